This is an optimization exercise on Yosys and OpenROAD, whose aim is small area, a short achievable clock period and few clock cycles, not a production implementation.
The RTL was checked by simulation tests, not by an equivalence proof against the original design.
Order is by start time. A run may have started before the one above it ended, and the first run may already hold edits.
The series may have gaps, and a smaller design here may also do less where the tests do not look.
Power and IR drop assume default switching activity.

--- flow/config.mk ---
export PLATFORM = sky130hd
export DESIGN_NAME = MIPS_TopModule
export DESIGN_NICKNAME = MIPS_TopModule
export VERILOG_FILES = /design/flow/design.v
export SDC_FILE = /design/flow/constraint.sdc
export NUM_CORES = 4
export LEC_CHECK = 0
export CAP_MARGIN = 20
export CORE_MARGIN = 2
export CORE_UTILIZATION = 40
export SLEW_MARGIN = 20
--- flow/constraint.sdc ---
create_clock -name core_clock -period 9.0 [get_ports {clk}]
set_input_delay 1.8000 -clock core_clock [delete_from_list [all_inputs] [get_ports {clk}]]
set_output_delay 1.8000 -clock core_clock [all_outputs]
set_load 0.01 [all_outputs]
--- flow/design.v ---
`timescale 1ns / 1ps
module Control(
    input [5:0] inst_in,
    output reg [1:0] RegDst,      
    output reg Branch,
    output reg MemRead,
    output reg [1:0] MemtoReg,    
    output reg [1:0] ALUop,       
    output reg MemWrite,
    output reg ALUsrc,
    output reg RegWrite,
    output reg Jump,
    output reg JumpReg,
    output reg Halt
    );
always @(*)
begin
	RegDst = 2'b00;
	ALUsrc = 0;
	MemtoReg = 2'b00;
	RegWrite = 0;
	MemRead = 0;
	MemWrite = 0;
	Branch = 0;
	ALUop = 2'b00;
	Jump = 0;
	JumpReg = 0;
	Halt = 0;
	case (inst_in)
	6'b000000: begin  
		RegDst = 2'b01; RegWrite = 1; ALUop = 2'b10;
	end
	6'b100011: begin  
		ALUsrc = 1; MemtoReg = 2'b01; RegWrite = 1; MemRead = 1;
	end
	6'b101011: begin  
		ALUsrc = 1; MemWrite = 1;
	end
	6'b001000: begin  
		ALUsrc = 1; RegWrite = 1;
	end
	6'b001100, 6'b001101: begin  
		ALUsrc = 1; RegWrite = 1; ALUop = 2'b11;
	end
	6'b000100: begin  
		Branch = 1; ALUop = 2'b01;
	end
	6'b000010: begin  
		Jump = 1;
	end
	6'b000011: begin  
		RegDst = 2'b10; MemtoReg = 2'b10; RegWrite = 1; Jump = 1;
	end
	6'b000111: begin  
		JumpReg = 1;
	end
	6'b111111: begin  
		Halt = 1;
	end
	default: ;
	endcase
end
endmodule
`timescale 1ns / 1ps
module ALU_control(
input [1:0]ALU_op,
input [5:0]inst,
input opcode_lsb,
output reg [3:0]op
 );
always @(*)
begin
	op = 4'b0010;
	if(ALU_op == 2'b01)
		op = 4'b0110;
	else if(ALU_op == 2'b11)
		op = opcode_lsb ? 4'b0001 : 4'b0000;  
	else if(ALU_op == 2'b10)
	begin
		case (inst)
		6'b100000: op = 4'b0010;  
		6'b011000: op = 4'b0010;  
		6'b100010: op = 4'b0110;  
		6'b100100: op = 4'b0000;  
		6'b100101: op = 4'b0001;  
		6'b101010: op = 4'b0111;  
		6'b100111: op = 4'b1100;  
		default:   op = 4'b0010;
		endcase
	end
end
endmodule
`timescale 1ns / 1ps
module ALU_32(
    output reg Zero,
    output reg [31:0] ALU_Result,
    input [3:0] ALU_Operation,
    input [31:0] in_left,
    input [31:0] in_right,
    input en,
	 input clk
    );
	reg [31:0] internal_ALU_Result;
	reg internal_Zero;
	always@(*)begin
		internal_Zero = (in_left==in_right);
		case(ALU_Operation)
			0: internal_ALU_Result = in_left & in_right;
			1:	internal_ALU_Result = in_left | in_right;
			2: internal_ALU_Result = in_left + in_right;
			6:	internal_ALU_Result = in_left - in_right;
			7:	internal_ALU_Result = ($signed(in_left) < $signed(in_right)) ? 32'd1 : 32'd0;
			12:internal_ALU_Result = ~(in_left | in_right);
			default:internal_ALU_Result = in_left + in_right;
		endcase
	end
	always@(posedge clk)begin
		if (en) begin
			Zero <= internal_Zero;
			ALU_Result <= internal_ALU_Result;
		end
	end
endmodule
`timescale 1ns / 1ps
module Register_File(
    input [4:0] ReadRegister_1,
	 output [31:0] Read_Data_1,
    input [4:0] ReadRegister_2,
	 output [31:0] Read_Data_2,
    input [4:0] WriteRegister,
    input [31:0] WriteData,
	 input RegWrite,
	 input clk
    );
	reg [31:0]reg_array[31:1];
	assign Read_Data_1 = (ReadRegister_1 == 5'd0) ? 32'd0 : reg_array[ReadRegister_1];
	assign Read_Data_2 = (ReadRegister_2 == 5'd0) ? 32'd0 : reg_array[ReadRegister_2];
	always@(posedge clk)begin
		if(RegWrite && WriteRegister != 5'd0)
			reg_array[WriteRegister] <= WriteData;
	end
endmodule
`timescale 1ns / 1ps
module Sign_Extend(
    input [15:0] in,
    output reg [31:0] out,
    input en,
	 input clk
    );
	always @( posedge clk ) begin
		if (en)
			out[31:0] <= { {16{in[15]}}, in[15:0] };
	end
endmodule
`timescale 1ns / 1ps
module MUX_2to1 #(parameter param = 32) (
    input [param-1:0] in_0,
    input [param-1:0] in_1,
	 input select,
    output reg [param-1:0] Out
    );
	always@(*)begin
		if(select)
			Out = in_1;
		else
			Out = in_0;
	end
endmodule
`timescale 1ns / 1ps
module MUX_3to1 #(parameter param = 32) (
	 input [param-1:0] in_0,
    input [param-1:0] in_1,
	 input [param-1:0] in_2,
	 input [1:0]select,
    output reg [param-1:0] Out
    );
	always@(*)begin
		if(select==2'd0)
			Out = in_0;
		else if(select==2'd1)
			Out = in_1;
		else
			Out = in_2;
	end
endmodule
`timescale 1ns / 1ps
module Incrementer(
    input [7:0] d,
    output [7:0] q
    );
	assign q = d + 8'd1;
endmodule
`timescale 1ns / 1ps
module Add(
    input [7:0] in_1,
    input [7:0] in_2,
    output [7:0] out
    );
	assign out = in_1 + in_2;
endmodule
`timescale 1ns / 1ps
module PC_Register(
    input clk,
    input rst,
    input en,
    input [7:0] d,
    output reg [7:0] q
    );
	always@(posedge clk)
		if (rst)
			q <= 8'd0;
		else if (en)
			q <= d;
endmodule
`timescale 1ns / 1ps
module MIPS_TopModule(
    input clk,
    input rst,
    output wire [7:0]  imem_addr,
    input  wire [31:0] imem_rdata,
    output wire [6:0]  dmem_addr,
    output wire [31:0] dmem_wdata,
    output wire        dmem_we,
    output wire        dmem_re,
    input  wire [31:0] dmem_rdata,
    output wire        halted
    );
	localparam S_FETCH = 3'd0, S_DECODE = 3'd1, S_EXEC = 3'd2, S_MEMWB = 3'd3,
	           S_LOADWB = 3'd4, S_HALT = 3'd5;
	reg [2:0] state;
	wire [31:0] Instruction = imem_rdata;
	wire [1:0] RegDst, MemtoReg, ALUop;
	wire Branch, MemRead, MemWrite, ALUsrc, RegWrite, Jump, JumpReg, Halt;
	Control UUT_Control(Instruction[31:26],RegDst,Branch,MemRead,MemtoReg,
	ALUop,MemWrite,ALUsrc,RegWrite,Jump,JumpReg,Halt);
	wire [7:0] q_pc, q_incrementer, output_mux_5, Add_Result, output_mux_4, jump_address;
	wire pc_en = (state == S_MEMWB && !MemRead && !Halt) || (state == S_LOADWB);
	PC_Register UUT_PC_Register(clk,rst,pc_en,output_mux_5,q_pc);
	Incrementer UUT_Incrementer(q_pc,q_incrementer);
	assign imem_addr = q_pc;
	wire [4:0] output_mux_1;
	MUX_3to1 #(5) UUT_1(Instruction[20:16],Instruction[15:11],5'd31,RegDst,output_mux_1);
	wire [31:0] Read_Data_1, Read_Data_2, output_mux_3;
	wire rf_we = (state == S_MEMWB && RegWrite && !MemRead) || (state == S_LOADWB);
	Register_File UUT_Register_File(Instruction[25:21],Read_Data_1,
	Instruction[20:16],Read_Data_2,output_mux_1,output_mux_3,rf_we,clk);
	wire [31:0] output_signExtend;
	Sign_Extend UUT_Sign_Extend(Instruction[15:0],output_signExtend,state == S_DECODE,clk);
	wire [31:0] output_mux_2;
	MUX_2to1 #(32) UUT_2(Read_Data_2,output_signExtend,ALUsrc,output_mux_2);
	wire [3:0] op;
	ALU_control UUT_ALU_control(ALUop,Instruction[5:0],Instruction[26],op);
	wire Zero;
	wire [31:0] ALU_Result;
	ALU_32 UUT_ALU_32(Zero,ALU_Result,op,Read_Data_1,output_mux_2,state == S_EXEC,clk);
	assign dmem_addr  = ALU_Result[6:0];
	assign dmem_wdata = Read_Data_2;
	assign dmem_we    = (state == S_MEMWB) && MemWrite;
	assign dmem_re    = (state == S_MEMWB) && MemRead;
	MUX_3to1 #(32) UUT_3(ALU_Result,dmem_rdata,{24'd0, q_incrementer},MemtoReg,output_mux_3);
	wire output_and = Branch & Zero;
	Add UUT_Add(output_signExtend[7:0],q_incrementer,Add_Result);
	MUX_2to1 #(8) UUT_4(q_incrementer,Add_Result,output_and,output_mux_4);
	assign jump_address = JumpReg ? Read_Data_1[7:0] : Instruction[7:0];
	MUX_2to1 #(8) UUT_5(output_mux_4,jump_address,Jump | JumpReg,output_mux_5);
	always @(posedge clk) begin
		if (rst)
			state <= S_FETCH;
		else case (state)
			S_FETCH:  state <= S_DECODE;
			S_DECODE: state <= S_EXEC;
			S_EXEC:   state <= S_MEMWB;
			S_MEMWB:  state <= Halt ? S_HALT : (MemRead ? S_LOADWB : S_FETCH);
			S_LOADWB: state <= S_FETCH;
			S_HALT:   state <= S_HALT;
			default:  state <= S_FETCH;
		endcase
	end
	assign halted = (state == S_HALT);
endmodule
--- flow/run.sh ---
#!/bin/bash
# synth_recipe.tcl (not shown) runs the flow's synth.tcl, then flattens the netlist and writes it again
# the make line also repeats each setting of config.mk as NAME=value (left out here)
make -C /OpenROAD-flow-scripts/flow DESIGN_CONFIG=/design/flow/config.mk WORK_HOME=/design/flow/orfs CLKGATE_MAP_FILE= SYNTH_SCRIPT=/design/flow/synth_recipe.tcl finish
==> flow_summary.ini, run 1 <==
[status]
status = finished clean

[yosys]
synth_edf_count = 1041
async_reset_ff_share_pct = 0
ys_warn_count = 11
syn_area_um2 = 55200
ys_ff_latch = 1052
syn-num-nets = 3698
yosys.area.top_type = edfxtp_1
ys_types = 98
synthCells = 3512
synth_top_area_share_pct = 56.7
yosys-top-cells-area = edfxtp_1, mux4_2, mux2i_1, ha_1, a21oi_1
yosysSeqAreaShare_pct = 57.1
avgSynthCellArea_um2 = 15.7
synth-main-ff-cell = edfxtp_1

[routing]
drc_errors = 0
wl_per_cell_um = 32.2
firstDrtPassIters = 5
vias = 35000
ant_nets = 0
vias_per_cell = 6.35
drt_iter0_drc = 4447
routed_wl_um = 177000

[timing]
setup_ws_ns = 1.60
max_freq_mhz = 135
finalCriticalPeriod_ns = 7.40
slew_headroom_pct = 19.1
finalHoldViolCount = 0
fin_skew_ns = 0.0440
rsz0062_at_grt = no
tightestPinTransition_ns = 1.21
setup-tns-final_ns = 0
finalSetupViolCount = 0
final-max-slew-violation-count = 0
fin_crit_sh_pct = 82.3

[final_layout]
fillerInstances = 11800
fin_util_pct = 45.7
final_cell_mix = edfxtp_1, mux4_2, nor2_1, a21oi_1, mux2i_1
fin_area_um2 = 62700
layout-drive-gt1-share_pct = 25.9
final_common_cell = edfxtp_1
area_growth_syn_to_layout_pct = 13.7
nNetsFinal = 3815

[placement]
dpl.hpwl_um = 110000
portBuffers = 115
pre_cts_ws_ns = 0.966
gp_congestion = 0.931
placed_area_um2 = 59000

[worst_setup_path]
path_class = in2out
start_kind = input pin
cp.arrival_ns = 5.60
cp_data_required_time_ns = 7.20
rr_startpoint = UUT_Register_File.reg_array[11][1]
reg2reg_to = UUT_ALU_32.ALU_Result[26]
cp-end-kind = output port
path_max_fanout = 65
rrSetupSlack_ns = 2.88
rr_worst_depth = 19

[clocking]
cts_tree = done
cts.sinks = 1052
cts_hold_buf = 0
postCtsResizedCells = 0
root_buffer = clkbuf_16
cts-buffers-inserted = 107
cts_htree_levels = 3
worstSkewPairLatency_ns = 0.74
clock_path_buffers = 3
clk_pin_slew_ns = 0.07
post-cts-setup-buffers = 0

[global_routing]
grt_max_degree = 80
track_usage_pct = 24.9
antenna_found_initial = 7
grt_pass1_vias = 34600
grt_pass1_wl_um = 253000
overflow = 0

[min_path]
min_from = UUT_PC_Register.q[7]
min_to = UUT_PC_Register.q[7]
hp-class = reg2reg
min_path_cells = 2

[floorplan]
dieArea_um2 = 141000
die-height_um = 375
core-area_um2 = 137000
die_x_um = 375
start_util_pct = 40.2
num_rows = 136
io_pins = 116

[power]
irDropWorstVdd_uv = 166
power_leakage_nw = 20.7
pwr_density_cell_nw_per_um2 = 193
power.total_w = 0.0121

[job]
drv_cap = 0
-- how the worst max path moves through the flow --
stage	startpoint	endpoint	slack (ns)	cells past startpoint
after floorplan	imem_rdata[16]	UUT_ALU_32.ALU_Result[26]	1.02	25
after global placement	imem_rdata[16]	UUT_ALU_32.ALU_Result[0]	0.98	18
after detailed placement	imem_rdata[16]	UUT_ALU_32.ALU_Result[0]	0.97	18
after CTS	imem_rdata[16]	dmem_wdata[16]	1.49	10
after global routing	imem_rdata[21]	UUT_ALU_32.ALU_Result[26]	1.30	20
final	imem_rdata[16]	dmem_wdata[16]	1.60	10
-- flip-flops by register name (all words and copies together), names as in the netlist --
signal	cells
UUT_ALU_32.Zero	1
UUT_ALU_32.ALU_Result	32
UUT_Register_File.reg_array	992
state	3
UUT_PC_Register.q	8
UUT_Sign_Extend.out	16
-- routing by layer --
metal | up-vias | part of all wire [%] | GRT usage, %
li1 | 14500 | - | -
met1 | 18400 | 40 | 35.0
met2 | 1828 | 47 | 39.7
met3 | 275 | 9.4 | 4.08
met4 | 4 | 3.0 | 8.18
met5 | - | 0.011 | 0
-- stage by stage --
step	instances	hold WS, ns
final	5516	0.538
after global routing	5516	0.554
after CTS	5515	0.547
after detailed placement	5314	0.532
after global placement	5313	0.524
after floorplan	3512	0.520
-- cell usage after synthesis, types with 7 or more instances --
| cell type | instances |
|---|---|
| nor3b_1 | 18 |
| dfxtp_1 | 11 |
| mux2_1 | 8 |
| nand3_1 | 21 |
| nor2b_1 | 19 |
| o21ai_1 | 10 |
| a221o_1 | 15 |
| ha_1 | 117 |
| o21bai_1 | 26 |
| a22oi_1 | 9 |
| o22ai_1 | 26 |
| nand3b_1 | 9 |
| a221oi_1 | 11 |
| or3_1 | 7 |
| nor2_1 | 268 |
| inv_1 | 105 |
| o221ai_1 | 17 |
| xnor2_1 | 31 |
| a2111oi_0 | 9 |
| a21o_1 | 13 |
| a31o_2 | 7 |
| clkbuf_1 | 146 |
| o21ai_0 | 91 |
| edfxtp_1 | 1041 |
| mux4_2 | 507 |
| nand2_1 | 162 |
| nand2b_1 | 19 |
| buf_2 | 41 |
| nor3_1 | 35 |
| and3_1 | 9 |
| a211oi_1 | 65 |
| xor2_1 | 14 |
| a211o_1 | 7 |
| buf_4 | 9 |
| a21oi_1 | 215 |
| mux2_2 | 10 |
| or2_2 | 29 |
| buf_1 | 41 |
| a31oi_1 | 9 |
| a311oi_1 | 20 |
| o31ai_1 | 8 |
| mux2i_1 | 162 |
| nor4_1 | 9 |
| and2_1 | 9 |
-- worst max-delay path, cell delays in order --
cell             delay [ns]
buf_8                  0.34
buf_4                  0.36
buf_12                 0.43
buf_12                 0.41
mux4_2                 0.60
a22o_1                 0.24
nand2_1                0.06
o2111ai_1              0.34
and2_1                 0.37
clkdlybuf4s50_1        0.53
-- layout make-up --
cell class,count,area [um2],area share [%]
antenna,1,2.50,0.00399
clock buffer,120,2750,4.38
clock inverter,81,880,1.40
inverter,108,410,0.654
multi-input combinational,2108,22700,36.2
sequential,1052,31500,50.2
tap,1794,2240,3.58
timing repair buffer,252,2270,3.63
-- where the power goes --
part           switching [W]  internal (W)
clock network        0.00200       0.00264
logic                0.00118      0.000760
registers          0.0000142       0.00550
-- cell families after synthesis --
kind of cell / after synthesis / synth area share [%]
DFF: 1052 / 57.1
muxes: 687 / 24.0
and+or+nand+nor: 640 / 5.37
AOI/OAI and AO/OA: 616 / 7.42
buffers and inverters: 352 / 2.66
adders and majority gates: 120 / 2.76
xor gates and xnor gates: 45 / 0.715
Testbench counts, summed over its fixed seeds: cycles 106,987.
==> run 2, diff against run 1 <==
--- a/flow/design.v
+++ b/flow/design.v
@@ -225,56 +225,144 @@
     input  wire [31:0] dmem_rdata,
     output wire        halted
     );
-	localparam S_FETCH = 3'd0, S_DECODE = 3'd1, S_EXEC = 3'd2, S_MEMWB = 3'd3,
-	           S_LOADWB = 3'd4, S_HALT = 3'd5;
-	reg [2:0] state;
-	wire [31:0] Instruction = imem_rdata;
-	wire [1:0] RegDst, MemtoReg, ALUop;
-	wire Branch, MemRead, MemWrite, ALUsrc, RegWrite, Jump, JumpReg, Halt;
-	Control UUT_Control(Instruction[31:26],RegDst,Branch,MemRead,MemtoReg,
-	ALUop,MemWrite,ALUsrc,RegWrite,Jump,JumpReg,Halt);
-	wire [7:0] q_pc, q_incrementer, output_mux_5, Add_Result, output_mux_4, jump_address;
-	wire pc_en = (state == S_MEMWB && !MemRead && !Halt) || (state == S_LOADWB);
-	PC_Register UUT_PC_Register(clk,rst,pc_en,output_mux_5,q_pc);
-	Incrementer UUT_Incrementer(q_pc,q_incrementer);
-	assign imem_addr = q_pc;
-	wire [4:0] output_mux_1;
-	MUX_3to1 #(5) UUT_1(Instruction[20:16],Instruction[15:11],5'd31,RegDst,output_mux_1);
-	wire [31:0] Read_Data_1, Read_Data_2, output_mux_3;
-	wire rf_we = (state == S_MEMWB && RegWrite && !MemRead) || (state == S_LOADWB);
-	Register_File UUT_Register_File(Instruction[25:21],Read_Data_1,
-	Instruction[20:16],Read_Data_2,output_mux_1,output_mux_3,rf_we,clk);
-	wire [31:0] output_signExtend;
-	Sign_Extend UUT_Sign_Extend(Instruction[15:0],output_signExtend,state == S_DECODE,clk);
-	wire [31:0] output_mux_2;
-	MUX_2to1 #(32) UUT_2(Read_Data_2,output_signExtend,ALUsrc,output_mux_2);
-	wire [3:0] op;
-	ALU_control UUT_ALU_control(ALUop,Instruction[5:0],Instruction[26],op);
-	wire Zero;
-	wire [31:0] ALU_Result;
-	ALU_32 UUT_ALU_32(Zero,ALU_Result,op,Read_Data_1,output_mux_2,state == S_EXEC,clk);
-	assign dmem_addr  = ALU_Result[6:0];
-	assign dmem_wdata = Read_Data_2;
-	assign dmem_we    = (state == S_MEMWB) && MemWrite;
-	assign dmem_re    = (state == S_MEMWB) && MemRead;
-	MUX_3to1 #(32) UUT_3(ALU_Result,dmem_rdata,{24'd0, q_incrementer},MemtoReg,output_mux_3);
-	wire output_and = Branch & Zero;
-	Add UUT_Add(output_signExtend[7:0],q_incrementer,Add_Result);
-	MUX_2to1 #(8) UUT_4(q_incrementer,Add_Result,output_and,output_mux_4);
-	assign jump_address = JumpReg ? Read_Data_1[7:0] : Instruction[7:0];
-	MUX_2to1 #(8) UUT_5(output_mux_4,jump_address,Jump | JumpReg,output_mux_5);
+	reg  [7:0]  pcR;    
+	reg         vR;     
+	reg  [31:0] ir;
+	reg  [7:0]  pcI;
+	reg         vI;
+	reg  [7:0]  link;   
+	reg         vE;
+	reg  [31:0] A, B, Op2;
+	reg  [4:0]  rdE;
+	reg         weE, isLwE, isSwE, isBeqE, isJrE, isHaltE;
+	reg         opAdd, opSub, opAnd, opOr, opNor, opSlt, opLink;
+	reg  [7:0]  tgtE;
+	reg         weW, isLwW;
+	reg  [4:0]  rdW;
+	reg  [31:0] resW;
+	reg         halted_r;
+	reg [31:0] rf [1:31];
+	wire [5:0] op    = ir[31:26];
+	wire [5:0] funct = ir[5:0];
+	wire [4:0] rs    = ir[25:21];
+	wire [4:0] rt    = ir[20:16];
+	wire [4:0] rd    = ir[15:11];
+	wire isR    = (op == 6'b000000);
+	wire isAddi = (op == 6'b001000);
+	wire isAndi = (op == 6'b001100);
+	wire isOri  = (op == 6'b001101);
+	wire isLw   = (op == 6'b100011);
+	wire isSw   = (op == 6'b101011);
+	wire isBeq  = (op == 6'b000100);
+	wire isJ    = (op == 6'b000010);
+	wire isJal  = (op == 6'b000011);
+	wire isJr   = (op == 6'b000111);
+	wire isHalt = (op == 6'b111111);
+	wire fSub = (funct == 6'b100010);
+	wire fAnd = (funct == 6'b100100);
+	wire fOr  = (funct == 6'b100101);
+	wire fSlt = (funct == 6'b101010);
+	wire fNor = (funct == 6'b100111);
+	wire dOpSub  = isR & fSub;
+	wire dOpAnd  = (isR & fAnd) | isAndi;
+	wire dOpOr   = (isR & fOr) | isOri;
+	wire dOpNor  = isR & fNor;
+	wire dOpSlt  = isR & fSlt;
+	wire dOpLink = isJal;
+	wire dOpAdd  = ~(dOpSub | dOpAnd | dOpOr | dOpNor | dOpSlt | dOpLink);
+	wire [4:0] dDest = isJal ? 5'd31 : (isR ? rd : rt);
+	wire dWrites = (isR | isAddi | isAndi | isOri | isLw | isJal) & (dDest != 5'd0);
+	wire usesRs  = ~(isJ | isJal | isHalt);
+	wire usesRt  = isR | isSw | isBeq;
+	wire [31:0] immExt = {{16{ir[15]}}, ir[15:0]};
+	wire [7:0]  pcI1   = pcI + 8'd1;
+	wire        sub    = opSub | opSlt;
+	wire [31:0] sum    = A + (Op2 ^ {32{sub}}) + {31'd0, sub};
+	wire        lt     = (A[31] ^ Op2[31]) ? A[31] : sum[31];
+	wire [31:0] orv    = A | Op2;
+	wire [31:0] resE   = ({32{opAdd | opSub}} & sum)
+	                   | ({32{opAnd}} & (A & Op2))
+	                   | ({32{opOr}}  & orv)
+	                   | ({32{opNor}} & ~orv)
+	                   | ({31'd0, opSlt & lt})
+	                   | ({32{opLink}} & Op2);
+	wire eq       = (A == B);
+	wire jrMiss   = (A[7:0] != tgtE);
+	wire redirE   = vE & ((isBeqE & eq) | (isJrE & jrMiss));
+	wire [7:0] targetE = isBeqE ? tgtE : A[7:0];
+	wire haltE      = vE & isHaltE;
+	wire halted_now = halted_r | haltE;
+	assign dmem_addr  = A[6:0] + Op2[6:0];
+	assign dmem_wdata = B;
+	assign dmem_we    = vE & isSwE;
+	assign dmem_re    = vE & isLwE;
+	assign halted     = halted_now;
+	wire [31:0] valW = isLwW ? dmem_rdata : resW;
+	wire stall = vI & vE & isLwE & weE &
+	             ((usesRs & (rdE == rs)) | (usesRt & (rdE == rt)));
+	wire fwdEa = vE & weE & (rdE == rs);
+	wire fwdEb = vE & weE & (rdE == rt);
+	wire fwdWa = weW & (rdW == rs);
+	wire fwdWb = weW & (rdW == rt);
+	wire [31:0] rfA = (rs == 5'd0) ? 32'd0 : rf[rs];
+	wire [31:0] rfB = (rt == 5'd0) ? 32'd0 : rf[rt];
+	wire [31:0] Av  = fwdEa ? resE : (fwdWa ? valW : rfA);
+	wire [31:0] Bv  = fwdEb ? resE : (fwdWb ? valW : rfB);
+	wire redirD = vI & ~stall & (isJ | isJal | isJr);
+	wire [7:0] targetD = isJr ? link : ir[7:0];
+	assign imem_addr = redirE ? targetE :
+	                   stall  ? pcR :
+	                   redirD ? targetD :
+	                            pcR + 8'd1;
 	always @(posedge clk) begin
-		if (rst)
-			state <= S_FETCH;
-		else case (state)
-			S_FETCH:  state <= S_DECODE;
-			S_DECODE: state <= S_EXEC;
-			S_EXEC:   state <= S_MEMWB;
-			S_MEMWB:  state <= Halt ? S_HALT : (MemRead ? S_LOADWB : S_FETCH);
-			S_LOADWB: state <= S_FETCH;
-			S_HALT:   state <= S_HALT;
-			default:  state <= S_FETCH;
-		endcase
+		if (rst) begin
+			pcR      <= 8'hff;
+			vR       <= 1'b0;
+			vI       <= 1'b0;
+			vE       <= 1'b0;
+			weW      <= 1'b0;
+			halted_r <= 1'b0;
+			link     <= 8'd0;
+		end else begin
+			pcR      <= imem_addr;
+			vR       <= ~halted_now;
+			halted_r <= halted_now;
+			if (!stall) begin
+				vI  <= vR & ~redirE & ~redirD & ~halted_now;
+				ir  <= imem_rdata;
+				pcI <= pcR;
+			end else begin
+				vI  <= vI & ~redirE & ~halted_now;
+			end
+			if (vI & ~stall & ~redirE & isJal)
+				link <= pcI1;
+			vE <= vI & ~stall & ~redirE & ~halted_now;
+			weW <= vE & weE;
+		end
+	end
+	always @(posedge clk) begin
+		A      <= Av;
+		B      <= Bv;
+		Op2    <= isJal ? {24'd0, pcI1} : (isR ? Bv : immExt);
+		rdE    <= dDest;
+		weE    <= dWrites;
+		isLwE  <= isLw;
+		isSwE  <= isSw;
+		isBeqE <= isBeq;
+		isJrE  <= isJr;
+		isHaltE<= isHalt;
+		opAdd  <= dOpAdd;
+		opSub  <= dOpSub;
+		opAnd  <= dOpAnd;
+		opOr   <= dOpOr;
+		opNor  <= dOpNor;
+		opSlt  <= dOpSlt;
+		opLink <= dOpLink;
+		tgtE   <= isJr ? link : (pcI1 + ir[7:0]);
+		rdW    <= rdE;
+		isLwW  <= isLwE;
+		resW   <= resE;
+		if (weW)
+			rf[rdW] <= valW;
 	end
-	assign halted = (state == S_HALT);
 endmodule
==> run 2 against run 1 <==
  * Clock skew is 0.018 ns lower
  * Worst setup slack improved by 0.83 ns
  * Synthesized area increased by 7.5%
  * Non-clock buffer count is 58 lower
  * Register-to-register slack improved by 1.9 ns
  * Clock power increased by 18%
  * Routed wire length grew 4.6%
  * Via count is 2.5% higher
  * Critical path depth is 2 lower
  * Critical path type is now reg2out
  * Largest cell class unchanged
==> flow_summary.ini, run 2 <==
[status]
status = finished clean

[min_path]
hp-class = reg2reg
min_from = isLwE

[power]
irDropWorstVdd_uv = 185
pwr_density_cell_nw_per_um2 = 239
power_leakage_nw = 21.8

[final_layout]
layout-drive-gt1-share_pct = 25.6
seq_area_um2 = 34800
final_cell_mix = edfxtp_1, mux4_2, dfxtp_1, mux2i_1, a21oi_1
nNetsFinal = 3786
multiInputGateArea_um2 = 23300
fin_util_pct = 45.4
num_antenna_cells = 0
fin_area_um2 = 66900
fillerInstances = 12600
area_growth_syn_to_layout_pct = 12.8
largest_reg_flops = 992
final_common_cell = edfxtp_1
largest-register = rf

[placement]
dpl.hpwl_um = 110000
gp_congestion = 0.936
portBuffers = 115
placed_area_um2 = 62600
pre_cts_ws_ns = 3.31

[worst_setup_path]
critPathLaunch = A[27]
max_stage_delay_ns = 0.86
start_kind = flip-flop
crit_family = simple AND/OR/NAND/NOR gates
cp_data_required_time_ns = 7.20
path_max_fanout = 21
path_cells = xor2_1 > nor4_1 > nand3_1 > o31ai_1 > nand2_1 > a211oi_1 > a31oi_1 > clkdlybuf4s50_1
worst_path_max_delay_cell = nor4_1
cp.arrival_ns = 4.77
path_buf_inv = 1
cp-end-kind = output port
path_class = reg2out

[timing]
max_freq_mhz = 152
fin_crit_sh_pct = 73.0
final-max-slew-violation-count = 0
finalHoldViolCount = 0
fin_skew_ns = 0.0258
finalSetupViolCount = 0
finalCriticalPeriod_ns = 6.57
tightestPinTransition_ns = 1.10
slew_headroom_pct = 26.6
setup_ws_ns = 2.43
rsz0062_at_grt = no
setup-tns-final_ns = 0

[clocking]
postCtsResizedCells = 0
cts_tree = done
cts_htree_levels = 4
cts_hold_buf = 0
clock_path_buffers = 3
clk_pin_slew_ns = 0.06
cts-buffers-inserted = 132
worstSkewPairLatency_ns = 0.77
cts.sinks = 1223
post-cts-setup-buffers = 0
root_buffer = clkbuf_16

[floorplan]
io_pins = 116
dieArea_um2 = 151000
start_util_pct = 40.2
die-height_um = 389
core-area_um2 = 147000
die_x_um = 389
num_rows = 141

[yosys]
yosys.area_share.simple_pct = 3.79
synth_common_cells = edfxtp_1, mux4_2, dfxtp_1
synth_top_family_by_area = multiplexers
yosysSeqAreaShare_pct = 58.7
synthXorXnorAreaFrac_pct = 1.79
synth_edf_count = 1032
ys_warn_count = 1
yosysMostFrequentCell = edfxtp_1
synth_compound_area_share_pct = 7.04
syn_area_um2 = 59300
synthCells = 3585
synthMuxAreaShare_pct = 24.7
synth-main-ff-cell = edfxtp_1
async_reset_ff_share_pct = 0
synth_top_area_share_pct = 52.2
yosys-top-cells-area = edfxtp_1, mux4_2, dfxtp_1, mux2i_1, a21oi_1
ys_ff_latch = 1223
syn-num-nets = 3715
yosys.area.top_type = edfxtp_1
avgSynthCellArea_um2 = 16.5
yosys.area_share.adder_pct = 1.39
ys_types = 101

[routing]
wl_met2_um = 89300
firstDrtPassIters = 5
vias_per_cell = 6.31
top_layer_used = met4
vias = 35900
drc_errors = 0
met1_length_um = 74500
wl_per_cell_um = 32.6
routed_wl_um = 185000
dr_wl_met3_um = 14500
drt_iter0_drc = 4163
ant_nets = 0

[global_routing]
antenna_found_initial = 3
grt_max_degree = 120
grt_pass1_wl_um = 264000
overflow = 0
grt_pass1_vias = 35900
track_usage_pct = 24.4

[job]
drv_cap = 0
==> run 2: final timing paths <==
check	endpoint	slack, ns	cells past startpoint
worst max register to register	A[20]	4.73	7
worst max-delay path	imem_addr[3]	2.43	8
worst min-delay path	isLwW	0.40	0
worst min register to register	isLwW	0.40	0
==> run 2: layout make-up <==
type,instances,area share [%]
Clock inverter,74,1.12
Sequential cell,1223,52.1
Tap cell,1930,3.61
Timing Repair Buffer,194,2.72
Multi-Input combinational cell,2039,34.7
Clock buffer,165,5.37
Inverter,66,0.370
==> run 2: logic make-up after synthesis <==
family                   after synthesis
flip-flops                          1223
multiplexers                         775
AO/OA/AOI/OAI                        604
AND/OR/NAND/NOR                      475
buffers and inverters                323
XOR/XNOR                             121
adder cells (fa/ha/maj)               64
==> run 2: per-stage QoR <==
stage	instances	total power [W]	hold WS, ns
after floorplan	3585	0.00933	0.337
after global placement	5452	0.0105	0.386
after detailed placement	5452	0.0106	0.394
after CTS	5691	0.0160	0.408
after global routing	5691	0.0165	0.409
final	5691	0.0160	0.397
==> run 2: worst register-to-register path, stage by stage (launching register included) <==
cell and delay [ns]:
dfxtp_4 0.94, buf_4 0.62, buf_4 0.84, mux4_2 0.51, mux4_2 0.52, mux2i_1 0.31, o22ai_1 0.12, mux2_2 0.29
==> run 2: per-layer routing <==
metal	track usage, %	vias to the layer above
li1	-	14900
met1	32.5	19000
met2	39.6	1697
met3	4.65	317
met4	9.35	0
met5	0	-
==> run 2: report_power, final <==
part           leakage, nW  internal [W]  switching (W)  total, W
Clock                 2.14       0.00321        0.00229   0.00551
Sequential            10.9       0.00702       0.000239   0.00726
Combinational         8.83       0.00114        0.00210   0.00324
Testbench counts for the RTL of run 2, summed over its fixed seeds: cycles 31,459.
==> run 3, diff against run 2 <==
--- a/flow/design.v
+++ b/flow/design.v
@@ -225,21 +225,30 @@
     input  wire [31:0] dmem_rdata,
     output wire        halted
     );
+	reg  [7:0]  fa;     
 	reg  [7:0]  pcR;    
 	reg         vR;     
 	reg  [31:0] ir;
 	reg  [7:0]  pcI;
 	reg         vI;
-	reg  [7:0]  link;   
+	reg         irJump, irJr;   
+	reg  [7:0]  link;           
+	reg         stall;          
+	reg  [31:1] selA, selB;     
+	reg         fEa, fEb, fMa, fMb, fWa, fWb;   
 	reg         vE;
 	reg  [31:0] A, B, Op2;
+	reg  [31:0] subE;           
 	reg  [4:0]  rdE;
 	reg         weE, isLwE, isSwE, isBeqE, isJrE, isHaltE;
 	reg         opAdd, opSub, opAnd, opOr, opNor, opSlt, opLink;
 	reg  [7:0]  tgtE;
-	reg         weW, isLwW;
-	reg  [4:0]  rdW;
+	reg  [31:0] resM, stM;
+	reg  [4:0]  rdM;
+	reg         weM, isLwM, memWe, memRe;
 	reg  [31:0] resW;
+	reg  [4:0]  rdW;
+	reg         weW, isLwW;
 	reg         halted_r;
 	reg [31:0] rf [1:31];
 	wire [5:0] op    = ir[31:26];
@@ -254,7 +263,6 @@
 	wire isLw   = (op == 6'b100011);
 	wire isSw   = (op == 6'b101011);
 	wire isBeq  = (op == 6'b000100);
-	wire isJ    = (op == 6'b000010);
 	wire isJal  = (op == 6'b000011);
 	wire isJr   = (op == 6'b000111);
 	wire isHalt = (op == 6'b111111);
@@ -272,12 +280,9 @@
 	wire dOpAdd  = ~(dOpSub | dOpAnd | dOpOr | dOpNor | dOpSlt | dOpLink);
 	wire [4:0] dDest = isJal ? 5'd31 : (isR ? rd : rt);
 	wire dWrites = (isR | isAddi | isAndi | isOri | isLw | isJal) & (dDest != 5'd0);
-	wire usesRs  = ~(isJ | isJal | isHalt);
-	wire usesRt  = isR | isSw | isBeq;
 	wire [31:0] immExt = {{16{ir[15]}}, ir[15:0]};
 	wire [7:0]  pcI1   = pcI + 8'd1;
-	wire        sub    = opSub | opSlt;
-	wire [31:0] sum    = A + (Op2 ^ {32{sub}}) + {31'd0, sub};
+	wire [31:0] sum    = A + (Op2 ^ subE) + {31'd0, subE[0]};
 	wire        lt     = (A[31] ^ Op2[31]) ? A[31] : sum[31];
 	wire [31:0] orv    = A | Op2;
 	wire [31:0] resE   = ({32{opAdd | opSub}} & sum)
@@ -286,61 +291,114 @@
 	                   | ({32{opNor}} & ~orv)
 	                   | ({31'd0, opSlt & lt})
 	                   | ({32{opLink}} & Op2);
-	wire eq       = (A == B);
-	wire jrMiss   = (A[7:0] != tgtE);
-	wire redirE   = vE & ((isBeqE & eq) | (isJrE & jrMiss));
+	wire eq      = (A == B);
+	wire jrMiss  = (A[7:0] != tgtE);
+	wire redirE  = vE & ((isBeqE & eq) | (isJrE & jrMiss));
 	wire [7:0] targetE = isBeqE ? tgtE : A[7:0];
-	wire haltE      = vE & isHaltE;
-	wire halted_now = halted_r | haltE;
-	assign dmem_addr  = A[6:0] + Op2[6:0];
-	assign dmem_wdata = B;
-	assign dmem_we    = vE & isSwE;
-	assign dmem_re    = vE & isLwE;
-	assign halted     = halted_now;
+	wire haltE   = vE & isHaltE;
+	assign imem_addr  = fa;
+	assign dmem_addr  = resM[6:0];
+	assign dmem_wdata = stM;
+	assign dmem_we    = memWe;
+	assign dmem_re    = memRe;
+	assign halted     = halted_r;
 	wire [31:0] valW = isLwW ? dmem_rdata : resW;
-	wire stall = vI & vE & isLwE & weE &
-	             ((usesRs & (rdE == rs)) | (usesRt & (rdE == rt)));
-	wire fwdEa = vE & weE & (rdE == rs);
-	wire fwdEb = vE & weE & (rdE == rt);
-	wire fwdWa = weW & (rdW == rs);
-	wire fwdWb = weW & (rdW == rt);
-	wire [31:0] rfA = (rs == 5'd0) ? 32'd0 : rf[rs];
-	wire [31:0] rfB = (rt == 5'd0) ? 32'd0 : rf[rt];
-	wire [31:0] Av  = fwdEa ? resE : (fwdWa ? valW : rfA);
-	wire [31:0] Bv  = fwdEb ? resE : (fwdWb ? valW : rfB);
-	wire redirD = vI & ~stall & (isJ | isJal | isJr);
-	wire [7:0] targetD = isJr ? link : ir[7:0];
-	assign imem_addr = redirE ? targetE :
-	                   stall  ? pcR :
-	                   redirD ? targetD :
-	                            pcR + 8'd1;
+	wire fwdEa = fEa & ~isLwE;
+	wire fwdEb = fEb & ~isLwE;
+	wire fwdMa = fMa & ~isLwM;
+	wire fwdMb = fMb & ~isLwM;
+	wire fwdWa = fWa;
+	wire fwdWb = fWb;
+	reg [31:0] rfA, rfB;
+	integer k, j;
+	always @(*) begin
+		rfA = 32'd0; rfB = 32'd0;
+		for (k = 1; k < 32; k = k + 1) begin
+			rfA = rfA | ({32{selA[k]}} & rf[k]);
+			rfB = rfB | ({32{selB[k]}} & rf[k]);
+		end
+	end
+	wire [31:0] Av = fwdEa ? resE : fwdMa ? resM : fwdWa ? valW : rfA;
+	wire [31:0] Bv = fwdEb ? resE : fwdMb ? resM : fwdWb ? valW : rfB;
+	wire redirD = vI & ~stall & irJump;
+	wire [5:0] opR = imem_rdata[31:26];
+	wire jumpR   = (opR == 6'b000010) | (opR == 6'b000011) | (opR == 6'b000111);
+	wire jrR     = (opR == 6'b000111);
+	wire vR_n  = ~redirE & ~haltE & ~halted_r;
+	wire vI_n  = stall ? (vI & ~redirE & ~haltE)
+	                   : (vR & ~redirE & ~redirD & ~haltE);
+	wire vE_n  = vI & ~stall & ~redirE & ~haltE;
+	wire [31:0] irN   = stall ? ir : imem_rdata;
+	wire [5:0]  opN   = irN[31:26];
+	wire [4:0]  rsN   = irN[25:21];
+	wire [4:0]  rtN   = irN[20:16];
+	wire usesRsN = ~((opN == 6'b000010) | (opN == 6'b000011) | (opN == 6'b111111));
+	wire usesRtN = (opN == 6'b000000) | (opN == 6'b101011) | (opN == 6'b000100);
+	wire ldE_n  = vE_n & isLw & dWrites;       
+	wire ldM_n  = vE & isLwE & weE;            
+	wire stall_n = vI_n &
+	     ((ldE_n & ((usesRsN & (dDest == rsN)) | (usesRtN & (dDest == rtN)))) |
+	      (ldM_n & ((usesRsN & (rdE   == rsN)) | (usesRtN & (rdE   == rtN)))));
+	wire wE_n = vE_n & dWrites;
+	wire wM_n = vE & weE;
+	wire wW_n = weM;
+	wire fEa_n = wE_n & (dDest == rsN);
+	wire fEb_n = wE_n & (dDest == rtN);
+	wire fMa_n = wM_n & (rdE == rsN);
+	wire fMb_n = wM_n & (rdE == rtN);
+	wire fWa_n = wW_n & (rdM == rsN);
+	wire fWb_n = wW_n & (rdM == rtN);
+	wire       irJump_n = stall ? irJump : jumpR;
+	wire       irJr_n   = stall ? irJr   : jrR;
+	wire [7:0] link_n   = (vI & ~stall & ~redirE & isJal) ? pcI1 : link;
+	wire       redirD_n = vI_n & ~stall_n & irJump_n;
+	wire [7:0] targetD_n = irJr_n ? link_n : irN[7:0];
+	wire [7:0] fa_n = redirE    ? targetE :
+	                  stall_n   ? fa :
+	                  redirD_n  ? targetD_n :
+	                              fa + 8'd1;
 	always @(posedge clk) begin
 		if (rst) begin
-			pcR      <= 8'hff;
+			fa       <= 8'd0;
 			vR       <= 1'b0;
 			vI       <= 1'b0;
+			stall    <= 1'b0;
+			link     <= 8'd0;
 			vE       <= 1'b0;
+			weM      <= 1'b0;
+			memWe    <= 1'b0;
+			memRe    <= 1'b0;
 			weW      <= 1'b0;
 			halted_r <= 1'b0;
-			link     <= 8'd0;
 		end else begin
-			pcR      <= imem_addr;
-			vR       <= ~halted_now;
-			halted_r <= halted_now;
-			if (!stall) begin
-				vI  <= vR & ~redirE & ~redirD & ~halted_now;
-				ir  <= imem_rdata;
-				pcI <= pcR;
-			end else begin
-				vI  <= vI & ~redirE & ~halted_now;
-			end
-			if (vI & ~stall & ~redirE & isJal)
-				link <= pcI1;
-			vE <= vI & ~stall & ~redirE & ~halted_now;
-			weW <= vE & weE;
+			fa       <= fa_n;
+			vR       <= vR_n;
+			vI       <= vI_n;
+			stall    <= stall_n;
+			link     <= link_n;
+			vE       <= vE_n;
+			weM      <= vE & weE;
+			memWe    <= vE & isSwE;
+			memRe    <= vE & isLwE;
+			weW      <= weM;
+			halted_r <= halted_r | haltE;
 		end
 	end
 	always @(posedge clk) begin
+		pcR <= fa;
+		if (!stall) begin
+			ir     <= imem_rdata;
+			pcI    <= pcR;
+			irJump <= jumpR;
+			irJr   <= jrR;
+			for (j = 1; j < 32; j = j + 1) begin
+				selA[j] <= (imem_rdata[25:21] == j);
+				selB[j] <= (imem_rdata[20:16] == j);
+			end
+		end
+		fEa <= fEa_n; fEb <= fEb_n;
+		fMa <= fMa_n; fMb <= fMb_n;
+		fWa <= fWa_n; fWb <= fWb_n;
 		A      <= Av;
 		B      <= Bv;
 		Op2    <= isJal ? {24'd0, pcI1} : (isR ? Bv : immExt);
@@ -353,15 +411,20 @@
 		isHaltE<= isHalt;
 		opAdd  <= dOpAdd;
 		opSub  <= dOpSub;
+		subE   <= {32{dOpSub | dOpSlt}};
 		opAnd  <= dOpAnd;
 		opOr   <= dOpOr;
 		opNor  <= dOpNor;
 		opSlt  <= dOpSlt;
 		opLink <= dOpLink;
 		tgtE   <= isJr ? link : (pcI1 + ir[7:0]);
-		rdW    <= rdE;
-		isLwW  <= isLwE;
-		resW   <= resE;
+		resM   <= resE;
+		stM    <= B;
+		rdM    <= rdE;
+		isLwM  <= isLwE;
+		resW   <= resM;
+		rdW    <= rdM;
+		isLwW  <= isLwM;
 		if (weW)
 			rf[rdW] <= valW;
 	end
==> flow/flow/run.sh (new file) <==
#!/bin/bash
set -o pipefail
export SETUP_SLACK_MARGIN=5.7
bash standard.sh > standard_flow.log 2>&1
==> flow/standard.sh (new file) <==
#!/bin/bash
# synth_recipe.tcl (not shown) runs the flow's synth.tcl, then flattens the netlist and writes it again
# the make line also repeats each setting of config.mk as NAME=value (left out here)
make -C /OpenROAD-flow-scripts/flow DESIGN_CONFIG=/design/flow/config.mk WORK_HOME=/design/flow/orfs CLKGATE_MAP_FILE= SYNTH_SCRIPT=/design/flow/synth_recipe.tcl "${@:-finish}"
removed: flow/run.sh
==> run 3 against run 2 <==
  * Register-to-register slack improved by 0.82 ns
  * Routed wire length up 42%
  * Count of clock-buffer cells in the layout increased by 8
  * Synthesized area is 2.4% lower
  * Largest cell class unchanged
  * Largest power group unchanged
==> flow_summary.ini, run 3 <==
[yosys]
synth_edf_count = 1070
yosys-top-cells-area = edfxtp_1, dfxtp_1, a22oi_1, a221oi_1, a22o_1
ys_types = 91
synth-main-ff-cell = edfxtp_1
yosysMostFrequentCell = edfxtp_1
synthCells = 4304
ys_ff_latch = 1366
synth_common_cells = edfxtp_1, a22oi_1, dfxtp_1
yosysSeqAreaShare_pct = 65.7
async_reset_ff_share_pct = 0
syn_area_um2 = 57900
avgSynthCellArea_um2 = 13.5
syn-num-nets = 4413
synth_top_area_share_pct = 55.5
ys_warn_count = 1
yosys.area.top_type = edfxtp_1

[final_layout]
fillerInstances = 12800
layout-drive-gt1-share_pct = 14.3
fin_area_um2 = 67700
final_cell_mix = edfxtp_1, a22oi_1, a221oi_1, a22o_1, dfxtp_1
seq_area_um2 = 38100
final_common_cell = edfxtp_1
multiInputGateArea_um2 = 19400
nNetsFinal = 4570
area_growth_syn_to_layout_pct = 17.0
largest_reg_flops = 992
largest-register = rf

[timing]
final-max-slew-violation-count = 0
finalSetupViolCount = 0
max_freq_mhz = 290
finalHoldViolCount = 0
fin_skew_ns = 0.0368
finalCriticalPeriod_ns = 3.45
tightestPinTransition_ns = 1.35
rsz0062_at_grt = yes
setup-tns-final_ns = 0
holdWs_ns = 0.365
slew_headroom_pct = 9.00
fin_crit_sh_pct = 38.3

[worst_setup_path]
cp-end-kind = flip-flop
path_max_fanout = 18
start_kind = flip-flop
cp.arrival_ns = 4.12
cp_data_required_time_ns = 9.67
path_class = reg2reg

[clocking]
root_buffer = clkbuf_16
clock_path_buffers = 3
cts_htree_levels = 4
cts-buffers-inserted = 142
cts_hold_buf = 0
clk_pin_slew_ns = 0.06
cts_tree = done
cts.sinks = 1366
worstSkewPairLatency_ns = 0.80

[routing]
vias_per_cell = 7.34
vias = 47600
wl_per_cell_um = 40.6
drt_iter0_drc = 11200
ant_nets = 0
firstDrtPassIters = 9
routed_wl_um = 263000
drc_errors = 0

[power]
irDropWorstVdd_uv = 156
pwr_density_cell_nw_per_um2 = 233
power_leakage_nw = 22.5
power.total_w = 0.0158

[placement]
dpl.hpwl_um = 139000
portBuffers = 115
placed_area_um2 = 61600
gp_congestion = 0.939

[global_routing]
met2_usage_pct = 46.5
track_usage_pct = 34.5
grt_use_met1_pct = 45.5
overflow = 0
grt_max_degree = 65
grt_pass1_vias = 44500
antenna_found_initial = 7
grt_pass1_wl_um = 354000
met3_usage_pct = 14.9
busiest_layer = met2

[floorplan]
io_pins = 116
core-area_um2 = 144000
dieArea_um2 = 148000
die_x_um = 384
start_util_pct = 40.3
die-height_um = 384
num_rows = 139

[status]
status = finished clean

[min_path]
hp-class = reg2reg

[job]
drv_cap = 0
==> run 3: changes by cell type in the layout (fill, tap and decap cells not counted), moves of 54 or more <==
cell / change
buf_4: +119
clkdlybuf4s50_1: -66
nand3_1: +64
a22oi_1: +375
a22o_1: +274
mux2_2: -54
dfxtp_1: +89
mux4_2: -545
mux2i_1: -74
a221oi_1: +273
nand4_1: +130
==> run 3: cell families (layout without fill, tap and decap cells) <==
logic type                 after synthesis  in the layout  synth area share (%)
AOI/OAI and AO/OA                     1491           1491                  19.6
xor gates and xnor gates               130            130                  2.02
adders and majority gates               43             43                 0.955
buffers and inverters                  394            661                  2.74
DFF                                   1366           1366                  65.7
muxes                                  122            122                  2.14
other                                    0              7                     0
and+or+nand+nor                        758            759                  6.82
==> run 3: layout make-up <==
cell class / count / area share, %
multi-input cells: 2545 / 28.7
clock buffers: 173 / 5.65
repair inverters: 3 / 0.0259
well taps: 1903 / 3.52
clock inverters: 82 / 1.33
repair buffers: 317 / 4.00
inverters: 86 / 0.501
flip-flops and latches: 1366 / 56.3
diodes: 7 / 0.0259
==> run 3: final timing paths <==
check	from	end	slack (ns)	cells after the start
setup reg to reg	selB[10]	Op2[30]	5.55	10
hold / removal	resM[8]	resW[8]	0.36	0
hold reg to reg	resM[8]	resW[8]	0.36	0
setup / recovery	selB[10]	Op2[30]	5.55	10
==> run 3: worst max-delay path, stage by stage, from the launching register on <==
cell	delay (ns)
edfxtp_1	0.36
buf_4	0.29
buf_4	0.38
a22o_1	0.27
a221oi_1	0.26
nand4_1	0.22
nor3_2	0.58
a211oi_1	0.13
a211oi_1	0.53
a311oi_2	0.09
a21o_1	0.20
==> run 3: through the flow <==
stage | setup slack, ns | instances | utilization [%]
floorplan | 5.21 | 4304 | -
global placement | 3.95 | 6159 | 42.9
detailed placement | 3.90 | 6159 | 42.9
CTS | 5.65 | 6442 | 46.6
global route | 5.56 | 6476 | 47.1
finish | 5.55 | 6482 | 47.1
==> run 3: what timing repair did <==
action,in CTS,in global routing
pin swaps,23,54
buffers inserted,25,28
cloned,3,3
resized for setup,206,125
setup endpoints to repair,145,153
==> run 3: power breakdown <==
part	leakage, nW	switching (W)	internal, W
sequential	12.3	0.000206	0.00754
combinational	7.93	0.00137	0.000526
clock	2.30	0.00254	0.00357
total	22.5	0.00412	0.0116
==> run 3: metal layers <==
layer | up-vias | part of all wire, % | wire length, um
met2 | 5224 | 39 | 103000
met4 | 4 | 7.7 | 20400
met1 | 23100 | 35 | 92400
li1 | 17900 | - | -
met5 | - | 0.022 | 57
met3 | 1234 | 18 | 46700
Testbench counts for the RTL of run 3, summed over its fixed seeds: cycles 32,672.
==> run 4, diff against run 3 <==
--- a/flow/design.v
+++ b/flow/design.v
@@ -238,17 +238,18 @@
 	reg         fEa, fEb, fMa, fMb, fWa, fWb;   
 	reg         vE;
 	reg  [31:0] A, B, Op2;
-	reg  [31:0] subE;           
+	reg  [3:0]  subE;           
+	reg  [6:0]  memA;           
 	reg  [4:0]  rdE;
-	reg         weE, isLwE, isSwE, isBeqE, isJrE, isHaltE;
+	reg         weE, isLwE, isSwE, isBeqE, isJrE;
 	reg         opAdd, opSub, opAnd, opOr, opNor, opSlt, opLink;
 	reg  [7:0]  tgtE;
-	reg  [31:0] resM, stM;
+	reg  [31:0] resM;
 	reg  [4:0]  rdM;
 	reg         weM, isLwM, memWe, memRe;
 	reg  [31:0] resW;
 	reg  [4:0]  rdW;
-	reg         weW, isLwW;
+	reg         weW;
 	reg         halted_r;
 	reg [31:0] rf [1:31];
 	wire [5:0] op    = ir[31:26];
@@ -282,7 +283,8 @@
 	wire dWrites = (isR | isAddi | isAndi | isOri | isLw | isJal) & (dDest != 5'd0);
 	wire [31:0] immExt = {{16{ir[15]}}, ir[15:0]};
 	wire [7:0]  pcI1   = pcI + 8'd1;
-	wire [31:0] sum    = A + (Op2 ^ subE) + {31'd0, subE[0]};
+	wire [31:0] subV   = {{8{subE[3]}}, {8{subE[2]}}, {8{subE[1]}}, {8{subE[0]}}};
+	wire [31:0] sum    = A + (Op2 ^ subV) + {31'd0, subE[0]};
 	wire        lt     = (A[31] ^ Op2[31]) ? A[31] : sum[31];
 	wire [31:0] orv    = A | Op2;
 	wire [31:0] resE   = ({32{opAdd | opSub}} & sum)
@@ -295,18 +297,17 @@
 	wire jrMiss  = (A[7:0] != tgtE);
 	wire redirE  = vE & ((isBeqE & eq) | (isJrE & jrMiss));
 	wire [7:0] targetE = isBeqE ? tgtE : A[7:0];
-	wire haltE   = vE & isHaltE;
 	assign imem_addr  = fa;
-	assign dmem_addr  = resM[6:0];
-	assign dmem_wdata = stM;
+	assign dmem_addr  = memA;
+	assign dmem_wdata = B;
 	assign dmem_we    = memWe;
 	assign dmem_re    = memRe;
 	assign halted     = halted_r;
-	wire [31:0] valW = isLwW ? dmem_rdata : resW;
+	wire [31:0] valM = isLwM ? dmem_rdata : resM;
 	wire fwdEa = fEa & ~isLwE;
 	wire fwdEb = fEb & ~isLwE;
-	wire fwdMa = fMa & ~isLwM;
-	wire fwdMb = fMb & ~isLwM;
+	wire fwdMa = fMa;
+	wire fwdMb = fMb;
 	wire fwdWa = fWa;
 	wire fwdWb = fWb;
 	reg [31:0] rfA, rfB;
@@ -318,27 +319,34 @@
 			rfB = rfB | ({32{selB[k]}} & rf[k]);
 		end
 	end
-	wire [31:0] Av = fwdEa ? resE : fwdMa ? resM : fwdWa ? valW : rfA;
-	wire [31:0] Bv = fwdEb ? resE : fwdMb ? resM : fwdWb ? valW : rfB;
+	wire [31:0] AvM = fwdMa ? valM : fwdWa ? resW : rfA;   
+	wire [31:0] Av  = fwdEa ? resE : AvM;
+	wire [31:0] Bv  = fwdEb ? resE : fwdMb ? valM : fwdWb ? resW : rfB;
+	wire [6:0]  addrD = AvM[6:0] + ir[6:0];
+	wire beqSame = isBeq & (rs == rt);
+	wire [7:0] tgtD = pcI1 + ir[7:0];
 	wire redirD = vI & ~stall & irJump;
 	wire [5:0] opR = imem_rdata[31:26];
 	wire jumpR   = (opR == 6'b000010) | (opR == 6'b000011) | (opR == 6'b000111);
 	wire jrR     = (opR == 6'b000111);
-	wire vR_n  = ~redirE & ~haltE & ~halted_r;
-	wire vI_n  = stall ? (vI & ~redirE & ~haltE)
-	                   : (vR & ~redirE & ~redirD & ~haltE);
-	wire vE_n  = vI & ~stall & ~redirE & ~haltE;
+	wire redirB = vI & ~stall & ~redirE & beqSame;    
+	wire haltD  = vI & ~stall & ~redirE & isHalt;
+	wire vR_n  = ~redirE & ~redirB & ~haltD & ~halted_r;
+	wire vI_n  = stall ? (vI & ~redirE)
+	                   : (vR & ~redirE & ~redirD & ~redirB & ~haltD);
+	wire vE_n  = vI & ~stall & ~redirE;
 	wire [31:0] irN   = stall ? ir : imem_rdata;
 	wire [5:0]  opN   = irN[31:26];
 	wire [4:0]  rsN   = irN[25:21];
 	wire [4:0]  rtN   = irN[20:16];
 	wire usesRsN = ~((opN == 6'b000010) | (opN == 6'b000011) | (opN == 6'b111111));
 	wire usesRtN = (opN == 6'b000000) | (opN == 6'b101011) | (opN == 6'b000100);
+	wire memN   = (opN == 6'b100011) | (opN == 6'b101011);
 	wire ldE_n  = vE_n & isLw & dWrites;       
-	wire ldM_n  = vE & isLwE & weE;            
+	wire wrE_n  = vE_n & dWrites;              
 	wire stall_n = vI_n &
 	     ((ldE_n & ((usesRsN & (dDest == rsN)) | (usesRtN & (dDest == rtN)))) |
-	      (ldM_n & ((usesRsN & (rdE   == rsN)) | (usesRtN & (rdE   == rtN)))));
+	      (wrE_n & memN & (dDest == rsN)));
 	wire wE_n = vE_n & dWrites;
 	wire wM_n = vE & weE;
 	wire wW_n = weM;
@@ -354,6 +362,7 @@
 	wire       redirD_n = vI_n & ~stall_n & irJump_n;
 	wire [7:0] targetD_n = irJr_n ? link_n : irN[7:0];
 	wire [7:0] fa_n = redirE    ? targetE :
+	                  redirB    ? tgtD :
 	                  stall_n   ? fa :
 	                  redirD_n  ? targetD_n :
 	                              fa + 8'd1;
@@ -378,10 +387,10 @@
 			link     <= link_n;
 			vE       <= vE_n;
 			weM      <= vE & weE;
-			memWe    <= vE & isSwE;
-			memRe    <= vE & isLwE;
+			memWe    <= vE_n & isSw;
+			memRe    <= vE_n & isLw;
 			weW      <= weM;
-			halted_r <= halted_r | haltE;
+			halted_r <= halted_r | haltD;
 		end
 	end
 	always @(posedge clk) begin
@@ -406,26 +415,24 @@
 		weE    <= dWrites;
 		isLwE  <= isLw;
 		isSwE  <= isSw;
-		isBeqE <= isBeq;
+		isBeqE <= isBeq & ~beqSame;
+		memA   <= addrD;
 		isJrE  <= isJr;
-		isHaltE<= isHalt;
 		opAdd  <= dOpAdd;
 		opSub  <= dOpSub;
-		subE   <= {32{dOpSub | dOpSlt}};
+		subE   <= {4{dOpSub | dOpSlt}};
 		opAnd  <= dOpAnd;
 		opOr   <= dOpOr;
 		opNor  <= dOpNor;
 		opSlt  <= dOpSlt;
 		opLink <= dOpLink;
-		tgtE   <= isJr ? link : (pcI1 + ir[7:0]);
+		tgtE   <= isJr ? link : tgtD;
 		resM   <= resE;
-		stM    <= B;
 		rdM    <= rdE;
 		isLwM  <= isLwE;
-		resW   <= resM;
+		resW   <= valM;
 		rdW    <= rdM;
-		isLwW  <= isLwM;
 		if (weW)
-			rf[rdW] <= valW;
+			rf[rdW] <= resW;
 	end
 endmodule
==> run 4 against run 3 <==
  * Largest power group unchanged
  * Total power is 1.0% lower
  * Die area decreased by 0.57%
  * Cell count up 2.0%
  * Core utilization up 1.2 points
  * Global-route usage up 2.1 points
==> flow_summary.ini, run 4 <==
[final_layout]
area_growth_syn_to_layout_pct = 20.4
final_common_cell = edfxtp_1
layout-drive-gt1-share_pct = 18.7
largest-register = rf
fin_area_um2 = 69300
nNetsFinal = 4690
fin_util_pct = 48.3
largest_reg_flops = 992
final_cell_mix = edfxtp_1, a22oi_1, a22o_1, a221oi_1, buf_4

[routing]
drt_iter0_drc = 11700
ant_nets = 0
drc_errors = 0
vias_per_cell = 7.48
routed_wl_um = 279000
vias = 49400
firstDrtPassIters = 17
wl_per_cell_um = 42.1

[timing]
final-max-slew-violation-count = 0
setup-tns-final_ns = 0
rsz0062_at_grt = yes
tightestPinTransition_ns = 1.35
finalSetupViolCount = 0
fin_skew_ns = 0.0598
fin_crit_sh_pct = 38.3
finalCriticalPeriod_ns = 3.45
finalHoldViolCount = 0
max_freq_mhz = 290
slew_headroom_pct = 9.91

[min_path]
min_path_cells = 0
hp-class = reg2reg
min_to = pcI[0]
min_from = pcR[0]

[worst_setup_path]
cp-end-kind = flip-flop
path_class = reg2reg
rr_startpoint = selA[24]
crit_family = compound AO/OA/AOI/OAI gates
reg2reg_to = A[15]
rr_worst_depth = 8
crit_cells = 8
worst_path_max_delay_cell = o32ai_1
rrSetupSlack_ns = 5.55
start_kind = flip-flop
path_cells = buf_4 > a22o_1 > a221oi_1 > nand4_1 > o32ai_1 > nor2_1 > a21oi_1 > o21ai_0
cp_data_required_time_ns = 9.68
cp.arrival_ns = 4.13
path_max_fanout = 26
path_buf_inv = 1
max_stage_delay_ns = 1.09

[clocking]
worstSkewPairLatency_ns = 0.84
cts_htree_levels = 4
root_buffer = clkbuf_16
cts_hold_buf = 0
cts_tree = done
cts.sinks = 1338
clk_pin_slew_ns = 0.06
cts-buffers-inserted = 139
clock_path_buffers = 3

[yosys]
synth_compound_area_share_pct = 20.2
ys_warn_count = 1
synth_common_cells = edfxtp_1, a22oi_1, a221oi_1
synthMuxAreaShare_pct = 2.12
synthXorXnorAreaFrac_pct = 2.22
avgSynthCellArea_um2 = 13.4
ys_ff_latch = 1338
yosysMostFrequentCell = edfxtp_1
yosys.area_share.simple_pct = 6.75
yosys.area.top_type = edfxtp_1
yosys-top-cells-area = edfxtp_1, dfxtp_1, a221oi_1, a22o_1, a22oi_1
ys_types = 80
synthCells = 4308
syn-num-nets = 4424
synth_edf_count = 1070
synth_top_area_share_pct = 55.8
synth_top_family_by_area = compound AO/OA/AOI/OAI gates
async_reset_ff_share_pct = 0
synth-main-ff-cell = edfxtp_1
syn_area_um2 = 57600
yosysSeqAreaShare_pct = 65.1
yosys.area_share.adder_pct = 1.13

[power]
pwr_density_cell_nw_per_um2 = 225
clockPowerShare_pct = 36.8
switching_share_pct = 27.6
switchingPower_w = 0.00430
power.internal_w = 0.0113
seq_power_share_pct = 51.1
irDropWorstVdd_uv = 119
combinationalPowerShare_pct = 12.1
power_leakage_nw = 23.1

[placement]
gp_congestion = 0.974
dpl.hpwl_um = 152000
portBuffers = 115
placed_area_um2 = 61500

[job]
drv_cap = 0

[floorplan]
die_x_um = 383
start_util_pct = 40.2
dieArea_um2 = 147000
die-height_um = 383
io_pins = 116
core-area_um2 = 143000
num_rows = 139

[global_routing]
antenna_found_initial = 11
overflow = 0
grt_pass1_wl_um = 371000
grt_pass1_vias = 45500
grt_max_degree = 65
track_usage_pct = 36.6

[status]
status = finished clean
[run 4: worst max-delay path by stage]
stage / from / end / slack, ns
global route: subE[0] / Op2[28] / 5.47
detailed placement: imem_rdata[25] / fa[5] / 4.20
global placement: imem_rdata[25] / fa[5] / 4.24
CTS: subE[0] / Op2[28] / 5.63
floorplan: imem_rdata[26] / fa[1] / 5.14
finish: selA[24] / A[15] / 5.55
[run 4: routing by layer]
layer  GRT usage [%]  part of all wire (%)
met2            48.2                    39
met5            1.59                  0.13
met1            46.1                    35
met3            18.2                    18
met4            26.0                   9.1
[run 4: power groups by stage]
stage,registers [W],clock network (W),logic (W)
floorplan,0.00789,0,0.000801
global placement,0.00803,0,0.00152
detailed placement,0.00805,0,0.00153
CTS,0.00792,0.00573,0.00162
global route,0.00800,0.00598,0.00194
finish,0.00796,0.00574,0.00189
[run 4: cell families (layout without fill, tap and decap cells)]
logic type | Yosys count | count (layout)
AOI/OAI and AO/OA | 1510 | 1511
DFF | 1338 | 1338
and+or+nand+nor | 781 | 783
buffers and inverters | 368 | 747
xor gates and xnor gates | 146 | 146
muxes | 115 | 115
adders and majority gates | 50 | 50
other | 0 | 18
[run 4: what timing repair did]
item                                    CTS  global route
cloned                                    8             2
pin swaps                                42            83
endpoints found under the hold margin     0             0
endpoints found under the setup margin  170            87
buffers inserted                         68            72
resized for setup                       334           183
[run 4: through the flow]
step	hold slack (ns)	setup WS [ns]	total power, W	instances
global placement	0.386	4.24	0.00955	6182
CTS	0.398	5.63	0.0153	6515
floorplan	0.367	5.14	0.00870	4308
global route	0.405	5.47	0.0159	6596
detailed placement	0.389	4.20	0.00957	6182
finish	0.399	5.55	0.0156	6611
[run 4: final cells by class]
| type | count | area, um2 |
|---|---|---|
| Multi-Input combinational cell | 2605 | 20400 |
| Clock inverter | 82 | 679 |
| Sequential cell | 1338 | 37600 |
| Timing Repair Buffer | 429 | 4180 |
| Inverter | 61 | 238 |
| Fill cell | 12500 | 74000 |
| Clock buffer | 175 | 3780 |
| Tap cell | 1903 | 2380 |
| Antenna cell | 18 | 45.0 |
Testbench counts for the RTL of run 4, summed over its fixed seeds: cycles 31,941.
==> run 5, diff against run 4 <==
--- a/flow/config.mk
+++ b/flow/config.mk
@@ -8,4 +8,6 @@
 export CAP_MARGIN = 20
 export CORE_MARGIN = 2
 export CORE_UTILIZATION = 40
+export CTS_CLUSTER_DIAMETER = 80
+export CTS_CLUSTER_SIZE = 20
 export SLEW_MARGIN = 20
==> run 5 against run 4 <==
  * Largest power group unchanged
  * Largest cell class unchanged
  * Routed wire length shrank 0.55%
  * Cell count decreased by 1.9%
  * Clock power decreased by 34%
  * Core utilization down 1.5 points
  * Still clean on timing, DRC and antenna
==> flow_summary.ini, run 5 <==
[yosys]
ys_types = 80
yosysMostFrequentCell = edfxtp_1
synth_common_cells = edfxtp_1, a22oi_1, a221oi_1
yosys-top-cells-area = edfxtp_1, dfxtp_1, a221oi_1, a22o_1, a22oi_1
yosysSeqAreaShare_pct = 65.1
ys_warn_count = 1
synth-main-ff-cell = edfxtp_1
synth_edf_count = 1070
syn_area_um2 = 57600
avgSynthCellArea_um2 = 13.4
synthCells = 4308
yosys.area.top_type = edfxtp_1
ys_ff_latch = 1338
syn-num-nets = 4424
async_reset_ff_share_pct = 0
synth_top_area_share_pct = 55.8

[placement]
dp_cells = 6182
portBuffers = 115
gp_congestion = 0.974
dpl.hpwl_um = 152000

[clocking]
root_buffer = clkbuf_16
cts_htree_levels = 3
cts-buffers-inserted = 77
clock_path_buffers = 3
cts.sinks = 1338
worstSkewPairLatency_ns = 0.71
cts_tree = done
clk_pin_slew_ns = 0.08

[floorplan]
core-area_um2 = 143000
io_pins = 116
die-height_um = 383
start_util_pct = 40.2
die_x_um = 383
num_rows = 139
dieArea_um2 = 147000

[timing]
tightestPinTransition_ns = 1.21
rsz0062_at_grt = yes
final-max-slew-violation-count = 0
fin_crit_sh_pct = 39.5
max_freq_mhz = 281
finalSetupViolCount = 0
finalHoldViolCount = 0
finalCriticalPeriod_ns = 3.55
slew_headroom_pct = 19.2
setup-tns-final_ns = 0
fin_skew_ns = 0.0286
holdWs_ns = 0.408

[routing]
vias = 49000
drc_errors = 0
wl_per_cell_um = 42.7
firstDrtPassIters = 11
drt_iter0_drc = 11500
routed_wl_um = 277000
ant_nets = 0
vias_per_cell = 7.55

[final_layout]
largest_reg_flops = 992
final_cell_mix = edfxtp_1, a22oi_1, a22o_1, a221oi_1, buf_4
layout.cells.non_filler = 6487
fillerInstances = 12700
layout-drive-gt1-share_pct = 16.4
area_growth_syn_to_layout_pct = 16.5
final_common_cell = edfxtp_1
nNetsFinal = 4625
largest-register = rf

[worst_setup_path]
path_max_fanout = 33
path_class = reg2reg
start_kind = flip-flop
cp-end-kind = flip-flop
cp.arrival_ns = 4.19
cp_data_required_time_ns = 9.64
rr_worst_depth = 13

[global_routing]
grt_pass1_vias = 44800
overflow = 0
track_usage_pct = 36.4
antenna_found_initial = 15
grt_max_degree = 65
grt_pass1_wl_um = 369000

[status]
status = finished clean

[power]
pwr_density_cell_nw_per_um2 = 203
power_leakage_nw = 22.1
irDropWorstVdd_uv = 170

[min_path]
min_path_cells = 0
hp-class = reg2reg

[job]
drv_cap = 0
[run 5: cell counts after synthesis]
No cell type changed its count.
[run 5: path summary, 6_finish.rpt]
kind                             start      end  slack, ns
worst max-delay path               fWa  memA[6]       5.45
worst min register to register  pcR[6]   pcI[6]       0.41
worst min-delay path            pcR[6]   pcI[6]       0.41
worst max register to register     fWa  memA[6]       5.45
[run 5: routing by layer]
layer / routed length, um / track usage (%) / share of wire (%) / vias to the layer above
met5: 307 / 0.585 / 0.11 / -
li1: - / - / - / 18100
met2: 106000 / 48.7 / 38 / 5540
met4: 25900 / 23.9 / 9.4 / 20
met3: 49100 / 17.9 / 18 / 1639
met1: 95400 / 46.0 / 34 / 23600
[run 5: logic make-up after synthesis]
family                   share of synthesized area (%)
buffers and inverters                             2.44
multiplexers                                      2.12
XOR/XNOR                                          2.22
flip-flops                                        65.1
adder cells (fa/ha/maj)                           1.13
AND/OR/NAND/NOR                                   6.75
AO/OA/AOI/OAI                                     20.2
[run 5: power breakdown]
| group | switching, W | leakage, nW | internal (W) |
|---|---|---|---|
| combinational | 0.00118 | 8.94 | 0.000716 |
| sequential | 0.000555 | 12.1 | 0.00739 |
| clock | 0.00207 | 1.06 | 0.00169 |
[run 5: area by class of cell]
| cell class | count | area, um2 | share of cell area, % |
|---|---|---|---|
| diodes | 26 | 65.1 | 0.0970 |
| clock buffers | 123 | 2160 | 3.22 |
| clock inverters | 5 | 60.1 | 0.0895 |
| inverters | 61 | 233 | 0.347 |
| multi-input cells | 2604 | 20400 | 30.5 |
| flip-flops and latches | 1338 | 37600 | 56.0 |
| well taps | 1903 | 2380 | 3.55 |
| repair buffers | 427 | 4180 | 6.23 |
[run 5: repair_timing]
action / CTS / global route
pin swaps: 51 / 81
gates resized for setup: 325 / 162
gates cloned: 9 / 2
setup buffers: 75 / 63
hold buffers: 0 / 0
setup endpoints to repair: 171 / 70
[run 5: per-stage QoR]
| stage | setup slack, ns | total power [W] | utilization, % | instance area [um2] |
|---|---|---|---|---|
| final | 5.45 | 0.0136 | 46.8 | 67100 |
| after global routing | 5.48 | 0.0139 | 46.8 | 67000 |
| after CTS | 5.57 | 0.0133 | 45.8 | 65600 |
| after detailed placement | 4.20 | 0.00957 | 42.9 | 61500 |
| after global placement | 4.24 | 0.00955 | 42.9 | 61500 |
| after floorplan | 5.14 | 0.00870 | - | 57600 |
[run 5: worst max-delay path, stage by stage (launching register included)]
cell,delay [ns]
dfxtp_2,0.33
buf_6,0.56
inv_2,0.51
buf_6,0.40
o32ai_4,0.37
o21ai_2,0.11
ha_1,0.36
inv_1,0.08
nor2_1,0.04
nor2_1,0.14
o21bai_1,0.09
a21oi_2,0.14
xnor2_1,0.15
xnor2_1,0.13
==> run 6, diff against run 5 <==
==> flow/design.v: back to that of run 3 <==
==> run 6 against run 5 <==
  * Still clean on timing, DRC and antenna
  * Via count fell by 4.5%
  * Cell area shrank 3.0%
  * Count of clock-buffer cells in the layout shrank 19
  * Die area is 0.57% higher
  * Synthesized area grew 0.58%
  * Register-to-register slack gained 0.07 ns
  * Critical path depth is 3 lower
  * Global-route usage is 2.2 points lower
  * Largest cell class unchanged
  * Largest power group unchanged
==> flow_summary.ini, run 6 <==
[routing]
wl_per_cell_um = 41.2
drt_iter0_drc = 10800
drc_errors = 0
vias = 46800
vias_per_cell = 7.39
ant_nets = 0
firstDrtPassIters = 12
routed_wl_um = 261000

[worst_setup_path]
path_max_fanout = 28
cp_data_required_time_ns = 9.61
cp.arrival_ns = 4.09
path_class = reg2reg
rr_worst_depth = 10
rrSetupSlack_ns = 5.52
cp-end-kind = flip-flop
start_kind = flip-flop

[global_routing]
grt_pass1_wl_um = 351000
track_usage_pct = 34.2
grt_max_degree = 65
grt_pass1_vias = 43800
antenna_found_initial = 7
overflow = 0

[clocking]
cts_htree_levels = 3
worstSkewPairLatency_ns = 0.73
clock_path_buffers = 3
cts.sinks = 1366
cts-buffers-inserted = 78
cts_hold_buf = 0
cts_tree = done
root_buffer = clkbuf_16
clk_pin_slew_ns = 0.09

[floorplan]
num_rows = 139
start_util_pct = 40.3
dieArea_um2 = 148000
io_pins = 116
core-area_um2 = 144000
die-height_um = 384
die_x_um = 384

[yosys]
synthCells = 4304
syn-num-nets = 4413
synth_common_cells = edfxtp_1, a22oi_1, dfxtp_1
ys_warn_count = 1
yosysSeqAreaShare_pct = 65.7
yosysMostFrequentCell = edfxtp_1
ys_types = 91
yosys-top-cells-area = edfxtp_1, dfxtp_1, a22oi_1, a221oi_1, a22o_1
yosys.area.top_type = edfxtp_1
async_reset_ff_share_pct = 0
ys_ff_latch = 1366
synth_edf_count = 1070
synth_top_area_share_pct = 55.5
synth-main-ff-cell = edfxtp_1
syn_area_um2 = 57900
avgSynthCellArea_um2 = 13.5

[timing]
finalSetupViolCount = 0
final-max-slew-violation-count = 0
finalHoldViolCount = 0
rsz0062_at_grt = yes
fin_skew_ns = 0.0238
tightestPinTransition_ns = 1.21
fin_crit_sh_pct = 38.7
max_freq_mhz = 287
finalCriticalPeriod_ns = 3.48
setup-tns-final_ns = 0
slew_headroom_pct = 18.7

[min_path]
hp-class = reg2reg
min_path_cells = 0

[job]
drv_cap = 0

[final_layout]
largest-register = rf
final_common_cell = edfxtp_1
fin_area_um2 = 65100
final_cell_mix = edfxtp_1, a22oi_1, a221oi_1, a22o_1, dfxtp_1
largest_reg_flops = 992
area_growth_syn_to_layout_pct = 12.4
nNetsFinal = 4504
layout-drive-gt1-share_pct = 12.3
fillerInstances = 13000

[power]
pwr_density_cell_nw_per_um2 = 206
irDropWorstVdd_uv = 147
power_leakage_nw = 21.3

[placement]
dpl.hpwl_um = 139000
placed_area_um2 = 61600
gp_congestion = 0.939
portBuffers = 115

[status]
status = finished clean
-- run 6: worst max-delay path, stage by stage, from the launching register on --
cell and delay (ns):
edfxtp_1 0.65, buf_4 0.49, a22o_1 0.31, a221oi_1 0.32, nand3_1 0.18, nor3_2 0.71, a211oi_1 0.11, a21oi_1 0.15
nor2_1 0.05, a21o_1 0.21, a21o_1 0.17
-- run 6: area by class of cell --
class | count | area, um2 | share of cell area, %
flip-flops and latches | 1366 | 38100 | 58.6
multi-input cells | 2545 | 19400 | 29.7
repair buffers | 316 | 2710 | 4.17
well taps | 1903 | 2380 | 3.66
clock buffers | 104 | 2110 | 3.25
inverters | 86 | 335 | 0.515
clock inverters | 6 | 50.0 | 0.0769
repair inverters | 2 | 12.5 | 0.0192
diodes | 4 | 10.0 | 0.0154
-- run 6: power breakdown --
group	switching (W)	leakage, nW	internal (W)
clock	0.00211	1.05	0.00165
combinational	0.00137	7.94	0.000526
sequential	0.000203	12.3	0.00753
-- run 6: metal layers --
layer	track usage [%]	vias to the layer above	routed length (um)	share of wire, %
met5	0.195	-	69	0.026
met4	20.3	6	20400	7.8
met3	14.6	1175	45900	18
met2	46.2	4991	102000	39
met1	45.3	22900	92600	35
li1	-	17700	-	-
-- run 6: logic make-up after synthesis --
group | synth area share [%]
adder cells (fa/ha/maj) | 0.955
AO/OA/AOI/OAI | 19.6
XOR/XNOR | 2.02
buffers and inverters | 2.74
AND/OR/NAND/NOR | 6.82
flip-flops | 65.7
multiplexers | 2.14
-- run 6: final timing paths --
check | startpoint | end
max | selB[28] | Op2[18]
min | resM[25] | resW[25]
max reg2reg | selB[28] | Op2[18]
min reg2reg | resM[25] | resW[25]
-- run 6: metrics by stage --
stage	power, W	worst slack, ns	util, %	instances	hold WS [ns]
2_1_floorplan	0.00877	5.21	-	4304	0.331
3_5_place_dp	0.00956	3.90	42.9	6159	0.358
6_report	0.0134	5.52	45.3	6332	0.359
4_1_cts	0.0132	5.64	44.8	6301	0.361
5_1_grt	0.0137	5.57	45.3	6329	0.373
3_3_place_gp	0.00953	3.95	42.9	6159	0.353
-- run 6: what timing repair did --
item | 4_1_cts | 5_1_grt
setup buffers | 28 | 24
gates cloned | 4 | 1
pin swaps | 24 | 37
resized for setup | 219 | 105
endpoints found under the setup margin | 230 | 153
Testbench counts for the RTL of run 6, summed over its fixed seeds: cycles 32,672.

==> afterwards: timing with drivers on the ports <==
How much do the figures lean on ideal ports? The routed layouts below were timed once more, with nothing changed but the port constraints.
Step 1 (the two cells are an assumption about what drives the block):
set clk [get_ports {clk}]
set_driving_cell -lib_cell sky130_fd_sc_hd__clkbuf_16 $clk
set_driving_cell -lib_cell sky130_fd_sc_hd__buf_2 [delete_from_list [all_inputs] $clk]
Step 2 moves the port delays by t, midway between the first and last clock arrival at a register: inputs arrive t later, outputs are due t later. That takes back most of the time a late clock gives input paths.
Three values: ideal, step 1, step 2; two values: the first two.
| run | t (ns) | setup slack, ns | worst setup path at the end |
|---|---|---|---|
| run 1 | 0.797 | 1.595 / 1.539 / 0.920 | input to register |
| run 2 | 0.844 | 2.427 / 2.341 / 3.185 | register to output |
| run 3 | 0.856 | 5.553 / 5.553 / 4.781 | input to register |
| run 4 | 0.896 | 5.551 / 5.551 / 4.833 | input to register |
| run 5 | 0.793 | 5.445 / 5.445 / 4.822 | input to register |
| run 6 | 0.805 | 5.520 / 5.520 / 4.901 | input to register |
After both steps setup and hold are still met in every run listed. For run 3, which loses most, drivers alone change the setup slack by 0.000 ns; drivers and shift together by -0.772 ns.
